Context: an optimization exercise on an open-source flow, tuned for small area. The choices shown serve that exercise and are no tape-out recipe. Function was checked by simulation only, so behaviour that the tests miss may differ from the original. Order is by start time. A run may have started before the one above it ended, and the first run may already hold edits. The series may have gaps, and a smaller design here may also do less where the tests do not look. No driver is modelled on the clock port, so clocking that relies on it looks cheaper here than on a real chip. Power is estimated from default activity; no workload was simulated.

===== design/flow/run.sh =====
#!/bin/bash
# synth_recipe.tcl (not shown) runs the flow's synth.tcl, then flattens the netlist and writes it again
# the make line also repeats each setting of config.mk as NAME=value (left out here)
make -C /OpenROAD-flow-scripts/flow DESIGN_CONFIG=/design/flow/config.mk WORK_HOME=/design/flow/orfs CLKGATE_MAP_FILE= SYNTH_SCRIPT=/design/flow/synth_recipe.tcl finish

===== design/flow/config.mk =====
export PLATFORM = sky130hd
export DESIGN_NAME = i2c_master_axi
export DESIGN_NICKNAME = i2c_master_axi
export VERILOG_FILES = /design/flow/design.v
export SDC_FILE = /design/flow/constraint.sdc
export NUM_CORES = 4
export LEC_CHECK = 0
export CAP_MARGIN = 20
export CORE_MARGIN = 2
export CORE_UTILIZATION = 40
export SLEW_MARGIN = 20

===== design/flow/constraint.sdc =====
create_clock -name core_clock -period 10.0 [get_ports {s_axi_aclk}]
set_input_delay 2.0000 -clock core_clock [delete_from_list [all_inputs] [get_ports {s_axi_aclk}]]
set_output_delay 2.0000 -clock core_clock [all_outputs]
set_load 0.01 [all_outputs]

===== design/flow/design.v =====
`timescale 1ns / 1ps
module i2c_master_core (
    input  wire        clk_i,
    input  wire        rstn_i,
    input  wire        ena_i,             
    input  wire        cmd_valid_i,       
    input  wire [2:0]  cmd_i,             
    input  wire [7:0]  din_i,             
    output reg  [7:0]  dout_o,            
    output reg         rx_ack_o,          
    output reg         ready_o,           
    output reg         arb_lost_o,        
    input  wire        arb_lost_clear_i,  
    output reg         busy_o,            
    input  wire        scl_i,             
    output reg         scl_oen_o,         
    input  wire        sda_i,             
    output reg         sda_oen_o          
);
    localparam [2:0] CMD_NOP     = 3'd0,
                     CMD_START   = 3'd1,
                     CMD_WRITE   = 3'd2,
                     CMD_READ    = 3'd3,
                     CMD_STOP    = 3'd4,
                     CMD_RESTART = 3'd5;
    localparam [2:0] ST_IDLE    = 3'd0,
                     ST_START   = 3'd1,
                     ST_DATA    = 3'd2,
                     ST_STOP    = 3'd3,
                     ST_RESTART = 3'd4;
    reg [2:0] state_r;
    reg [1:0] phase_r;
    reg [2:0] cmd_r;          
    reg [3:0] bit_cnt_r;      
    reg [8:0] tx_shift_r;     
    reg [8:0] rx_shift_r;     
    reg sda_d_r;
    always @(posedge clk_i or negedge rstn_i) begin
        if (!rstn_i)
            sda_d_r <= 1'b1;
        else
            sda_d_r <= sda_i;
    end
    wire sda_rising  =  sda_i & ~sda_d_r;
    wire sda_falling = ~sda_i &  sda_d_r;
    wire start_on_bus = sda_falling & scl_i;
    wire stop_on_bus  = sda_rising  & scl_i;
    always @(posedge clk_i or negedge rstn_i) begin
        if (!rstn_i)
            busy_o <= 1'b0;
        else if (start_on_bus)
            busy_o <= 1'b1;
        else if (stop_on_bus)
            busy_o <= 1'b0;
    end
    wire sda_input_mode = (state_r == ST_DATA) && (
        (cmd_r == CMD_READ  && bit_cnt_r < 4'd8) ||
        (cmd_r == CMD_WRITE && bit_cnt_r == 4'd8)
    );
    wire al_data = (state_r == ST_DATA) && (phase_r == 2'd1) && scl_i &&
                   !sda_input_mode && sda_oen_o && !sda_i;
    wire al_start = (state_r == ST_START   && phase_r == 2'd0 && sda_oen_o && scl_i && !sda_i) ||
                    (state_r == ST_RESTART  && phase_r == 2'd1 && sda_oen_o && scl_i && !sda_i);
    wire al_event = al_data | al_start;
    always @(posedge clk_i or negedge rstn_i) begin
        if (!rstn_i)
            arb_lost_o <= 1'b0;
        else if (arb_lost_clear_i)
            arb_lost_o <= 1'b0;
        else if (ena_i && al_event)
            arb_lost_o <= 1'b1;
    end
    always @(posedge clk_i or negedge rstn_i) begin
        if (!rstn_i) begin
            state_r    <= ST_IDLE;
            phase_r    <= 2'd0;
            cmd_r      <= CMD_NOP;
            bit_cnt_r  <= 4'd0;
            tx_shift_r <= 9'd0;
            rx_shift_r <= 9'd0;
            scl_oen_o  <= 1'b1;
            sda_oen_o  <= 1'b1;
            ready_o    <= 1'b1;
            dout_o     <= 8'd0;
            rx_ack_o   <= 1'b0;
        end else if (ena_i) begin
            if (al_event && state_r != ST_IDLE) begin
                state_r   <= ST_IDLE;
                phase_r   <= 2'd0;
                scl_oen_o <= 1'b1;
                sda_oen_o <= 1'b1;
                ready_o   <= 1'b1;
            end else begin
            case (state_r)
            ST_IDLE: begin
                if (cmd_valid_i && !arb_lost_o) begin
                    ready_o <= 1'b0;
                    case (cmd_i)
                        CMD_START: begin
                            state_r <= ST_START;
                            phase_r <= 2'd0;
                        end
                        CMD_WRITE: begin
                            state_r    <= ST_DATA;
                            phase_r    <= 2'd0;
                            bit_cnt_r  <= 4'd0;
                            cmd_r      <= CMD_WRITE;
                            tx_shift_r <= {din_i, 1'b0};
                        end
                        CMD_READ: begin
                            state_r    <= ST_DATA;
                            phase_r    <= 2'd0;
                            bit_cnt_r  <= 4'd0;
                            cmd_r      <= CMD_READ;
                            tx_shift_r <= {8'hFF, din_i[0]};
                        end
                        CMD_STOP: begin
                            state_r <= ST_STOP;
                            phase_r <= 2'd0;
                        end
                        CMD_RESTART: begin
                            state_r <= ST_RESTART;
                            phase_r <= 2'd0;
                        end
                        default: ready_o <= 1'b1;
                    endcase
                end else if (!busy_o) begin
                    scl_oen_o <= 1'b1;
                    sda_oen_o <= 1'b1;
                end
            end
            ST_START: begin
                case (phase_r)
                    2'd0: begin
                        sda_oen_o <= 1'b1;
                        scl_oen_o <= 1'b1;
                        if (scl_i) phase_r <= 2'd1;
                    end
                    2'd1: begin
                        sda_oen_o <= 1'b1;
                        scl_oen_o <= 1'b1;
                        phase_r   <= 2'd2;
                    end
                    2'd2: begin
                        sda_oen_o <= 1'b0;    
                        scl_oen_o <= 1'b1;
                        phase_r   <= 2'd3;
                    end
                    2'd3: begin
                        sda_oen_o <= 1'b0;
                        scl_oen_o <= 1'b0;    
                        state_r   <= ST_IDLE;
                        ready_o   <= 1'b1;
                    end
                endcase
            end
            ST_DATA: begin
                case (phase_r)
                    2'd0: begin
                        scl_oen_o <= 1'b0;
                        if (sda_input_mode)
                            sda_oen_o <= 1'b1;
                        else
                            sda_oen_o <= tx_shift_r[8];
                        phase_r <= 2'd1;
                    end
                    2'd1: begin
                        scl_oen_o <= 1'b1;    
                        if (sda_input_mode)
                            sda_oen_o <= 1'b1;
                        else
                            sda_oen_o <= tx_shift_r[8];
                        if (scl_i) begin       
                            rx_shift_r <= {rx_shift_r[7:0], sda_i};
                            phase_r    <= 2'd2;
                        end
                    end
                    2'd2: begin
                        scl_oen_o <= 1'b1;
                        if (sda_input_mode)
                            sda_oen_o <= 1'b1;
                        else
                            sda_oen_o <= tx_shift_r[8];
                        phase_r <= 2'd3;
                    end
                    2'd3: begin
                        scl_oen_o <= 1'b0;    
                        if (bit_cnt_r == 4'd8) begin
                            dout_o   <= rx_shift_r[8:1];
                            rx_ack_o <= rx_shift_r[0];
                            state_r  <= ST_IDLE;
                            ready_o  <= 1'b1;
                        end else begin
                            bit_cnt_r  <= bit_cnt_r + 4'd1;
                            tx_shift_r <= {tx_shift_r[7:0], 1'b0};
                            phase_r    <= 2'd0;
                        end
                    end
                endcase
            end
            ST_STOP: begin
                case (phase_r)
                    2'd0: begin
                        sda_oen_o <= 1'b0;
                        scl_oen_o <= 1'b0;
                        phase_r   <= 2'd1;
                    end
                    2'd1: begin
                        sda_oen_o <= 1'b0;
                        scl_oen_o <= 1'b1;
                        if (scl_i) phase_r <= 2'd2;
                    end
                    2'd2: begin
                        sda_oen_o <= 1'b1;    
                        scl_oen_o <= 1'b1;
                        phase_r   <= 2'd3;
                    end
                    2'd3: begin
                        sda_oen_o <= 1'b1;
                        scl_oen_o <= 1'b1;
                        state_r   <= ST_IDLE;
                        ready_o   <= 1'b1;
                    end
                endcase
            end
            ST_RESTART: begin
                case (phase_r)
                    2'd0: begin
                        sda_oen_o <= 1'b1;
                        scl_oen_o <= 1'b0;
                        phase_r   <= 2'd1;
                    end
                    2'd1: begin
                        sda_oen_o <= 1'b1;
                        scl_oen_o <= 1'b1;
                        if (scl_i) phase_r <= 2'd2;
                    end
                    2'd2: begin
                        sda_oen_o <= 1'b0;    
                        scl_oen_o <= 1'b1;
                        phase_r   <= 2'd3;
                    end
                    2'd3: begin
                        sda_oen_o <= 1'b0;
                        scl_oen_o <= 1'b0;
                        state_r   <= ST_IDLE;
                        ready_o   <= 1'b1;
                    end
                endcase
            end
            default: begin
                state_r   <= ST_IDLE;
                scl_oen_o <= 1'b1;
                sda_oen_o <= 1'b1;
                ready_o   <= 1'b1;
            end
            endcase
            end  
        end  
    end
endmodule
`timescale 1ns / 1ps
module i2c_master_axi #(
    parameter C_S_AXI_DATA_WIDTH = 32,
    parameter C_S_AXI_ADDR_WIDTH = 5,
    parameter DEFAULT_PRESCALE   = 16'd249    
)(
    input  wire                              s_axi_aclk,
    input  wire                              s_axi_aresetn,
    input  wire [C_S_AXI_ADDR_WIDTH-1:0]     s_axi_awaddr,
    input  wire                              s_axi_awvalid,
    output reg                               s_axi_awready,
    input  wire [C_S_AXI_DATA_WIDTH-1:0]     s_axi_wdata,
    input  wire [C_S_AXI_DATA_WIDTH/8-1:0]   s_axi_wstrb,
    input  wire                              s_axi_wvalid,
    output reg                               s_axi_wready,
    output reg  [1:0]                        s_axi_bresp,
    output reg                               s_axi_bvalid,
    input  wire                              s_axi_bready,
    input  wire [C_S_AXI_ADDR_WIDTH-1:0]     s_axi_araddr,
    input  wire                              s_axi_arvalid,
    output reg                               s_axi_arready,
    output reg  [C_S_AXI_DATA_WIDTH-1:0]     s_axi_rdata,
    output reg  [1:0]                        s_axi_rresp,
    output reg                               s_axi_rvalid,
    input  wire                              s_axi_rready,
    output wire                              irq_o,
    input  wire                              scl_pad_i,
    output wire                              scl_pad_o,
    output wire                              scl_padoen_o,   
    input  wire                              sda_pad_i,
    output wire                              sda_pad_o,
    output wire                              sda_padoen_o    
);
    wire clk   = s_axi_aclk;
    wire rst_n = s_axi_aresetn;
    assign scl_pad_o = 1'b0;
    assign sda_pad_o = 1'b0;
    reg [1:0] scl_sync_r;
    reg [1:0] sda_sync_r;
    always @(posedge clk or negedge rst_n) begin
        if (!rst_n) begin
            scl_sync_r <= 2'b11;
            sda_sync_r <= 2'b11;
        end else begin
            scl_sync_r <= {scl_sync_r[0], scl_pad_i};
            sda_sync_r <= {sda_sync_r[0], sda_pad_i};
        end
    end
    wire scl_sync = scl_sync_r[1];
    wire sda_sync = sda_sync_r[1];
    localparam [C_S_AXI_ADDR_WIDTH-1:0]
        ADDR_CTRL     = 5'h00,
        ADDR_STATUS   = 5'h04,
        ADDR_CMD      = 5'h08,
        ADDR_TX_DATA  = 5'h0C,
        ADDR_RX_DATA  = 5'h10,
        ADDR_PRESCALE = 5'h14,
        ADDR_ISR      = 5'h18;
    reg        ctrl_en_r;         
    reg        ctrl_ien_r;        
    reg [15:0] prescale_r;        
    reg [7:0]  tx_data_r;         
    reg        cmd_sta_r, cmd_sto_r, cmd_rd_r, cmd_wr_r, cmd_nack_r;
    reg        cmd_write_strobe;
    reg        isr_done_r;        
    reg        isr_al_r;          
    wire [7:0] core_dout;
    wire       core_rx_ack;
    wire       core_ready;
    wire       core_arb_lost;
    wire       core_busy;
    wire       core_scl_oen;
    wire       core_sda_oen;
    assign scl_padoen_o = ctrl_en_r ? core_scl_oen : 1'b1;
    assign sda_padoen_o = ctrl_en_r ? core_sda_oen : 1'b1;
    reg [15:0] prescale_cnt_r;
    reg        core_ena_r;
    always @(posedge clk or negedge rst_n) begin
        if (!rst_n) begin
            prescale_cnt_r <= 16'd0;
            core_ena_r     <= 1'b0;
        end else if (!ctrl_en_r) begin
            prescale_cnt_r <= prescale_r;
            core_ena_r     <= 1'b0;
        end else if (prescale_cnt_r == 16'd0) begin
            prescale_cnt_r <= prescale_r;
            core_ena_r     <= 1'b1;
        end else begin
            prescale_cnt_r <= prescale_cnt_r - 16'd1;
            core_ena_r     <= 1'b0;
        end
    end
    localparam [2:0] CMD_C_NOP     = 3'd0,
                     CMD_C_START   = 3'd1,
                     CMD_C_WRITE   = 3'd2,
                     CMD_C_READ    = 3'd3,
                     CMD_C_STOP    = 3'd4,
                     CMD_C_RESTART = 3'd5;
    localparam [2:0] SEQ_IDLE  = 3'd0,
                     SEQ_START = 3'd1,
                     SEQ_WRITE = 3'd2,
                     SEQ_READ  = 3'd3,
                     SEQ_STOP  = 3'd4;
    reg [2:0]  seq_state_r;
    reg        seq_sto_r, seq_wr_r, seq_rd_r, seq_nack_r;
    reg        core_cmd_valid_r;
    reg [2:0]  core_cmd_r;
    reg [7:0]  core_din_r;
    reg        tip_r;
    reg        sub_cmd_sent_r;       
    wire       core_arb_lost_clear = cmd_write_strobe;
    reg        core_ready_d_r;
    always @(posedge clk or negedge rst_n) begin
        if (!rst_n) core_ready_d_r <= 1'b1;
        else        core_ready_d_r <= core_ready;
    end
    always @(posedge clk or negedge rst_n) begin
        if (!rst_n) begin
            seq_state_r      <= SEQ_IDLE;
            core_cmd_valid_r <= 1'b0;
            core_cmd_r       <= CMD_C_NOP;
            core_din_r       <= 8'd0;
            tip_r            <= 1'b0;
            sub_cmd_sent_r   <= 1'b0;
            seq_sto_r        <= 1'b0;
            seq_wr_r         <= 1'b0;
            seq_rd_r         <= 1'b0;
            seq_nack_r       <= 1'b0;
        end else if (!ctrl_en_r) begin
            seq_state_r      <= SEQ_IDLE;
            core_cmd_valid_r <= 1'b0;
            tip_r            <= 1'b0;
            sub_cmd_sent_r   <= 1'b0;
        end else if (core_arb_lost) begin
            seq_state_r      <= SEQ_IDLE;
            core_cmd_valid_r <= 1'b0;
            tip_r            <= 1'b0;
            sub_cmd_sent_r   <= 1'b0;
        end else begin
            case (seq_state_r)
            SEQ_IDLE: begin
                core_cmd_valid_r <= 1'b0;
                sub_cmd_sent_r   <= 1'b0;
                if (cmd_write_strobe) begin
                    tip_r      <= 1'b1;
                    seq_sto_r  <= cmd_sto_r;
                    seq_wr_r   <= cmd_wr_r;
                    seq_rd_r   <= cmd_rd_r;
                    seq_nack_r <= cmd_nack_r;
                    if (cmd_sta_r) begin
                        core_cmd_r       <= core_busy ? CMD_C_RESTART : CMD_C_START;
                        core_cmd_valid_r <= 1'b1;
                        seq_state_r      <= SEQ_START;
                    end else if (cmd_wr_r) begin
                        core_cmd_r       <= CMD_C_WRITE;
                        core_din_r       <= tx_data_r;
                        core_cmd_valid_r <= 1'b1;
                        seq_state_r      <= SEQ_WRITE;
                    end else if (cmd_rd_r) begin
                        core_cmd_r       <= CMD_C_READ;
                        core_din_r       <= {7'd0, cmd_nack_r};
                        core_cmd_valid_r <= 1'b1;
                        seq_state_r      <= SEQ_READ;
                    end else if (cmd_sto_r) begin
                        core_cmd_r       <= CMD_C_STOP;
                        core_cmd_valid_r <= 1'b1;
                        seq_state_r      <= SEQ_STOP;
                    end else begin
                        tip_r <= 1'b0;
                    end
                end
            end
            SEQ_START: begin
                if (!sub_cmd_sent_r) begin
                    if (!core_ready) begin
                        core_cmd_valid_r <= 1'b0;
                        sub_cmd_sent_r   <= 1'b1;
                    end
                end else begin
                    if (core_ready) begin
                        sub_cmd_sent_r <= 1'b0;
                        if (seq_wr_r) begin
                            core_cmd_r       <= CMD_C_WRITE;
                            core_din_r       <= tx_data_r;
                            core_cmd_valid_r <= 1'b1;
                            seq_state_r      <= SEQ_WRITE;
                        end else if (seq_rd_r) begin
                            core_cmd_r       <= CMD_C_READ;
                            core_din_r       <= {7'd0, seq_nack_r};
                            core_cmd_valid_r <= 1'b1;
                            seq_state_r      <= SEQ_READ;
                        end else begin
                            tip_r       <= 1'b0;
                            seq_state_r <= SEQ_IDLE;
                        end
                    end
                end
            end
            SEQ_WRITE: begin
                if (!sub_cmd_sent_r) begin
                    if (!core_ready) begin
                        core_cmd_valid_r <= 1'b0;
                        sub_cmd_sent_r   <= 1'b1;
                    end
                end else begin
                    if (core_ready) begin
                        sub_cmd_sent_r <= 1'b0;
                        if (seq_sto_r) begin
                            core_cmd_r       <= CMD_C_STOP;
                            core_cmd_valid_r <= 1'b1;
                            seq_state_r      <= SEQ_STOP;
                        end else begin
                            tip_r       <= 1'b0;
                            seq_state_r <= SEQ_IDLE;
                        end
                    end
                end
            end
            SEQ_READ: begin
                if (!sub_cmd_sent_r) begin
                    if (!core_ready) begin
                        core_cmd_valid_r <= 1'b0;
                        sub_cmd_sent_r   <= 1'b1;
                    end
                end else begin
                    if (core_ready) begin
                        sub_cmd_sent_r <= 1'b0;
                        if (seq_sto_r) begin
                            core_cmd_r       <= CMD_C_STOP;
                            core_cmd_valid_r <= 1'b1;
                            seq_state_r      <= SEQ_STOP;
                        end else begin
                            tip_r       <= 1'b0;
                            seq_state_r <= SEQ_IDLE;
                        end
                    end
                end
            end
            SEQ_STOP: begin
                if (!sub_cmd_sent_r) begin
                    if (!core_ready) begin
                        core_cmd_valid_r <= 1'b0;
                        sub_cmd_sent_r   <= 1'b1;
                    end
                end else begin
                    if (core_ready) begin
                        sub_cmd_sent_r <= 1'b0;
                        tip_r          <= 1'b0;
                        seq_state_r    <= SEQ_IDLE;
                    end
                end
            end
            default: seq_state_r <= SEQ_IDLE;
            endcase
        end
    end
    reg tip_d_r;
    reg core_al_d_r;
    always @(posedge clk or negedge rst_n) begin
        if (!rst_n) begin
            tip_d_r     <= 1'b0;
            core_al_d_r <= 1'b0;
        end else begin
            tip_d_r     <= tip_r;
            core_al_d_r <= core_arb_lost;
        end
    end
    wire tip_fall = tip_d_r & ~tip_r;
    wire al_rise  = core_arb_lost & ~core_al_d_r;
    assign irq_o = ctrl_ien_r & (isr_done_r | isr_al_r);
    reg aw_done_r, w_done_r;
    reg [C_S_AXI_ADDR_WIDTH-1:0] aw_addr_r;
    reg [C_S_AXI_DATA_WIDTH-1:0] w_data_r;
    reg [C_S_AXI_DATA_WIDTH/8-1:0] w_strb_r;
    always @(posedge clk or negedge rst_n) begin
        if (!rst_n) begin
            s_axi_awready <= 1'b0;
            s_axi_wready  <= 1'b0;
            s_axi_bvalid  <= 1'b0;
            s_axi_bresp   <= 2'b00;
            aw_done_r     <= 1'b0;
            w_done_r      <= 1'b0;
            aw_addr_r     <= {C_S_AXI_ADDR_WIDTH{1'b0}};
            w_data_r      <= {C_S_AXI_DATA_WIDTH{1'b0}};
            w_strb_r      <= {(C_S_AXI_DATA_WIDTH/8){1'b0}};
            ctrl_en_r     <= 1'b0;
            ctrl_ien_r    <= 1'b0;
            prescale_r    <= DEFAULT_PRESCALE;
            tx_data_r     <= 8'd0;
            cmd_sta_r     <= 1'b0;
            cmd_sto_r     <= 1'b0;
            cmd_rd_r      <= 1'b0;
            cmd_wr_r      <= 1'b0;
            cmd_nack_r    <= 1'b0;
            cmd_write_strobe <= 1'b0;
            isr_done_r    <= 1'b0;
            isr_al_r      <= 1'b0;
        end else begin
            s_axi_awready    <= 1'b0;
            s_axi_wready     <= 1'b0;
            cmd_write_strobe <= 1'b0;
            if (tip_fall) isr_done_r <= 1'b1;
            if (al_rise)  isr_al_r   <= 1'b1;
            if (s_axi_awvalid && !aw_done_r) begin
                s_axi_awready <= 1'b1;
                aw_addr_r     <= s_axi_awaddr;
                aw_done_r     <= 1'b1;
            end
            if (s_axi_wvalid && !w_done_r) begin
                s_axi_wready <= 1'b1;
                w_data_r     <= s_axi_wdata;
                w_strb_r     <= s_axi_wstrb;
                w_done_r     <= 1'b1;
            end
            if (aw_done_r && w_done_r && !s_axi_bvalid) begin
                s_axi_bvalid <= 1'b1;
                s_axi_bresp  <= 2'b00;     
                aw_done_r    <= 1'b0;
                w_done_r     <= 1'b0;
                case (aw_addr_r)
                    ADDR_CTRL: begin
                        if (w_strb_r[0]) begin
                            ctrl_en_r  <= w_data_r[0];
                            ctrl_ien_r <= w_data_r[1];
                        end
                    end
                    ADDR_CMD: begin
                        if (w_strb_r[0]) begin
                            cmd_sta_r  <= w_data_r[0];
                            cmd_sto_r  <= w_data_r[1];
                            cmd_rd_r   <= w_data_r[2];
                            cmd_wr_r   <= w_data_r[3];
                            cmd_nack_r <= w_data_r[4];
                            cmd_write_strobe <= 1'b1;
                        end
                    end
                    ADDR_TX_DATA: begin
                        if (w_strb_r[0]) tx_data_r <= w_data_r[7:0];
                    end
                    ADDR_PRESCALE: begin
                        if (w_strb_r[0]) prescale_r[7:0]  <= w_data_r[7:0];
                        if (w_strb_r[1]) prescale_r[15:8]  <= w_data_r[15:8];
                    end
                    ADDR_ISR: begin
                        if (w_strb_r[0]) begin
                            if (w_data_r[0]) isr_done_r <= 1'b0;
                            if (w_data_r[1]) isr_al_r   <= 1'b0;
                        end
                    end
                    default: ;
                endcase
            end
            if (s_axi_bvalid && s_axi_bready)
                s_axi_bvalid <= 1'b0;
        end
    end
    always @(posedge clk or negedge rst_n) begin
        if (!rst_n) begin
            s_axi_arready <= 1'b0;
            s_axi_rvalid  <= 1'b0;
            s_axi_rdata   <= {C_S_AXI_DATA_WIDTH{1'b0}};
            s_axi_rresp   <= 2'b00;
        end else begin
            s_axi_arready <= 1'b0;
            if (s_axi_arvalid && !s_axi_rvalid) begin
                s_axi_arready <= 1'b1;
                s_axi_rvalid  <= 1'b1;
                s_axi_rresp   <= 2'b00;
                s_axi_rdata   <= {C_S_AXI_DATA_WIDTH{1'b0}};
                case (s_axi_araddr)
                    ADDR_CTRL:     s_axi_rdata[1:0]  <= {ctrl_ien_r, ctrl_en_r};
                    ADDR_STATUS:   s_axi_rdata[3:0]  <= {core_arb_lost, core_busy, core_rx_ack, tip_r};
                    ADDR_CMD:      s_axi_rdata        <= {C_S_AXI_DATA_WIDTH{1'b0}};
                    ADDR_TX_DATA:  s_axi_rdata[7:0]  <= tx_data_r;
                    ADDR_RX_DATA:  s_axi_rdata[7:0]  <= core_dout;
                    ADDR_PRESCALE: s_axi_rdata[15:0] <= prescale_r;
                    ADDR_ISR:      s_axi_rdata[1:0]  <= {isr_al_r, isr_done_r};
                    default:       s_axi_rdata        <= {C_S_AXI_DATA_WIDTH{1'b0}};
                endcase
            end
            if (s_axi_rvalid && s_axi_rready)
                s_axi_rvalid <= 1'b0;
        end
    end
    i2c_master_core u_core (
        .clk_i            (clk),
        .rstn_i           (rst_n),
        .ena_i            (core_ena_r),
        .cmd_valid_i      (core_cmd_valid_r),
        .cmd_i            (core_cmd_r),
        .din_i            (core_din_r),
        .dout_o           (core_dout),
        .rx_ack_o         (core_rx_ack),
        .ready_o          (core_ready),
        .arb_lost_o       (core_arb_lost),
        .arb_lost_clear_i (core_arb_lost_clear),
        .busy_o           (core_busy),
        .scl_i            (scl_sync),
        .scl_oen_o        (core_scl_oen),
        .sda_i            (sda_sync),
        .sda_oen_o        (core_sda_oen)
    );
endmodule

==> reports/summary.log, run 1 <==
[run_status] status no timing/DRC/antenna violations
[synth] largest cells by area after synthesis dfrtp_1 (49%), mux2_2 (11%), nand2_1 (4.9%)
[synth] predominant post-synthesis flop cell dfrtp_1
[clocking] level count of the clock H-tree 4
[critical_path] slowest cell delay on critical path 0.62 ns
[cells_and_area] Syn-to-layout area delta 16.9%
[global_route] number of antenna violations at the first check in global routing 0
[critical_path] Slowest cell on crit path nor2_1
[clocking] clock transition at the registers of the reported paths 0.06 ns
[placement] # port buffers 60
[cells_and_area] final cell count without fillers 1,072
[sta] Min Clock Period, post-route 3.81 ns
[drt] Detailed Route WL 17,100 µm
[floorplanning] Chip Width 145 µm
[critical_path] number of buffers and inverters on the critical path 1
[cells_and_area] final design instance area without fill 9280 µm²
[sta] final setup fails 0
[power] worst vdd ir 0.000163 V
[global_route] maximum number of pins on one net before global-route repair 98
[critical_path] Setup Crit Path Kind in -> reg
[drt] via count of the routed design 5,588
[synth] async set or reset register ratio after synthesis 1.00
[clocking] clock sinks 168
[synth] per-instance average area after synthesis 10.7 µm²
[drt] post-route ant nets 0
[synth] share of Yosys cell area claimed by the top area cell type 0.486
[sta] worst max-slew margin expressed relative to the limit 0.399
[sta] Max Fclk 262 MHz
[critical_path] required time at the worst-slack endpoint 10.37 ns
[sta] period utilization 0.381
[drt] total iterations of the first detailed-routing run 5
[synth] number of flops mapped to enable cells by yosys 0
[synth] leading cell types by count after synthesis dfrtp_1 (154), nand2_1 (104), mux2_2 (78)
[worst_hold_path] class of the tightest hold or removal check reg -> reg
[drt] count of unresolved DRC violations after routing 0
[sta] pin slew with the least headroom to its limit 0.901 ns
[critical_path] crit-path cells clkdlybuf4s50_1 -> nor3_1 -> nand2_1 -> nor2_1 -> a222oi_1 -> o311ai_0 -> o21a_1
[floorplanning] chip height 145 µm
[synth] total number of yosys warnings 2
[sta] Worst Clk Skew 0.00986 ns
[clocking] # Post-CTS Setup Buffers 0
[synth] register bit total from synthesis 168
[cells_and_area] proportion of layout cells with a drive suffix above 1 0.169
[critical_path] nature of the critical path endpoint flop
[sta] Final WS setup 6.19 ns
[sta] Hold Worst Slack 0.356 ns
[clocking] root cell of the clock tree clkbuf_16
[flow_run] Maximum Capacitance Violations 0
[synth] count of unique library cells instantiated by Yosys 66
[sta] accumulated negative setup slack 0 ns
[cells_and_area] final layout net count 859
[placement] placed wire-length estimate after detailed placement 12,400 µm
[critical_path] arrival time of the worst setup path 4.19 ns
[global_route] overall routing resource usage 0.175
[cells_and_area] antenna cells 0
[critical_path] CP max FO 10
[floorplanning] number of cell rows 51
[sta] RSZ-0062 raised after global routing no
[power] LEAKAGE 4.07 nW
[placement] # placed instances 1,040
[clocking] hold_buf cts 0
[synth] largest area contributor in the netlist dfrtp_1
[clocking] number of gates resized after CTS 0
[placement] Setup WS pre-CTS 5.76 ns
[floorplanning] I/O Pins 101
[critical_path] kind of start point of the critical path input port
[drt] mean number of vias per cell 5.21
[synth] Syn Std Cell Area 7940 µm²
[clocking] maximum clock insertion buffer count 2
[drt] average detailed-routed wire length per instance 16.0 µm
[synth] cells after synthesis 745
[global_route] wire length of the first global-routing pass 28,500 µm
[clocking] cts bufs inserted 17
[global_route] total gr overflow 0
[drt] count of routing violations after the opening detailed-route iteration 404
[floorplanning] area of the die 21,000 µm²
[sta] Hold Fails Final Rpt 0
[power] PD cells 222 nW/µm²
[floorplanning] placeable core area 19,500 µm²
[power] total power consumption of the routed design 2.06 mW
[cells_and_area] final design utilization 0.477
[synth] Seq/Total Area, Yosys 0.532
[placement] placed cell areas 8670 µm²
[synth] most instantiated library cell after synthesis dfrtp_1
[sta] Max Transition Viols Final 0
[placement] Routability Congestion 0.895
[clocking] clock latency reported for the late side of the worst-skew pair 0.44 ns
[global_route] number of global-route vias before repair 5,596
[critical_path] cell type group with the largest total delay on the critical path simple AND/OR/NAND/NOR gates
[clocking] clock tree from TritonCTS done
[floorplanning] starting density of the core 0.408
## sequential cells by signal, summed over array words and instances (netlist names), 4 cells and up
name,cells
u_core.bit_cnt_r,4
prescale_r,16
u_core.dout_o,8
prescale_cnt_r,16
s_axi_rdata,16
w_data_r,16
aw_addr_r,5
u_core.tx_shift_r,9
core_din_r,8
tx_data_r,8
u_core.rx_shift_r,9
## where the power goes
part	internal [mW]	total, mW	switching [mW]
Combinational	0.231	0.449	0.218
Clock	0.382	0.669	0.287
Sequential	0.814	0.941	0.127
Total	1.43	2.06	0.632
## metal layers
metal	wire, µm	vias up	track usage
met5	0	-	0
met1	8120	2720	0.238
met4	342	0	0.0613
met2	7880	159	0.269
met3	792	28	0.0474
li1	-	2681	-
## kinds of logic (layout without fill, tap and decap cells)
logic type / Yosys count / in the layout / synth area share
and+or+nand+nor: 224 / 224 / 0.133
DFF: 168 / 168 / 0.532
AOI/OAI and AO/OA: 154 / 154 / 0.126
muxes: 89 / 89 / 0.125
buffers and inverters: 82 / 123 / 0.0500
xor gates and xnor gates: 17 / 17 / 0.0188
adders and majority gates: 10 / 10 / 0.0158
other: 1 / 22 / 0.000473
## worst paths after layout
check / from / to / slack, ns / depth (start not counted)
worst min-delay path: sda_sync_r[0] / sda_sync_r[1] / 0.36 / 0
worst max-delay path: s_axi_araddr[1] / s_axi_rdata[0] / 6.19 / 7
worst min register to register: sda_sync_r[0] / sda_sync_r[1] / 0.36 / 0
min in group asynchronous: s_axi_aresetn / u_core.phase_r[0] / 1.62 / 1
max in group asynchronous: s_axi_aresetn / tx_data_r[6] / 6.92 / 2
worst max register to register: u_core.state_r[1] / u_core.bit_cnt_r[3] / 7.12 / 6
## placed cells by master (no fill, tap or decap), drive strengths merged, types with 10 or more instances in the layout
cell type	netlist	layout
clkbuf	27	19
inv	29	35
nand3	10	10
conb	1	22
o22ai	10	10
nor2	43	43
a21oi	27	27
mux2	78	78
mux2i	11	11
nand2	104	104
ha	10	10
clkdlybuf4s50	0	59
o21ai	68	68
nor3	18	18
dfstp	14	14
dfrtp	154	154
## layout make-up
type / count / area [µm²]
Timing Repair Buffer: 62 / 617
Clock inverter: 13 / 159
Inverter: 29 / 109
Multi-Input combinational cell: 516 / 3400
Sequential cell: 168 / 4220
Fill cell: 1802 / 10200
Tap cell: 265 / 332
Clock buffer: 19 / 443
## worst register-to-register path: stages, from the launching register on
cell and delay (ns):
dfrtp_1 0.71, nor3b_4 0.46, o2111ai_2 0.23, a41oi_4 0.45, o211ai_4 0.30, or4_1 0.56
nand2_1 0.08
==> run 2, diff against run 1 <==
==> design/flow/design.v (replaced) <==
`timescale 1ns / 1ps
module i2c_master_core (
    input  wire        clk_i,
    input  wire        rstn_i,
    input  wire        ena_i,
    input  wire        cmd_valid_i,
    input  wire [2:0]  cmd_i,
    input  wire        load_i,            
    input  wire [8:0]  din_i,             
    output reg  [7:0]  dout_o,
    output reg         rx_ack_o,
    output wire        ready_o,
    output reg         arb_lost_o,
    input  wire        arb_lost_clear_i,
    output reg         busy_o,
    input  wire        scl_i,
    output reg         scl_oen_o,
    input  wire        sda_i,
    output reg         sda_oen_o
);
    localparam [2:0] CMD_START   = 3'd1,
                     CMD_WRITE   = 3'd2,
                     CMD_READ    = 3'd3,
                     CMD_STOP    = 3'd4,
                     CMD_RESTART = 3'd5;
    localparam [2:0] ST_IDLE    = 3'd0,
                     ST_START   = 3'd1,
                     ST_DATA    = 3'd2,
                     ST_STOP    = 3'd3,
                     ST_RESTART = 3'd4;
    reg [2:0] state_r;
    reg [1:0] phase_r;
    reg       rd_r;           
    reg [3:0] bit_cnt_r;
    reg [8:0] shift_r;
    assign ready_o = (state_r == ST_IDLE);
    reg sda_d_r;
    always @(posedge clk_i or negedge rstn_i) begin
        if (!rstn_i) sda_d_r <= 1'b1;
        else         sda_d_r <= sda_i;
    end
    wire sda_rising  =  sda_i & ~sda_d_r;
    wire sda_falling = ~sda_i &  sda_d_r;
    always @(posedge clk_i or negedge rstn_i) begin
        if (!rstn_i)
            busy_o <= 1'b0;
        else if (sda_falling & scl_i)
            busy_o <= 1'b1;
        else if (sda_rising & scl_i)
            busy_o <= 1'b0;
    end
    wire in_data = (state_r == ST_DATA);
    wire last_bit = (bit_cnt_r == 4'd8);
    wire sda_input_mode = in_data && (rd_r ? !last_bit : last_bit);
    wire al_data = in_data && (phase_r == 2'd1) && scl_i &&
                   !sda_input_mode && sda_oen_o && !sda_i;
    wire al_start = (((state_r == ST_START) && (phase_r == 2'd0)) ||
                     ((state_r == ST_RESTART) && (phase_r == 2'd1))) &&
                    sda_oen_o && scl_i && !sda_i;
    wire al_event = al_data | al_start;
    always @(posedge clk_i or negedge rstn_i) begin
        if (!rstn_i)
            arb_lost_o <= 1'b0;
        else if (arb_lost_clear_i)
            arb_lost_o <= 1'b0;
        else if (ena_i && al_event)
            arb_lost_o <= 1'b1;
    end
    wire data_end = in_data && (phase_r == 2'd3) && last_bit && ena_i;
    always @(posedge clk_i) begin
        if (load_i && (!in_data || data_end))
            shift_r <= din_i;
        else if (ena_i && in_data && (phase_r == 2'd1) && scl_i)
            shift_r <= {shift_r[7:0], sda_i};
    end
    always @(posedge clk_i or negedge rstn_i) begin
        if (!rstn_i) begin
            state_r    <= ST_IDLE;
            phase_r    <= 2'd0;
            rd_r       <= 1'b0;
            bit_cnt_r  <= 4'd0;
            scl_oen_o  <= 1'b1;
            sda_oen_o  <= 1'b1;
            dout_o     <= 8'd0;
            rx_ack_o   <= 1'b0;
        end else if (ena_i) begin
            if (al_event && state_r != ST_IDLE) begin
                state_r   <= ST_IDLE;
                phase_r   <= 2'd0;
                scl_oen_o <= 1'b1;
                sda_oen_o <= 1'b1;
            end else begin
            case (state_r)
            ST_IDLE: begin
                if (cmd_valid_i && !arb_lost_o) begin
                    phase_r <= 2'd0;
                    case (cmd_i)
                        CMD_START:   state_r <= ST_START;
                        CMD_WRITE: begin
                            state_r   <= ST_DATA;
                            bit_cnt_r <= 4'd0;
                            rd_r      <= 1'b0;
                        end
                        CMD_READ: begin
                            state_r   <= ST_DATA;
                            bit_cnt_r <= 4'd0;
                            rd_r      <= 1'b1;
                        end
                        CMD_STOP:    state_r <= ST_STOP;
                        CMD_RESTART: state_r <= ST_RESTART;
                        default: ;
                    endcase
                end else if (!busy_o) begin
                    scl_oen_o <= 1'b1;
                    sda_oen_o <= 1'b1;
                end
            end
            ST_START: begin
                case (phase_r)
                    2'd0: begin
                        sda_oen_o <= 1'b1;
                        scl_oen_o <= 1'b1;
                        if (scl_i) phase_r <= 2'd1;
                    end
                    2'd1: begin
                        sda_oen_o <= 1'b1;
                        scl_oen_o <= 1'b1;
                        phase_r   <= 2'd2;
                    end
                    2'd2: begin
                        sda_oen_o <= 1'b0;
                        scl_oen_o <= 1'b1;
                        phase_r   <= 2'd3;
                    end
                    2'd3: begin
                        sda_oen_o <= 1'b0;
                        scl_oen_o <= 1'b0;
                        state_r   <= ST_IDLE;
                    end
                endcase
            end
            ST_DATA: begin
                case (phase_r)
                    2'd0: begin
                        scl_oen_o <= 1'b0;
                        sda_oen_o <= sda_input_mode | shift_r[8];
                        phase_r   <= 2'd1;
                    end
                    2'd1: begin
                        scl_oen_o <= 1'b1;
                        if (scl_i) phase_r <= 2'd2;
                    end
                    2'd2: begin
                        phase_r <= 2'd3;
                    end
                    2'd3: begin
                        scl_oen_o <= 1'b0;
                        if (last_bit) begin
                            dout_o   <= shift_r[8:1];
                            rx_ack_o <= shift_r[0];
                            state_r  <= ST_IDLE;
                        end else begin
                            bit_cnt_r <= bit_cnt_r + 4'd1;
                            phase_r   <= 2'd0;
                        end
                    end
                endcase
            end
            ST_STOP: begin
                case (phase_r)
                    2'd0: begin
                        sda_oen_o <= 1'b0;
                        scl_oen_o <= 1'b0;
                        phase_r   <= 2'd1;
                    end
                    2'd1: begin
                        sda_oen_o <= 1'b0;
                        scl_oen_o <= 1'b1;
                        if (scl_i) phase_r <= 2'd2;
                    end
                    2'd2: begin
                        sda_oen_o <= 1'b1;
                        scl_oen_o <= 1'b1;
                        phase_r   <= 2'd3;
                    end
                    2'd3: begin
                        sda_oen_o <= 1'b1;
                        scl_oen_o <= 1'b1;
                        state_r   <= ST_IDLE;
                    end
                endcase
            end
            ST_RESTART: begin
                case (phase_r)
                    2'd0: begin
                        sda_oen_o <= 1'b1;
                        scl_oen_o <= 1'b0;
                        phase_r   <= 2'd1;
                    end
                    2'd1: begin
                        sda_oen_o <= 1'b1;
                        scl_oen_o <= 1'b1;
                        if (scl_i) phase_r <= 2'd2;
                    end
                    2'd2: begin
                        sda_oen_o <= 1'b0;
                        scl_oen_o <= 1'b1;
                        phase_r   <= 2'd3;
                    end
                    2'd3: begin
                        sda_oen_o <= 1'b0;
                        scl_oen_o <= 1'b0;
                        state_r   <= ST_IDLE;
                    end
                endcase
            end
            default: begin
                state_r   <= ST_IDLE;
                scl_oen_o <= 1'b1;
                sda_oen_o <= 1'b1;
            end
            endcase
            end
        end
    end
endmodule
`timescale 1ns / 1ps
module i2c_master_axi #(
    parameter C_S_AXI_DATA_WIDTH = 32,
    parameter C_S_AXI_ADDR_WIDTH = 5,
    parameter DEFAULT_PRESCALE   = 16'd249
)(
    input  wire                              s_axi_aclk,
    input  wire                              s_axi_aresetn,
    input  wire [C_S_AXI_ADDR_WIDTH-1:0]     s_axi_awaddr,
    input  wire                              s_axi_awvalid,
    output reg                               s_axi_awready,
    input  wire [C_S_AXI_DATA_WIDTH-1:0]     s_axi_wdata,
    input  wire [C_S_AXI_DATA_WIDTH/8-1:0]   s_axi_wstrb,
    input  wire                              s_axi_wvalid,
    output reg                               s_axi_wready,
    output wire [1:0]                        s_axi_bresp,
    output reg                               s_axi_bvalid,
    input  wire                              s_axi_bready,
    input  wire [C_S_AXI_ADDR_WIDTH-1:0]     s_axi_araddr,
    input  wire                              s_axi_arvalid,
    output reg                               s_axi_arready,
    output wire [C_S_AXI_DATA_WIDTH-1:0]     s_axi_rdata,
    output wire [1:0]                        s_axi_rresp,
    output reg                               s_axi_rvalid,
    input  wire                              s_axi_rready,
    output wire                              irq_o,
    input  wire                              scl_pad_i,
    output wire                              scl_pad_o,
    output wire                              scl_padoen_o,
    input  wire                              sda_pad_i,
    output wire                              sda_pad_o,
    output wire                              sda_padoen_o
);
    wire clk   = s_axi_aclk;
    wire rst_n = s_axi_aresetn;
    assign scl_pad_o   = 1'b0;
    assign sda_pad_o   = 1'b0;
    assign s_axi_bresp = 2'b00;
    assign s_axi_rresp = 2'b00;
    reg [1:0] scl_sync_r;
    reg [1:0] sda_sync_r;
    always @(posedge clk or negedge rst_n) begin
        if (!rst_n) begin
            scl_sync_r <= 2'b11;
            sda_sync_r <= 2'b11;
        end else begin
            scl_sync_r <= {scl_sync_r[0], scl_pad_i};
            sda_sync_r <= {sda_sync_r[0], sda_pad_i};
        end
    end
    wire scl_sync = scl_sync_r[1];
    wire sda_sync = sda_sync_r[1];
    localparam [4:0] ADDR_CTRL     = 5'h00,
                     ADDR_STATUS   = 5'h04,
                     ADDR_CMD      = 5'h08,
                     ADDR_TX_DATA  = 5'h0C,
                     ADDR_RX_DATA  = 5'h10,
                     ADDR_PRESCALE = 5'h14,
                     ADDR_ISR      = 5'h18;
    reg        ctrl_en_r;
    reg        ctrl_ien_r;
    reg [15:0] prescale_r;
    reg [7:0]  tx_data_r;
    reg        cmd_write_strobe;
    reg        isr_done_r;
    reg        isr_al_r;
    reg [15:0] data_r;
    assign s_axi_rdata = {16'd0, data_r};
    wire [7:0] core_dout;
    wire       core_rx_ack;
    wire       core_ready;
    wire       core_arb_lost;
    wire       core_busy;
    wire       core_scl_oen;
    wire       core_sda_oen;
    assign scl_padoen_o = ~ctrl_en_r | core_scl_oen;
    assign sda_padoen_o = ~ctrl_en_r | core_sda_oen;
    reg [15:0] prescale_cnt_r;
    reg        core_ena_r;
    wire       cnt_zero = (prescale_cnt_r == 16'd0);
    always @(posedge clk) begin
        if (!ctrl_en_r || cnt_zero)
            prescale_cnt_r <= prescale_r;
        else
            prescale_cnt_r <= prescale_cnt_r - 16'd1;
    end
    always @(posedge clk or negedge rst_n) begin
        if (!rst_n) core_ena_r <= 1'b0;
        else        core_ena_r <= ctrl_en_r & cnt_zero;
    end
    localparam [2:0] SEQ_IDLE    = 3'd0,
                     SEQ_START   = 3'd1,
                     SEQ_WRITE   = 3'd2,
                     SEQ_READ    = 3'd3,
                     SEQ_STOP    = 3'd4,
                     SEQ_RESTART = 3'd5;
    reg [2:0] seq_state_r;
    reg       seq_sto_r, seq_wr_r, seq_rd_r, seq_nack_r;
    reg       sub_cmd_sent_r;
    wire tip = (seq_state_r != SEQ_IDLE);
    wire core_cmd_valid = tip & ~sub_cmd_sent_r;
    reg       core_load;
    reg       load_rd;
    reg       load_nack;
    always @(*) begin
        core_load = 1'b0;
        load_rd   = 1'b0;
        load_nack = 1'b0;
        if (ctrl_en_r && !core_arb_lost) begin
            if (seq_state_r == SEQ_IDLE) begin
                if (cmd_write_strobe && !data_r[0]) begin
                    core_load = data_r[3] | data_r[2];
                    load_rd   = ~data_r[3];
                    load_nack = data_r[4];
                end
            end else if ((seq_state_r == SEQ_START || seq_state_r == SEQ_RESTART) &&
                         sub_cmd_sent_r && core_ready) begin
                core_load = seq_wr_r | seq_rd_r;
                load_rd   = ~seq_wr_r;
                load_nack = seq_nack_r;
            end
        end
    end
    wire [8:0] core_din = load_rd ? {8'hFF, load_nack} : {tx_data_r, 1'b0};
    always @(posedge clk or negedge rst_n) begin
        if (!rst_n) begin
            seq_state_r    <= SEQ_IDLE;
            sub_cmd_sent_r <= 1'b0;
        end else if (!ctrl_en_r || core_arb_lost) begin
            seq_state_r    <= SEQ_IDLE;
            sub_cmd_sent_r <= 1'b0;
        end else begin
            case (seq_state_r)
            SEQ_IDLE: begin
                if (cmd_write_strobe) begin
                    if (data_r[0])
                        seq_state_r <= core_busy ? SEQ_RESTART : SEQ_START;
                    else if (data_r[3])
                        seq_state_r <= SEQ_WRITE;
                    else if (data_r[2])
                        seq_state_r <= SEQ_READ;
                    else if (data_r[1])
                        seq_state_r <= SEQ_STOP;
                end
            end
            SEQ_START, SEQ_RESTART: begin
                if (!sub_cmd_sent_r) begin
                    if (!core_ready) sub_cmd_sent_r <= 1'b1;
                end else if (core_ready) begin
                    sub_cmd_sent_r <= 1'b0;
                    if (seq_wr_r)      seq_state_r <= SEQ_WRITE;
                    else if (seq_rd_r) seq_state_r <= SEQ_READ;
                    else               seq_state_r <= SEQ_IDLE;
                end
            end
            SEQ_WRITE, SEQ_READ: begin
                if (!sub_cmd_sent_r) begin
                    if (!core_ready) sub_cmd_sent_r <= 1'b1;
                end else if (core_ready) begin
                    sub_cmd_sent_r <= 1'b0;
                    seq_state_r <= seq_sto_r ? SEQ_STOP : SEQ_IDLE;
                end
            end
            SEQ_STOP: begin
                if (!sub_cmd_sent_r) begin
                    if (!core_ready) sub_cmd_sent_r <= 1'b1;
                end else if (core_ready) begin
                    sub_cmd_sent_r <= 1'b0;
                    seq_state_r    <= SEQ_IDLE;
                end
            end
            default: seq_state_r <= SEQ_IDLE;
            endcase
        end
    end
    always @(posedge clk) begin
        if (seq_state_r == SEQ_IDLE && cmd_write_strobe) begin
            seq_sto_r  <= data_r[1];
            seq_rd_r   <= data_r[2];
            seq_wr_r   <= data_r[3];
            seq_nack_r <= data_r[4];
        end
    end
    reg tip_d_r;
    reg core_al_d_r;
    always @(posedge clk or negedge rst_n) begin
        if (!rst_n) begin
            tip_d_r     <= 1'b0;
            core_al_d_r <= 1'b0;
        end else begin
            tip_d_r     <= tip;
            core_al_d_r <= core_arb_lost;
        end
    end
    wire tip_fall = tip_d_r & ~tip;
    wire al_rise  = core_arb_lost & ~core_al_d_r;
    assign irq_o = ctrl_ien_r & (isr_done_r | isr_al_r);
    reg       aw_done_r, w_done_r;
    reg [4:0] aw_addr_r;
    reg [1:0] w_strb_r;
    wire aw_take = s_axi_awvalid & ~aw_done_r;
    wire w_take  = s_axi_wvalid & ~w_done_r;
    wire do_wr   = aw_done_r & w_done_r & ~s_axi_bvalid;
    wire ar_take = s_axi_arvalid & ~s_axi_rvalid;
    always @(posedge clk) begin
        if (aw_take) aw_addr_r <= s_axi_awaddr;
        if (w_take)  w_strb_r  <= s_axi_wstrb[1:0];
    end
    always @(posedge clk or negedge rst_n) begin
        if (!rst_n) begin
            s_axi_awready    <= 1'b0;
            s_axi_wready     <= 1'b0;
            s_axi_bvalid     <= 1'b0;
            aw_done_r        <= 1'b0;
            w_done_r         <= 1'b0;
            ctrl_en_r        <= 1'b0;
            ctrl_ien_r       <= 1'b0;
            prescale_r       <= DEFAULT_PRESCALE;
            tx_data_r        <= 8'd0;
            cmd_write_strobe <= 1'b0;
            isr_done_r       <= 1'b0;
            isr_al_r         <= 1'b0;
        end else begin
            s_axi_awready    <= aw_take;
            s_axi_wready     <= w_take;
            cmd_write_strobe <= 1'b0;
            if (tip_fall) isr_done_r <= 1'b1;
            if (al_rise)  isr_al_r   <= 1'b1;
            if (aw_take) aw_done_r <= 1'b1;
            if (w_take)  w_done_r  <= 1'b1;
            if (do_wr) begin
                s_axi_bvalid <= 1'b1;
                aw_done_r    <= 1'b0;
                w_done_r     <= 1'b0;
                if (w_strb_r[0]) begin
                    case (aw_addr_r)
                        ADDR_CTRL: begin
                            ctrl_en_r  <= data_r[0];
                            ctrl_ien_r <= data_r[1];
                        end
                        ADDR_CMD:      cmd_write_strobe <= 1'b1;
                        ADDR_TX_DATA:  tx_data_r <= data_r[7:0];
                        ADDR_PRESCALE: prescale_r[7:0] <= data_r[7:0];
                        ADDR_ISR: begin
                            if (data_r[0]) isr_done_r <= 1'b0;
                            if (data_r[1]) isr_al_r   <= 1'b0;
                        end
                        default: ;
                    endcase
                end
                if (w_strb_r[1] && aw_addr_r == ADDR_PRESCALE)
                    prescale_r[15:8] <= data_r[15:8];
            end
            if (s_axi_bvalid && s_axi_bready)
                s_axi_bvalid <= 1'b0;
        end
    end
    always @(posedge clk or negedge rst_n) begin
        if (!rst_n) begin
            s_axi_arready <= 1'b0;
            s_axi_rvalid  <= 1'b0;
        end else begin
            s_axi_arready <= ar_take;
            if (ar_take)
                s_axi_rvalid <= 1'b1;
            else if (s_axi_rready)
                s_axi_rvalid <= 1'b0;
        end
    end
    reg [15:0] rd_mux;
    always @(*) begin
        case (s_axi_araddr)
            ADDR_CTRL:     rd_mux = {14'd0, ctrl_ien_r, ctrl_en_r};
            ADDR_STATUS:   rd_mux = {12'd0, core_arb_lost, core_busy, core_rx_ack, tip};
            ADDR_TX_DATA:  rd_mux = {8'd0, tx_data_r};
            ADDR_RX_DATA:  rd_mux = {8'd0, core_dout};
            ADDR_PRESCALE: rd_mux = prescale_r;
            ADDR_ISR:      rd_mux = {14'd0, isr_al_r, isr_done_r};
            default:       rd_mux = 16'd0;
        endcase
    end
    always @(posedge clk) begin
        if (ar_take)
            data_r <= rd_mux;
        else if (w_take)
            data_r <= s_axi_wdata[15:0];
    end
    i2c_master_core u_core (
        .clk_i            (clk),
        .rstn_i           (rst_n),
        .ena_i            (core_ena_r),
        .cmd_valid_i      (core_cmd_valid),
        .cmd_i            (seq_state_r),
        .load_i           (core_load),
        .din_i            (core_din),
        .dout_o           (core_dout),
        .rx_ack_o         (core_rx_ack),
        .ready_o          (core_ready),
        .arb_lost_o       (core_arb_lost),
        .arb_lost_clear_i (cmd_write_strobe),
        .busy_o           (core_busy),
        .scl_i            (scl_sync),
        .scl_oen_o        (core_scl_oen),
        .sda_i            (sda_sync),
        .sda_oen_o        (core_sda_oen)
    );
endmodule
==> run 2 against run 1 <==
Effect of this change:
- still clean on timing, DRC and antenna
- clock skew grew 0.0064 ns
- final area shrank 20%
- global-route usage grew 0.94 points
- critical endpoint is now data_r[1]
==> reports/summary.log, run 2 <==
[sta] final setup fails 0 [unchanged]
[floorplanning] Chip Width 128 µm [-12%]
[synth] leading cell types by count after synthesis dfrtp_1 (58), mux2_2 (45), nand2_1 (43)
[sta] Hold Fails Final Rpt 0 [unchanged]
[synth] cells after synthesis 549 [-26%]
[placement] Routability Congestion 0.837 [-6.6%]
[sta] worst max-slew margin expressed relative to the limit 0.364 [-0.0356]
[drt] total iterations of the first detailed-routing run 8 [+3]
[global_route] maximum number of pins on one net before global-route repair 72 [-27%]
[floorplanning] area of the die 16,400 µm² [-22%]
[synth] async set or reset register ratio after synthesis 0.577 [-0.423]
[sta] accumulated negative setup slack 0 ns [unchanged]
[power] worst vdd ir 0.000139 V [-15%]
[worst_hold_path] class of the tightest hold or removal check reg -> reg
[cells_and_area] leading cell type in the layout, fill and taps excluded clkdlybuf4s50_1
[synth] number of flops mapped to enable cells by yosys 36 [+36]
[floorplanning] placeable core area 15,100 µm² [-22%]
[cells_and_area] filler cell count in the final layout 1,388 [-23%]
[synth] simple-gate portion of the synthesized area 0.141 [+0.00780]
[synth] largest cells by area after synthesis dfrtp_1 (24%), edfxtp_1 (18%), mux2_2 (8.2%)
[clocking] clock transition at the registers of the reported paths 0.05 ns [about the same]
[drt] count of unresolved DRC violations after routing 0 [unchanged]
[clocking] maximum clock insertion buffer count 2 [unchanged]
[synth] parity-gate share of the synthesized area counting xor and xnor cells 0.0199 [+0.00117]
[sta] Min Clock Period, post-route 3.69 ns [-0.125 ns]
[critical_path] slowest cell delay on critical path 0.70 ns [+0.08 ns]
[flow_run] Maximum Capacitance Violations 0 [unchanged]
[cells_and_area] proportion of layout cells with a drive suffix above 1 0.171 [+0.00272]
[placement] placed wire-length estimate after detailed placement 10000 µm [-19%]
[synth] main combinational cell family by area after synthesis compound AO/OA/AOI/OAI gates
[floorplanning] starting density of the core 0.408 [about the same]
[clocking] root cell of the clock tree clkbuf_16
[clocking] cts bufs inserted 17 [unchanged]
[clocking] hold_buf cts 0 [unchanged]
[critical_path] required time at the worst-slack endpoint 10.13 ns [-0.24 ns]
[placement] # port buffers 60 [unchanged]
[clocking] clock tree from TritonCTS done
[cells_and_area] most frequent cells in the layout clkdlybuf4s50_1 (59), dfrtp_1 (58), mux2_2 (45)
[synth] predominant post-synthesis flop cell dfrtp_1
[clocking] # Post-CTS Setup Buffers 0 [unchanged]
[clocking] level count of the clock H-tree 4 [unchanged]
[critical_path] Worst Reg2Reg Path Length in Cells 4 [-2]
[placement] Setup WS pre-CTS 5.91 ns [+0.155 ns]
[critical_path] CP max FO 14 [+4]
[synth] count of unique library cells instantiated by Yosys 77 [+17%]
[clocking] clock latency reported for the late side of the worst-skew pair 0.42 ns [-0.02 ns]
[cells_and_area] antenna cells 0 [unchanged]
[drt] count of routing violations after the opening detailed-route iteration 446 [+10%]
[cells_and_area] final design utilization 0.490 [+0.0133]
[power] LEAKAGE 3.05 nW [-25%]
[synth] adder and majority cell fraction of the synthesized area 0.0224 [+0.00661]
[global_route] number of antenna violations at the first check in global routing 0 [unchanged]
[global_route] wire length of the first global-routing pass 23,400 µm [-18%]
[synth] Syn Std Cell Area 6150 µm² [-22%]
[synth] fraction of the mapped netlist area in compound gates 0.151 [+0.0249]
[drt] via count of the routed design 4,525 [-19%]
[sta] pin slew with the least headroom to its limit 0.954 ns [+0.0535 ns]
[global_route] overall routing resource usage 0.184 [+0.00942]
[drt] post-route ant nets 0 [unchanged]
[cells_and_area] Syn-to-layout area delta 20.2%
[sta] Max Transition Viols Final 0 [unchanged]
[floorplanning] number of cell rows 45 [-12%]
[worst_hold_path] startpoint of the lowest-slack hold path scl_sync_r[0]
[critical_path] Setup Crit Path Kind in -> reg
[global_route] total gr overflow 0 [unchanged]
[drt] average detailed-routed wire length per instance 17.8 µm [+11%]
[critical_path] arrival time of the worst setup path 3.82 ns [-0.37 ns]
[critical_path] cell type group with the largest total delay on the critical path buffers and inverters
[sta] Final WS setup 6.31 ns [+0.125 ns]
[critical_path] Slowest cell on crit path clkdlybuf4s50_1
[cells_and_area] top flop regs data_r: 16 flops, prescale_cnt_r: 16 flops, prescale_r: 16 flops
[synth] total number of yosys warnings 2 [unchanged]
[critical_path] kind of start point of the critical path input port
[synth] share of Yosys cell area claimed by the top area cell type 0.236 [-0.250]
[critical_path] destination of the worst register-to-register timing path u_core.shift_r[1]
[synth] per-instance average area after synthesis 11.2 µm² [+5.2%]
[synth] register bit total from synthesis 123 [-27%]
[floorplanning] I/O Pins 101 [unchanged]
[worst_hold_path] hold path endpoint scl_sync_r[1]
[critical_path] setup slack of the worst register-to-register path 7.05 ns [-0.07 ns]
[synth] Seq/Total Area, Yosys 0.519 [-0.0127]
[cells_and_area] final layout net count 672 [-22%]
[worst_hold_path] Hold Crit Depth 0 [unchanged]
[synth] mux cell area share after synthesis 0.0930 [-0.0316]
[critical_path] nature of the critical path endpoint flop
[synth] most instantiated library cell after synthesis dfrtp_1
[floorplanning] chip height 128 µm [-12%]
[drt] mean number of vias per cell 5.61 [+7.6%]
[critical_path] number of buffers and inverters on the critical path 1 [unchanged]
[power] PD cells 242 nW/µm² [+8.9%]
[synth] largest area contributor in the netlist dfrtp_1
[sta] Max Fclk 271 MHz [+3.4%]
[drt] Detailed Route WL 14,400 µm [-16%]
[critical_path] crit-path cells clkdlybuf4s50_1 -> nor2b_1 -> and3_1 -> a222oi_1 -> o21ai_0
[critical_path] Crit Reg-Reg Startpoint u_core.state_r[0]
[sta] Worst Clk Skew 0.0163 ns [+0.00640 ns]
[sta] RSZ-0062 raised after global routing no
[clocking] number of gates resized after CTS 0 [unchanged]
[sta] period utilization 0.369 [-0.0125]
[clocking] clock sinks 123 [-27%]
[run_status] status no timing/DRC/antenna violations
[global_route] number of global-route vias before repair 4,549 [-19%]
[run 2: changes by cell type after synthesis, moves of 16 or more]
cell	before	now
o21ai_0	63	40
dfxtp_1	0	16
nor2_1	42	25
nand2_1	104	43
a22o_1	1	19
mux2_2	78	45
edfxtp_1	0	36
dfrtp_1	154	58
[run 2: cells by family after synthesis]
kind of cell	count (synthesis)
AOI/OAI and AO/OA	129
xor gates and xnor gates	14
adders and majority gates	11
buffers and inverters	63
DFF	123
muxes	51
other	1
and+or+nand+nor	157
[run 2: final cells by class]
cell class | count | area (µm²) | share of cell area
clock buffer | 19 | 443 | 0.0599
clock inverter | 13 | 143 | 0.0193
inverter | 20 | 75.1 | 0.0102
multi-input combinational | 384 | 2710 | 0.366
sequential | 123 | 3190 | 0.432
tap | 188 | 235 | 0.0318
timing repair buffer | 60 | 598 | 0.0809
[run 2: worst max path at each step]
stage | slack (ns) | start | to | cells past startpoint
2_1_floorplan | 6.74 | s_axi_araddr[3] | data_r[10] | 6
3_3_place_gp | 5.93 | s_axi_araddr[2] | data_r[1] | 5
3_5_place_dp | 5.91 | s_axi_araddr[2] | data_r[1] | 5
4_1_cts | 6.33 | data_r[0] | s_axi_rdata[0] | 1
5_1_grt | 6.14 | s_axi_araddr[2] | data_r[2] | 4
6_report | 6.31 | s_axi_araddr[2] | data_r[1] | 5
[run 2: stage by stage]
stage	cell area (µm²)	total power, mW	hold WS, ns	instances
detailed placement	6810	1.19	0.347	775
global route	7390	1.89	0.356	807
CTS	7390	1.80	0.355	807
finish	7390	1.79	0.354	807
global placement	6810	1.18	0.346	775
floorplan	6230	1.04	0.345	570
[run 2: per-layer routing]
metal | up-vias | global-route usage | wire, µm | share of wire
met4 | 0 | 0.0595 | 120 | 0.0084
li1 | 2102 | - | - | -
met1 | 2283 | 0.241 | 6460 | 0.45
met3 | 11 | 0.0434 | 645 | 0.045
met5 | - | 0 | 0 | 0
met2 | 129 | 0.303 | 7130 | 0.50
[run 2: where the power goes]
| part | internal [mW] | total [mW] | switching, mW |
|---|---|---|---|
| combinational | 0.216 | 0.447 | 0.231 |
| clock | 0.375 | 0.606 | 0.231 |
| sequential | 0.631 | 0.733 | 0.102 |
==> run 3, diff against run 2 <==
--- a/design/flow/design.v
+++ b/design/flow/design.v
@@ -11,6 +11,7 @@
     output reg         rx_ack_o,
     output wire        ready_o,
     output reg         arb_lost_o,
+    output wire        al_abort_o,        
     input  wire        arb_lost_clear_i,
     output reg         busy_o,
     input  wire        scl_i,
@@ -25,12 +26,12 @@
                      CMD_RESTART = 3'd5;
     localparam [2:0] ST_IDLE    = 3'd0,
                      ST_START   = 3'd1,
-                     ST_DATA    = 3'd2,
-                     ST_STOP    = 3'd3,
-                     ST_RESTART = 3'd4;
+                     ST_DATA_W  = 3'd2,
+                     ST_DATA_R  = 3'd3,
+                     ST_STOP    = 3'd4,
+                     ST_RESTART = 3'd5;
     reg [2:0] state_r;
     reg [1:0] phase_r;
-    reg       rd_r;           
     reg [3:0] bit_cnt_r;
     reg [8:0] shift_r;
     assign ready_o = (state_r == ST_IDLE);
@@ -49,7 +50,8 @@
         else if (sda_rising & scl_i)
             busy_o <= 1'b0;
     end
-    wire in_data = (state_r == ST_DATA);
+    wire in_data = (state_r[2:1] == 2'b01);
+    wire rd_r    = state_r[0];
     wire last_bit = (bit_cnt_r == 4'd8);
     wire sda_input_mode = in_data && (rd_r ? !last_bit : last_bit);
     wire al_data = in_data && (phase_r == 2'd1) && scl_i &&
@@ -73,12 +75,32 @@
         else if (ena_i && in_data && (phase_r == 2'd1) && scl_i)
             shift_r <= {shift_r[7:0], sda_i};
     end
+    assign al_abort_o = (state_r == ST_IDLE) && (phase_r == 2'd1);
+    always @(posedge clk_i) begin
+        if (ena_i && al_event) begin
+            phase_r <= 2'd1;
+        end else if (al_abort_o) begin
+            phase_r <= 2'd0;
+        end else if (ena_i) begin
+            if (state_r == ST_IDLE) begin
+                phase_r   <= 2'd0;
+                bit_cnt_r <= 4'd0;
+            end else begin
+                case (phase_r)
+                    2'd0: if (scl_i || state_r != ST_START) phase_r <= 2'd1;
+                    2'd1: if (scl_i || state_r == ST_START) phase_r <= 2'd2;
+                    2'd2: phase_r <= 2'd3;
+                    2'd3: begin
+                        phase_r <= 2'd0;
+                        if (in_data) bit_cnt_r <= bit_cnt_r + 4'd1;
+                    end
+                endcase
+            end
+        end
+    end
     always @(posedge clk_i or negedge rstn_i) begin
         if (!rstn_i) begin
             state_r    <= ST_IDLE;
-            phase_r    <= 2'd0;
-            rd_r       <= 1'b0;
-            bit_cnt_r  <= 4'd0;
             scl_oen_o  <= 1'b1;
             sda_oen_o  <= 1'b1;
             dout_o     <= 8'd0;
@@ -86,30 +108,13 @@
         end else if (ena_i) begin
             if (al_event && state_r != ST_IDLE) begin
                 state_r   <= ST_IDLE;
-                phase_r   <= 2'd0;
                 scl_oen_o <= 1'b1;
                 sda_oen_o <= 1'b1;
             end else begin
             case (state_r)
             ST_IDLE: begin
                 if (cmd_valid_i && !arb_lost_o) begin
-                    phase_r <= 2'd0;
-                    case (cmd_i)
-                        CMD_START:   state_r <= ST_START;
-                        CMD_WRITE: begin
-                            state_r   <= ST_DATA;
-                            bit_cnt_r <= 4'd0;
-                            rd_r      <= 1'b0;
-                        end
-                        CMD_READ: begin
-                            state_r   <= ST_DATA;
-                            bit_cnt_r <= 4'd0;
-                            rd_r      <= 1'b1;
-                        end
-                        CMD_STOP:    state_r <= ST_STOP;
-                        CMD_RESTART: state_r <= ST_RESTART;
-                        default: ;
-                    endcase
+                    state_r <= cmd_i;
                 end else if (!busy_o) begin
                     scl_oen_o <= 1'b1;
                     sda_oen_o <= 1'b1;
@@ -120,17 +125,14 @@
                     2'd0: begin
                         sda_oen_o <= 1'b1;
                         scl_oen_o <= 1'b1;
-                        if (scl_i) phase_r <= 2'd1;
                     end
                     2'd1: begin
                         sda_oen_o <= 1'b1;
                         scl_oen_o <= 1'b1;
-                        phase_r   <= 2'd2;
                     end
                     2'd2: begin
                         sda_oen_o <= 1'b0;
                         scl_oen_o <= 1'b1;
-                        phase_r   <= 2'd3;
                     end
                     2'd3: begin
                         sda_oen_o <= 1'b0;
@@ -139,19 +141,14 @@
                     end
                 endcase
             end
-            ST_DATA: begin
+            ST_DATA_W, ST_DATA_R: begin
                 case (phase_r)
                     2'd0: begin
                         scl_oen_o <= 1'b0;
                         sda_oen_o <= sda_input_mode | shift_r[8];
-                        phase_r   <= 2'd1;
                     end
                     2'd1: begin
                         scl_oen_o <= 1'b1;
-                        if (scl_i) phase_r <= 2'd2;
-                    end
-                    2'd2: begin
-                        phase_r <= 2'd3;
                     end
                     2'd3: begin
                         scl_oen_o <= 1'b0;
@@ -159,9 +156,6 @@
                             dout_o   <= shift_r[8:1];
                             rx_ack_o <= shift_r[0];
                             state_r  <= ST_IDLE;
-                        end else begin
-                            bit_cnt_r <= bit_cnt_r + 4'd1;
-                            phase_r   <= 2'd0;
                         end
                     end
                 endcase
@@ -171,17 +165,14 @@
                     2'd0: begin
                         sda_oen_o <= 1'b0;
                         scl_oen_o <= 1'b0;
-                        phase_r   <= 2'd1;
                     end
                     2'd1: begin
                         sda_oen_o <= 1'b0;
                         scl_oen_o <= 1'b1;
-                        if (scl_i) phase_r <= 2'd2;
                     end
                     2'd2: begin
                         sda_oen_o <= 1'b1;
                         scl_oen_o <= 1'b1;
-                        phase_r   <= 2'd3;
                     end
                     2'd3: begin
                         sda_oen_o <= 1'b1;
@@ -195,17 +186,14 @@
                     2'd0: begin
                         sda_oen_o <= 1'b1;
                         scl_oen_o <= 1'b0;
-                        phase_r   <= 2'd1;
                     end
                     2'd1: begin
                         sda_oen_o <= 1'b1;
                         scl_oen_o <= 1'b1;
-                        if (scl_i) phase_r <= 2'd2;
                     end
                     2'd2: begin
                         sda_oen_o <= 1'b0;
                         scl_oen_o <= 1'b1;
-                        phase_r   <= 2'd3;
                     end
                     2'd3: begin
                         sda_oen_o <= 1'b0;
@@ -296,6 +284,7 @@
     wire       core_rx_ack;
     wire       core_ready;
     wire       core_arb_lost;
+    wire       core_al_abort;
     wire       core_busy;
     wire       core_scl_oen;
     wire       core_sda_oen;
@@ -310,10 +299,8 @@
         else
             prescale_cnt_r <= prescale_cnt_r - 16'd1;
     end
-    always @(posedge clk or negedge rst_n) begin
-        if (!rst_n) core_ena_r <= 1'b0;
-        else        core_ena_r <= ctrl_en_r & cnt_zero;
-    end
+    always @(posedge clk)
+        core_ena_r <= ctrl_en_r & cnt_zero;
     localparam [2:0] SEQ_IDLE    = 3'd0,
                      SEQ_START   = 3'd1,
                      SEQ_WRITE   = 3'd2,
@@ -322,7 +309,7 @@
                      SEQ_RESTART = 3'd5;
     reg [2:0] seq_state_r;
     reg       seq_sto_r, seq_wr_r, seq_rd_r, seq_nack_r;
-    reg       sub_cmd_sent_r;
+    reg       sub_cmd_sent_r;    
     wire tip = (seq_state_r != SEQ_IDLE);
     wire core_cmd_valid = tip & ~sub_cmd_sent_r;
     reg       core_load;
@@ -354,10 +341,11 @@
             sub_cmd_sent_r <= 1'b0;
         end else if (!ctrl_en_r || core_arb_lost) begin
             seq_state_r    <= SEQ_IDLE;
-            sub_cmd_sent_r <= 1'b0;
+            sub_cmd_sent_r <= tip;
         end else begin
             case (seq_state_r)
             SEQ_IDLE: begin
+                sub_cmd_sent_r <= 1'b0;
                 if (cmd_write_strobe) begin
                     if (data_r[0])
                         seq_state_r <= core_busy ? SEQ_RESTART : SEQ_START;
@@ -372,30 +360,34 @@
             SEQ_START, SEQ_RESTART: begin
                 if (!sub_cmd_sent_r) begin
                     if (!core_ready) sub_cmd_sent_r <= 1'b1;
+                end else if (seq_wr_r | seq_rd_r) begin
+                    if (core_ready) begin
+                        sub_cmd_sent_r <= 1'b0;
+                        seq_state_r    <= seq_wr_r ? SEQ_WRITE : SEQ_READ;
+                    end
                 end else if (core_ready) begin
-                    sub_cmd_sent_r <= 1'b0;
-                    if (seq_wr_r)      seq_state_r <= SEQ_WRITE;
-                    else if (seq_rd_r) seq_state_r <= SEQ_READ;
-                    else               seq_state_r <= SEQ_IDLE;
+                    seq_state_r <= SEQ_IDLE;
                 end
             end
             SEQ_WRITE, SEQ_READ: begin
                 if (!sub_cmd_sent_r) begin
                     if (!core_ready) sub_cmd_sent_r <= 1'b1;
                 end else if (core_ready) begin
-                    sub_cmd_sent_r <= 1'b0;
-                    seq_state_r <= seq_sto_r ? SEQ_STOP : SEQ_IDLE;
+                    sub_cmd_sent_r <= ~seq_sto_r;
+                    seq_state_r    <= seq_sto_r ? SEQ_STOP : SEQ_IDLE;
                 end
             end
             SEQ_STOP: begin
                 if (!sub_cmd_sent_r) begin
                     if (!core_ready) sub_cmd_sent_r <= 1'b1;
                 end else if (core_ready) begin
-                    sub_cmd_sent_r <= 1'b0;
                     seq_state_r    <= SEQ_IDLE;
                 end
             end
-            default: seq_state_r <= SEQ_IDLE;
+            default: begin
+                seq_state_r    <= SEQ_IDLE;
+                sub_cmd_sent_r <= 1'b1;
+            end
             endcase
         end
     end
@@ -407,29 +399,33 @@
             seq_nack_r <= data_r[4];
         end
     end
-    reg tip_d_r;
-    reg core_al_d_r;
-    always @(posedge clk or negedge rst_n) begin
-        if (!rst_n) begin
-            tip_d_r     <= 1'b0;
-            core_al_d_r <= 1'b0;
-        end else begin
-            tip_d_r     <= tip;
-            core_al_d_r <= core_arb_lost;
-        end
-    end
-    wire tip_fall = tip_d_r & ~tip;
-    wire al_rise  = core_arb_lost & ~core_al_d_r;
+    wire tip_fall = ~tip & sub_cmd_sent_r;
+    wire al_rise  = core_arb_lost & core_al_abort;
     assign irq_o = ctrl_ien_r & (isr_done_r | isr_al_r);
     reg       aw_done_r, w_done_r;
-    reg [4:0] aw_addr_r;
+    reg [2:0] aw_sel_r;         
     reg [1:0] w_strb_r;
+    localparam [2:0] SEL_NONE = 3'd0, SEL_CTRL = 3'd1, SEL_CMD = 3'd2,
+                     SEL_TX = 3'd3, SEL_PRE = 3'd4, SEL_ISR = 3'd5;
+    reg [2:0] aw_sel;
+    always @(*) begin
+        case (s_axi_awaddr)
+            ADDR_CTRL:     aw_sel = SEL_CTRL;
+            ADDR_CMD:      aw_sel = SEL_CMD;
+            ADDR_TX_DATA:  aw_sel = SEL_TX;
+            ADDR_PRESCALE: aw_sel = SEL_PRE;
+            ADDR_ISR:      aw_sel = SEL_ISR;
+            default:       aw_sel = SEL_NONE;
+        endcase
+    end
     wire aw_take = s_axi_awvalid & ~aw_done_r;
     wire w_take  = s_axi_wvalid & ~w_done_r;
     wire do_wr   = aw_done_r & w_done_r & ~s_axi_bvalid;
     wire ar_take = s_axi_arvalid & ~s_axi_rvalid;
+    always @(posedge clk)
+        cmd_write_strobe <= do_wr & w_strb_r[0] & (aw_sel_r == SEL_CMD);
     always @(posedge clk) begin
-        if (aw_take) aw_addr_r <= s_axi_awaddr;
+        if (aw_take) aw_sel_r <= aw_sel;
         if (w_take)  w_strb_r  <= s_axi_wstrb[1:0];
     end
     always @(posedge clk or negedge rst_n) begin
@@ -443,13 +439,11 @@
             ctrl_ien_r       <= 1'b0;
             prescale_r       <= DEFAULT_PRESCALE;
             tx_data_r        <= 8'd0;
-            cmd_write_strobe <= 1'b0;
             isr_done_r       <= 1'b0;
             isr_al_r         <= 1'b0;
         end else begin
             s_axi_awready    <= aw_take;
             s_axi_wready     <= w_take;
-            cmd_write_strobe <= 1'b0;
             if (tip_fall) isr_done_r <= 1'b1;
             if (al_rise)  isr_al_r   <= 1'b1;
             if (aw_take) aw_done_r <= 1'b1;
@@ -459,22 +453,21 @@
                 aw_done_r    <= 1'b0;
                 w_done_r     <= 1'b0;
                 if (w_strb_r[0]) begin
-                    case (aw_addr_r)
-                        ADDR_CTRL: begin
+                    case (aw_sel_r)
+                        SEL_CTRL: begin
                             ctrl_en_r  <= data_r[0];
                             ctrl_ien_r <= data_r[1];
                         end
-                        ADDR_CMD:      cmd_write_strobe <= 1'b1;
-                        ADDR_TX_DATA:  tx_data_r <= data_r[7:0];
-                        ADDR_PRESCALE: prescale_r[7:0] <= data_r[7:0];
-                        ADDR_ISR: begin
+                        SEL_TX:  tx_data_r <= data_r[7:0];
+                        SEL_PRE: prescale_r[7:0] <= data_r[7:0];
+                        SEL_ISR: begin
                             if (data_r[0]) isr_done_r <= 1'b0;
                             if (data_r[1]) isr_al_r   <= 1'b0;
                         end
                         default: ;
                     endcase
                 end
-                if (w_strb_r[1] && aw_addr_r == ADDR_PRESCALE)
+                if (w_strb_r[1] && aw_sel_r == SEL_PRE)
                     prescale_r[15:8] <= data_r[15:8];
             end
             if (s_axi_bvalid && s_axi_bready)
@@ -523,6 +516,7 @@
         .rx_ack_o         (core_rx_ack),
         .ready_o          (core_ready),
         .arb_lost_o       (core_arb_lost),
+        .al_abort_o       (core_al_abort),
         .arb_lost_clear_i (cmd_write_strobe),
         .busy_o           (core_busy),
         .scl_i            (scl_sync),
==> design/flow/flow/run.sh (new file) <==
#!/bin/bash
# The standard ORFS layout (standard.sh), changed only in how cells are chosen:
#  - synthesis maps the combinational logic with an area-oriented abc script
#    (flow/synth.tcl wraps synth_recipe.tcl; registers are mapped as standard);
#  - every input and output port still gets a buffer, of the smallest size;
#  - the clock tree uses clkbuf_8 buffers and no dummy loads.
set -euo pipefail
here=$(pwd)
bash standard.sh \
  "SYNTH_SCRIPT=$here/flow/synth.tcl" \
  "BUFFER_PORTS_ARGS=-buffer_cell sky130_fd_sc_hd__buf_1" \
  "CTS_ARGS=-sink_clustering_enable -repair_clock_nets -dont_use_dummy_load -buf_list sky130_fd_sc_hd__clkbuf_8" \
  finish > standard.log 2>&1
==> design/flow/flow/abc_area.script (new file) <==
strash
dch
map -a
topo
dnsize
==> design/flow/flow/synth.tcl (new file) <==
# The standard synthesis (synth_recipe.tcl, one folder up), with the
# combinational logic mapped by the area-oriented abc script beside this file
# instead of ORFS's speed script. Flip-flops are mapped before abc runs, so
# the registers are the standard synthesis's.
set my_dir [file dirname [file normalize [info script]]]
proc abc {args} {
  set i [lsearch -exact $args -script]
  if {$i >= 0} { set args [lreplace $args $i [expr {$i + 1}]] }
  set args [linsert $args 0 -script [file join $::my_dir abc_area.script]]
  puts "abc (flow/synth.tcl): $args"
  yosys abc {*}$args
}
source [file join [file dirname $my_dir] synth_recipe.tcl]
==> design/flow/standard.sh (new file) <==
#!/bin/bash
# synth_recipe.tcl (not shown) runs the flow's synth.tcl, then flattens the netlist and writes it again
# the make line also repeats each setting of config.mk as NAME=value (left out here)
make -C /OpenROAD-flow-scripts/flow DESIGN_CONFIG=/design/flow/config.mk WORK_HOME=/design/flow/orfs CLKGATE_MAP_FILE= SYNTH_SCRIPT=/design/flow/synth_recipe.tcl "${@:-finish}"
removed: design/flow/run.sh
==> run 3 against run 2 <==
Effect of this change:
- routed wire length shrank 11%
- synthesized cell count grew 13%
- fmax grew 4.3%
- setup slack gained 0.15 ns
- sequential share of layout area grew 5.7 points
- final area shrank 15%
- register-to-register slack gained 0.11 ns
- critical path depth grew 1
- critical path type unchanged
- critical endpoint is now data_r[11]
- highest routed layer unchanged
==> reports/summary.log, run 3 <==
[critical_path] slowest cell delay on critical path 0.56 ns [-0.14 ns]
[synth] register bit total from synthesis 118 [-4.1%]
[critical_path] CP max FO 9 [-5]
[critical_path] nature of the critical path endpoint flop
[cells_and_area] proportion of layout cells with a drive suffix above 1 0.0630 [-0.108]
[sta] accumulated negative setup slack 0 ns [unchanged]
[power] worst vdd ir 0.000115 V [-17%]
[cells_and_area] sequential standard cell area 3060 µm² [-4.2%]
[floorplanning] starting density of the core 0.407 [about the same]
[synth] total number of yosys warnings 2 [unchanged]
[critical_path] Top cell by count, worst path nor2_1
[synth] count of unique library cells instantiated by Yosys 36 [-53%]
[synth] per-instance average area after synthesis 9.08 µm² [-19%]
[drt] count of routing violations after the opening detailed-route iteration 255 [-43%]
[floorplanning] area of the die 15,000 µm² [-8.5%]
[global_route] total gr overflow 0 [unchanged]
[placement] # port buffers 60 [unchanged]
[placement] placed wire-length estimate after detailed placement 9260 µm [-7.4%]
[drt] post-route ant nets 0 [unchanged]
[floorplanning] placeable core area 13,800 µm² [-8.7%]
[critical_path] kind of start point of the critical path input port
[global_route] number of global-route vias before repair 4,222 [-7.2%]
[placement] Routability Congestion 0.993 [+19%]
[global_route] wire length of the first global-routing pass 20,800 µm [-11%]
[synth] most instantiated library cell after synthesis nand2_1
[drt] count of unresolved DRC violations after routing 0 [unchanged]
[synth] async set or reset register ratio after synthesis 0.508 [-0.0688]
[floorplanning] number of cell rows 43 [-4.4%]
[synth] share of Yosys cell area claimed by the top area cell type 0.210 [-0.0264]
[cells_and_area] final layout net count 765 [+14%]
[drt] via count of the routed design 4,522 [-0.066%]
[flow_run] Maximum Capacitance Violations 0 [unchanged]
[floorplanning] chip height 122 µm [-4.3%]
[critical_path] crit-path cells buf_1 -> nor2_1 -> nand3_1 -> nor2_1 -> clkinv_1 -> o31ai_1
[run_status] status no timing/DRC/antenna violations
[critical_path] required time at the worst-slack endpoint 10.27 ns [+0.14 ns]
[critical_path] Slowest cell on crit path nor2_1
[critical_path] number of buffers and inverters on the critical path 2 [+1]
[synth] cells after synthesis 618 [+13%]
[critical_path] arrival time of the worst setup path 3.80 ns [-0.02 ns]
[clocking] cts bufs inserted 17 [unchanged]
[critical_path] Setup Crit Path Kind in -> reg
[critical_path] setup slack of the worst register-to-register path 7.16 ns [+0.11 ns]
[cells_and_area] area occupied by multi-input gates 2160 µm² [-20%]
[global_route] maximum number of pins on one net before global-route repair 61 [-15%]
[sta] worst max-slew margin expressed relative to the limit 0.361 [-0.00260]
[critical_path] Worst Reg2Reg Path Length in Cells 9 [+5]
[sta] Max Transition Viols Final 0 [unchanged]
[synth] number of flops mapped to enable cells by yosys 38 [+5.6%]
[sta] final setup fails 0 [unchanged]
[clocking] clock tree from TritonCTS done
[sta] Hold Fails Final Rpt 0 [unchanged]
[synth] predominant post-synthesis flop cell dfrtp_1
[global_route] number of antenna violations at the first check in global routing 1 [+1]
[floorplanning] I/O Pins 101 [unchanged]
[synth] Seq/Total Area, Yosys 0.545 [+0.0258]
[cells_and_area] top flop regs data_r: 16 flops, prescale_cnt_r: 16 flops, prescale_r: 16 flops
[global_route] overall routing resource usage 0.182 [-0.00216]
[synth] leading cell types by count after synthesis nand2_1 (86), clkinv_1 (85), o21ai_0 (80)
[worst_hold_path] Hold Crit Depth 0 [unchanged]
[cells_and_area] final design utilization 0.454 [-0.0360]
[sta] period utilization 0.354 [-0.0153]
[clocking] clock latency reported for the late side of the worst-skew pair 0.45 ns [+0.03 ns]
[sta] Min Clock Period, post-route 3.54 ns [-0.153 ns]
[drt] average detailed-routed wire length per instance 14.6 µm [-18%]
[power] PD cells 239 nW/µm² [-1.1%]
[drt] total iterations of the first detailed-routing run 5 [-3]
[clocking] # Post-CTS Setup Buffers 0 [unchanged]
[clocking] clock sinks 118 [-4.1%]
[clocking] root cell of the clock tree clkbuf_8
[critical_path] Crit Reg-Reg Startpoint u_core.state_r[0]
[cells_and_area] Syn-to-layout area delta 11.4%
[synth] largest area contributor in the netlist dfrtp_1
[clocking] hold_buf cts 0 [unchanged]
[clocking] clock transition at the registers of the reported paths 0.07 ns [+0.02 ns]
[clocking] maximum clock insertion buffer count 2 [unchanged]
[critical_path] destination of the worst register-to-register timing path u_core.shift_r[2]
[sta] Max Fclk 283 MHz [+4.3%]
[drt] Detailed Route WL 12,800 µm [-11%]
[critical_path] cell type group with the largest total delay on the critical path simple AND/OR/NAND/NOR gates
[sta] Final WS setup 6.46 ns [+0.153 ns]
[worst_hold_path] class of the tightest hold or removal check reg -> reg
[clocking] level count of the clock H-tree 4 [unchanged]
[sta] RSZ-0062 raised after global routing no
[floorplanning] Chip Width 122 µm [-4.3%]
[drt] mean number of vias per cell 5.14 [-8.3%]
[clocking] number of gates resized after CTS 0 [unchanged]
[worst_hold_path] startpoint of the lowest-slack hold path scl_sync_r[0]
[sta] Worst Clk Skew 0.0234 ns [+0.00714 ns]
[sta] pin slew with the least headroom to its limit 0.958 ns [+0.00389 ns]
[power] LEAKAGE 2.36 nW [-22%]
[worst_hold_path] hold path endpoint scl_sync_r[1]
[synth] largest cells by area after synthesis dfrtp_1 (21%), edfxtp_1 (20%), dfxtp_1 (7.1%)
[placement] Setup WS pre-CTS 6.03 ns [+0.114 ns]
[cells_and_area] filler cell count in the final layout 1,364 [-1.7%]
[synth] Syn Std Cell Area 5610 µm² [-8.8%]
[cells_and_area] most frequent cells in the layout nand2_1 (85), clkinv_1 (85), o21ai_0 (79)
-- run 3: cell types whose count changed after synthesis, sizes merged, moves of 19 or more --
cell / change
clkinv: +85
o21ai: +38
nand2: +43
nor2: +31
mux2: -45
a22o: -19
inv: -20
a21oi: +28
-- run 3: how the worst max path moves through the flow --
| stage | slack (ns) | startpoint | to | cells past startpoint |
|---|---|---|---|---|
| after global routing | 6.20 | s_axi_araddr[1] | data_r[11] | 6 |
| after global placement | 6.14 | s_axi_araddr[1] | data_r[11] | 6 |
| after CTS | 6.47 | ctrl_en_r | scl_padoen_o | 3 |
| final | 6.46 | s_axi_araddr[1] | data_r[11] | 6 |
| after floorplan | 6.24 | s_axi_arvalid | data_r[0] | 2 |
| after detailed placement | 6.03 | s_axi_araddr[1] | data_r[11] | 6 |
-- run 3: power breakdown --
group / switching [mW] / total, mW / internal, mW / leakage, nW
Sequential: 0.0996 / 0.747 / 0.648 / 1.27
Clock: 0.157 / 0.306 / 0.148 / 0.122
Combinational: 0.288 / 0.441 / 0.153 / 0.976
-- run 3: layout make-up --
cell class,instances,share of cell area
Sequential cell,118,0.489
Timing Repair Buffer,64,0.0410
Multi-Input combinational cell,414,0.345
Tap cell,180,0.0360
Inverter,85,0.0510
Antenna cell,1,0.000400
Clock buffer,17,0.0374
-- run 3: per-stage QoR --
step / cell area (µm²) / power, mW / cells / hold slack [ns]
after floorplan: 5690 / 1.05 / 639 / 0.345
after global placement: 6010 / 1.18 / 861 / 0.346
after detailed placement: 6010 / 1.19 / 861 / 0.348
after CTS: 6250 / 1.50 / 878 / 0.355
after global routing: 6250 / 1.61 / 878 / 0.352
final: 6250 / 1.49 / 879 / 0.355
-- run 3: logic make-up (layout without fill, tap and decap cells) --
kind of cell | after synthesis | after routing | share of synthesized area
fa+ha+maj | 10 | 10 | 0.0223
compound gates | 174 | 174 | 0.179
flops | 118 | 118 | 0.545
buf+inv | 107 | 166 | 0.0863
xor+xnor | 11 | 11 | 0.0172
simple gates | 196 | 196 | 0.147
mux | 1 | 1 | 0.00201
other cells | 1 | 23 | 0.000668
-- run 3: routing by layer --
metal | up-vias | wire length (µm) | track usage
li1 | 2247 | - | -
met1 | 2096 | 5870 | 0.236
met2 | 157 | 5960 | 0.279
met3 | 22 | 699 | 0.0516
met4 | 0 | 299 | 0.0905
met5 | - | 0 | 0
==> run 4, diff against run 3 <==
==> design/flow/flow/run.sh (replaced) <==
#!/bin/bash
# The standard ORFS layout (standard.sh), changed only in how cells are chosen:
#  - synthesis maps the combinational logic with an area-oriented abc script
#    (flow/synth.tcl wraps synth_recipe.tcl; registers are mapped as standard);
#  - every input and output port still gets a buffer, of the smallest size;
#  - the clock tree is built with clkbuf_8 and no dummy loads, then each
#    clock buffer is sized down as far as a 110 ps clock-pin slew allows
#    (flow/post_cts.tcl);
#  - the constant outputs share the one tie cell synthesis gives them
#    (SKIP_REPAIR_TIE_FANOUT) instead of one tie cell per port.
# standard.sh's make output goes to standard.log; ORFS keeps each step's
# log under orfs/logs.
set -euo pipefail
here=$(pwd)
bash standard.sh \
  "SYNTH_SCRIPT=$here/flow/synth.tcl" \
  "BUFFER_PORTS_ARGS=-buffer_cell sky130_fd_sc_hd__buf_1" \
  "CTS_ARGS=-sink_clustering_enable -repair_clock_nets -dont_use_dummy_load -buf_list sky130_fd_sc_hd__clkbuf_8" \
  "POST_CTS_TCL=$here/flow/post_cts.tcl" \
  SKIP_REPAIR_TIE_FANOUT=1 \
  finish > standard.log 2>&1
==> design/flow/flow/abc_area.script (replaced) <==
strash
dc2
dc2
dch -f
amap
topo
==> design/flow/flow/post_cts.tcl (new file) <==
set cts_slew_target 0.110
estimate_parasitics -placement
proc cts_load_slew {inst} {
  set net [get_nets -of_objects [get_pins -of_objects $inst -filter "direction==output"]]
  set mx 0
  foreach p [get_pins -of_objects $net -filter "direction==input"] {
    foreach e {rise fall} {
      set s [get_property $p slew_max_$e]
      if {$s > $mx} { set mx $s }
    }
  }
  return $mx
}
set cts_resized 0
foreach inst [get_cells clkbuf_*] {
  set orig [get_property $inst ref_name]
  foreach cand {sky130_fd_sc_hd__clkbuf_2 sky130_fd_sc_hd__clkbuf_4} {
    if {$cand eq $orig} break
    replace_cell $inst $cand
    estimate_parasitics -placement
    if {[cts_load_slew $inst] < $cts_slew_target} { incr cts_resized; break }
    replace_cell $inst $orig
    estimate_parasitics -placement
  }
}
puts "post_cts.tcl: resized $cts_resized clock buffers"
==> run 4 against run 3 <==
Effect of this change:
- total power decreased by 5.6%
- setup slack got worse by 0.23 ns
- hold slack improved by 0.0070 ns
- global-route usage increased by 0.27 points
==> reports/summary.log, run 4 <==
[synth] async set or reset register ratio after synthesis 0.508 [unchanged]
[sta] RSZ-0062 raised after global routing no
[global_route] number of global-route vias before repair 4,300 [+1.8%]
[synth] largest cells by area after synthesis dfrtp_1 (21%), edfxtp_1 (21%), dfxtp_1 (7.2%)
[run_status] status no timing/DRC/antenna violations
[worst_hold_path] startpoint of the lowest-slack hold path scl_sync_r[0]
[global_route] maximum number of pins on one net before global-route repair 61 [unchanged]
[floorplanning] starting density of the core 0.405 [-0.00223]
[sta] period utilization 0.377 [+0.0234]
[cells_and_area] top flop regs data_r: 16 flops, prescale_cnt_r: 16 flops, prescale_r: 16 flops
[placement] # port buffers 60 [unchanged]
[synth] Syn Std Cell Area 5560 µm² [-0.94%]
[sta] Hold Fails Final Rpt 0 [unchanged]
[critical_path] Slowest cell on crit path clkinv_1
[cells_and_area] final design utilization 0.439 [-0.0148]
[sta] accumulated negative setup slack 0 ns [unchanged]
[drt] mean number of vias per cell 5.33 [+3.6%]
[cells_and_area] filler cell count in the final layout 1,387 [+1.7%]
[synth] leading cell types by count after synthesis nor2_1 (86), clkinv_1 (82), dfrtp_1 (47)
[critical_path] Crit Reg-Reg Startpoint u_core.state_r[0]
[synth] count of unique library cells instantiated by Yosys 41 [+14%]
[drt] total iterations of the first detailed-routing run 4 [-1]
[cells_and_area] Syn-to-layout area delta 8.37%
[global_route] total gr overflow 0 [unchanged]
[sta] Hold Worst Slack 0.362 ns [+0.00703 ns]
[global_route] overall routing resource usage 0.185 [+0.00272]
[sta] pin slew with the least headroom to its limit 0.988 ns [+0.0294 ns]
[synth] number of flops mapped to enable cells by yosys 38 [unchanged]
[drt] post-route ant nets 0 [unchanged]
[power] Combinational Power Share 0.310 [+0.015]
[cells_and_area] leading cell type in the layout, fill and taps excluded nor2_1
[critical_path] destination of the worst register-to-register timing path u_core.state_r[0]
[sta] worst max-slew margin expressed relative to the limit 0.325 [-0.0366]
[critical_path] Top cell by count, worst path o21ai_0
[sta] Worst Clk Skew 0.0376 ns [+0.0142 ns]
[cells_and_area] final layout net count 706 [-7.7%]
[synth] register bit total from synthesis 118 [unchanged]
[synth] per-instance average area after synthesis 9.60 µm² [+5.7%]
[clocking] clock latency reported for the late side of the worst-skew pair 0.42 ns [-0.03 ns]
[power] worst vdd ir 0.000124 V [+8.4%]
[floorplanning] Chip Width 122 µm [-0.45%]
[power] PD cells 234 nW/µm² [-2.1%]
[placement] Setup WS pre-CTS 5.74 ns [-0.287 ns]
[worst_hold_path] hold path endpoint scl_sync_r[1]
[critical_path] cell type group with the largest total delay on the critical path compound AO/OA/AOI/OAI gates
[power] internal power of the cells 895 µW [-5.7%]
[floorplanning] number of cell rows 43 [unchanged]
[synth] largest area contributor in the netlist dfrtp_1
[drt] Detailed Route WL 12,800 µm [-0.10%]
[critical_path] slowest cell delay on critical path 0.60 ns [+0.04 ns]
[synth] share of Yosys cell area claimed by the top area cell type 0.212 [+0.00198]
[critical_path] Worst Reg2Reg Path Length in Cells 11 [+2]
[clocking] clock tree from TritonCTS done
[cells_and_area] most frequent cells in the layout nor2_1 (86), clkinv_1 (82), buf_1 (59)
[floorplanning] area of the die 14,900 µm² [-0.90%]
[flow_run] Maximum Capacitance Violations 0 [unchanged]
[critical_path] crit-path cells buf_1 -> nand2_1 -> clkinv_1 -> o21ai_0 -> a31o_1 -> o21ai_0
[critical_path] number of gates on the worst path with buffers counted 6 [unchanged]
[sta] Final WS setup 6.23 ns [-0.234 ns]
[synth] most instantiated library cell after synthesis nor2_1
[power] total power consumption of the routed design 1.41 mW [-5.6%]
[sta] Min Clock Period, post-route 3.77 ns [+0.234 ns]
[drt] via count of the routed design 4,364 [-3.5%]
[drt] count of unresolved DRC violations after routing 0 [unchanged]
[clocking] clock transition at the registers of the reported paths 0.09 ns [+0.02 ns]
[sta] final setup fails 0 [unchanged]
[placement] placed wire-length estimate after detailed placement 9460 µm [+2.2%]
[cells_and_area] antenna cells 0 [-1]
[critical_path] Crit. Startpoint s_axi_arvalid
[power] LEAKAGE 2.19 nW [-7.5%]
[critical_path] number of buffers and inverters on the critical path 2 [unchanged]
[power] switching power as a share of total power 0.365 [+0.000691]
[floorplanning] placeable core area 13,700 µm² [-0.39%]
[clocking] clock sinks 118 [unchanged]
[critical_path] setup slack of the worst register-to-register path 6.50 ns [-0.66 ns]
[critical_path] Setup Crit Path Kind in -> reg
[critical_path] CP max FO 17 [+8]
[cells_and_area] sequential standard cell area 3060 µm² [unchanged]
[drt] count of routing violations after the opening detailed-route iteration 311 [+22%]
[synth] predominant post-synthesis flop cell dfrtp_1
[synth] Seq/Total Area, Yosys 0.550 [+0.00515]
[critical_path] nature of the critical path endpoint flop
[sta] Max Fclk 265 MHz [-6.2%]
[global_route] wire length of the first global-routing pass 21,000 µm [+0.99%]
[sta] Max Transition Viols Final 0 [unchanged]
[floorplanning] I/O Pins 101 [unchanged]
[placement] Routability Congestion 0.903 [-9.0%]
[worst_hold_path] class of the tightest hold or removal check reg -> reg
[critical_path] kind of start point of the critical path input port
[synth] total number of yosys warnings 2 [unchanged]
[floorplanning] chip height 122 µm [-0.45%]
[global_route] number of antenna violations at the first check in global routing 0 [-1]
[power] share of total power in the clock network 0.160 [-0.045]
[cells_and_area] proportion of layout cells with a drive suffix above 1 0.0579 [-0.00513]
[critical_path] required time at the worst-slack endpoint 10.14 ns [-0.13 ns]
[synth] cells after synthesis 579 [-6.3%]
[worst_hold_path] Hold Crit Depth 0 [unchanged]
[cells_and_area] area occupied by multi-input gates 2040 µm² [-5.5%]
[power] net switching power 515 µW [-5.5%]
[drt] average detailed-routed wire length per instance 15.6 µm [+7.2%]
[critical_path] arrival time of the worst setup path 3.91 ns [+0.11 ns]
[power] sequential power share 0.530 [+0.030]
run 4: changes by cell type in the layout (fill, tap and decap cells not counted), moves of 11 or more:
cell      previous run  this run
conb_1              22         1
o22a_1               0        17
o21ai_0             79        30
o22ai_1              4        21
nor2_1              57        86
clkbuf_4             0        11
nand2_1             85        38
clkbuf_8            17         2
nand3_1             24         7
run 4: kinds of logic after synthesis:
family / after synthesis / share of synthesized area
AO/OA/AOI/OAI: 169 / 0.204
other: 1 / 0.000675
AND/OR/NAND/NOR: 177 / 0.138
buffers and inverters: 104 / 0.0851
flip-flops: 118 / 0.550
adder cells (fa/ha/maj): 10 / 0.0225
run 4: worst max-delay path by stage:
| stage | to | slack (ns) |
|---|---|---|
| after global placement | data_r[3] | 5.84 |
| after global routing | data_r[3] | 6.01 |
| final | data_r[3] | 6.23 |
| after floorplan | data_r[0] | 6.34 |
| after detailed placement | data_r[3] | 5.74 |
run 4: metrics by stage:
step	instances	area, µm²
2_1_floorplan	579	5560
3_3_place_gp	802	5890
3_5_place_dp	802	5890
5_1_grt	819	6020
6_report	819	6020
run 4: power groups by stage:
stage                     combinational [mW]  clock (mW)  sequential (mW)
after floorplan                        0.321           0            0.737
after global placement                 0.424           0            0.751
after detailed placement               0.436           0            0.757
after global routing                   0.500       0.254            0.764
final                                  0.437       0.226            0.747
run 4: worst reg2reg max path, cell delays in order, from the launching register on:
cell and delay (ns):
dfrtp_1 0.36, clkinv_1 0.14, nor2_1 0.26, clkinv_1 0.14, nor2_1 0.16, a21boi_0 0.12, o22a_1 0.17, nor3_1 0.44
nor2_1 0.15, a2111oi_0 0.90, clkinv_1 0.27, o32ai_1 0.29
run 4: cell type report:
cell class / count / share of cell area
tap: 180 / 0.0374
multi-input combinational: 357 / 0.338
inverter: 82 / 0.0511
timing repair buffer: 65 / 0.0438
sequential: 118 / 0.508
clock buffer: 17 / 0.0216
run 4: routing by layer:
| metal | global-route usage | routed length, µm | part of all wire |
|---|---|---|---|
| met5 | 0 | 0 | 0 |
| met2 | 0.301 | 6110 | 0.48 |
| met1 | 0.232 | 5740 | 0.45 |
| met4 | 0.0726 | 305 | 0.024 |
| met3 | 0.0534 | 658 | 0.051 |
==> run 5, diff against run 4 <==
--- a/design/flow/design.v
+++ b/design/flow/design.v
@@ -52,7 +52,7 @@
     end
     wire in_data = (state_r[2:1] == 2'b01);
     wire rd_r    = state_r[0];
-    wire last_bit = (bit_cnt_r == 4'd8);
+    wire last_bit = bit_cnt_r[2] & ~bit_cnt_r[1] & ~bit_cnt_r[0];
     wire sda_input_mode = in_data && (rd_r ? !last_bit : last_bit);
     wire al_data = in_data && (phase_r == 2'd1) && scl_i &&
                    !sda_input_mode && sda_oen_o && !sda_i;
@@ -92,7 +92,7 @@
                     2'd2: phase_r <= 2'd3;
                     2'd3: begin
                         phase_r <= 2'd0;
-                        if (in_data) bit_cnt_r <= bit_cnt_r + 4'd1;
+                        if (in_data) bit_cnt_r <= {bit_cnt_r[2:0], ~(bit_cnt_r[3] ^ bit_cnt_r[2])};
                     end
                 endcase
             end
@@ -313,28 +313,20 @@
     wire tip = (seq_state_r != SEQ_IDLE);
     wire core_cmd_valid = tip & ~sub_cmd_sent_r;
     reg       core_load;
-    reg       load_rd;
-    reg       load_nack;
+    wire      load_nack = (seq_state_r == SEQ_IDLE) ? data_r[4] : seq_nack_r;
     always @(*) begin
         core_load = 1'b0;
-        load_rd   = 1'b0;
-        load_nack = 1'b0;
         if (ctrl_en_r && !core_arb_lost) begin
             if (seq_state_r == SEQ_IDLE) begin
-                if (cmd_write_strobe && !data_r[0]) begin
+                if (cmd_write_strobe && !data_r[0])
                     core_load = data_r[3] | data_r[2];
-                    load_rd   = ~data_r[3];
-                    load_nack = data_r[4];
-                end
             end else if ((seq_state_r == SEQ_START || seq_state_r == SEQ_RESTART) &&
                          sub_cmd_sent_r && core_ready) begin
                 core_load = seq_wr_r | seq_rd_r;
-                load_rd   = ~seq_wr_r;
-                load_nack = seq_nack_r;
             end
         end
     end
-    wire [8:0] core_din = load_rd ? {8'hFF, load_nack} : {tx_data_r, 1'b0};
+    wire [8:0] core_din = {tx_data_r, load_nack};
     always @(posedge clk or negedge rst_n) begin
         if (!rst_n) begin
             seq_state_r    <= SEQ_IDLE;
==> design/flow/flow/abc_area.script (replaced) <==
strash
&get -n
&deepsyn -J 100 -T 120
&put
amap
topo
==> run 5 against run 4 <==
Effect of this change:
- count of clock-buffer cells in the layout is the same
- final cell count decreased by 4.8%
- critical path depth rose by 2
- synthesized cell count shrank 6.2%
- fmax fell by 11%
- register-to-register slack worse by 0.08 ns
- clock power about the same
- hold slack about the same
==> reports/summary.log, run 5 <==
[synth] share of Yosys cell area claimed by the top area cell type 0.219 [+0.00780]
[critical_path] required time at the worst-slack endpoint 10.22 ns [+0.08 ns]
[flow_run] Maximum Capacitance Violations 0 [unchanged]
[power] total power consumption of the routed design 1.38 mW [-2.4%]
[sta] pin slew with the least headroom to its limit 1.03 ns [+0.0389 ns]
[critical_path] Crit. Startpoint s_axi_arvalid
[drt] post-route ant nets 0 [unchanged]
[sta] RSZ-0062 raised after global routing no
[synth] largest area contributor in the netlist dfrtp_1
[cells_and_area] most frequent cells in the layout clkinv_1 (113), buf_1 (59), o22ai_1 (56)
[clocking] clock latency reported for the late side of the worst-skew pair 0.40 ns [-0.02 ns]
[placement] # port buffers 60 [unchanged]
[synth] predominant post-synthesis flop cell dfrtp_1
[power] LEAKAGE 2.11 nW [-3.7%]
[cells_and_area] final layout net count 669 [-5.2%]
[critical_path] slowest cell delay on critical path 0.62 ns [+0.02 ns]
[run_status] status no timing/DRC/antenna violations
[synth] count of unique library cells instantiated by Yosys 37 [-9.8%]
[cells_and_area] antenna cells 0 [unchanged]
[clocking] clock sinks 118 [unchanged]
[sta] Worst Clk Skew 0.0477 ns [+0.0101 ns]
[critical_path] capture point of the critical path data_r[0]
[cells_and_area] Syn-to-layout area delta 8.77%
[clocking] clock transition at the registers of the reported paths 0.10 ns [about the same]
[critical_path] setup slack of the worst register-to-register path 6.42 ns [-0.08 ns]
[critical_path] nature of the critical path endpoint flop
[sta] Min Clock Period, post-route 4.21 ns [+0.443 ns]
[critical_path] arrival time of the worst setup path 4.44 ns [+0.53 ns]
[synth] mux cell area share after synthesis 0 [unchanged]
[critical_path] Setup Crit Path Kind in -> reg
[floorplanning] chip height 120 µm [-1.7%]
[global_route] number of global-route vias before repair 4,214 [-2.0%]
[cells_and_area] top flop regs data_r: 16 flops, prescale_cnt_r: 16 flops, prescale_r: 16 flops
[cells_and_area] final design utilization 0.442 [+0.00301]
[floorplanning] area of the die 14,300 µm² [-3.4%]
[sta] worst max-slew margin expressed relative to the limit 0.310 [-0.0141]
[critical_path] CP max FO 20 [+3]
[placement] placed wire-length estimate after detailed placement 9430 µm [-0.33%]
[floorplanning] number of cell rows 42 [-2.3%]
[drt] mean number of vias per cell 5.36 [+0.50%]
[critical_path] crit-path cells buf_1 -> nand2_1 -> or3_1 -> nand2b_1 -> nor3_1 -> buf_4 -> clkinv_1 -> o211ai_1
[placement] Routability Congestion 0.902 [-0.14%]
[sta] Max Transition Viols Final 0 [unchanged]
[floorplanning] Chip Width 120 µm [-1.7%]
[sta] Max Fclk 237 MHz [-11%]
[cells_and_area] leading cell type in the layout, fill and taps excluded clkinv_1
[critical_path] number of buffers and inverters on the critical path 3 [+1]
[sta] period utilization 0.421 [+0.0443]
[drt] count of routing violations after the opening detailed-route iteration 241 [-23%]
[drt] Detailed Route WL 12,600 µm [-1.5%]
[sta] accumulated negative setup slack 0 ns [unchanged]
[drt] average detailed-routed wire length per instance 16.2 µm [+3.4%]
[global_route] routing usage on met1 0.257 [+0.0249]
[global_route] routing usage on met3 0.0433 [-0.0101]
[floorplanning] I/O Pins 101 [unchanged]
[critical_path] kind of start point of the critical path input port
[critical_path] Worst Reg2Reg Path Length in Cells 12 [+1]
[drt] count of unresolved DRC violations after routing 0 [unchanged]
[global_route] number of antenna violations at the first check in global routing 0 [unchanged]
[synth] register bit total from synthesis 118 [unchanged]
[synth] Seq/Total Area, Yosys 0.571 [+0.0203]
[critical_path] destination of the worst register-to-register timing path u_core.shift_r[0]
[cells_and_area] proportion of layout cells with a drive suffix above 1 0.0646 [+0.00667]
[critical_path] Slowest cell on crit path nor3_1
[power] worst vdd ir 0.000108 V [-13%]
[synth] per-instance average area after synthesis 9.87 µm² [+2.8%]
[synth] total number of yosys warnings 2 [unchanged]
[sta] final setup fails 0 [unchanged]
[synth] Syn Std Cell Area 5360 µm² [-3.6%]
[sta] Hold Fails Final Rpt 0 [unchanged]
[floorplanning] starting density of the core 0.406 [+0.00127]
[synth] number of flops mapped to enable cells by yosys 38 [unchanged]
[critical_path] Crit Reg-Reg Startpoint u_core.state_r[1]
[cells_and_area] final cell count without fillers 780 [-4.8%]
[synth] simple-gate portion of the synthesized area 0.107 [-0.0304]
[clocking] clock tree from TritonCTS done
[power] PD cells 236 nW/µm² [+0.78%]
[drt] via count of the routed design 4,177 [-4.3%]
[synth] async set or reset register ratio after synthesis 0.508 [unchanged]
[global_route] wire length of the first global-routing pass 21,100 µm [+0.49%]
[synth] cells after synthesis 543 [-6.2%]
[synth] leading cell types by count after synthesis clkinv_1 (113), o22ai_1 (56), dfrtp_1 (47)
[worst_hold_path] class of the tightest hold or removal check reg -> reg
[placement] # placed instances 763 [-4.9%]
[synth] fraction of the mapped netlist area in compound gates 0.193 [-0.0109]
[synth] largest cells by area after synthesis dfrtp_1 (22%), edfxtp_1 (21%), clkinv_1 (7.9%)
[synth] parity-gate share of the synthesized area counting xor and xnor cells 0 [unchanged]
[global_route] maximum number of pins on one net before global-route repair 61 [unchanged]
[global_route] total gr overflow 0 [unchanged]
[synth] most instantiated library cell after synthesis clkinv_1
[global_route] busiest layer in global routing met2
[synth] main combinational cell family by area after synthesis compound AO/OA/AOI/OAI gates
[global_route] overall routing resource usage 0.190 [+0.00571]
[floorplanning] placeable core area 13,200 µm² [-3.9%]
[global_route] met2 demand-to-capacity share in global routing 0.292 [-0.00883]
[synth] adder and majority cell fraction of the synthesized area 0.0187 [-0.00384]
[drt] total iterations of the first detailed-routing run 5 [+1]
[critical_path] number of gates on the worst path with buffers counted 8 [+2]
[critical_path] cell type group with the largest total delay on the critical path simple AND/OR/NAND/NOR gates
## run 5: area by class of cell
| type | instances | area (µm²) |
|---|---|---|
| timing repair buffer | 66 | 272 |
| fill | 1300 | 7360 |
| tap | 176 | 220 |
| clock buffer | 17 | 133 |
| inverter | 113 | 424 |
| multi-input combinational | 290 | 1720 |
| sequential | 118 | 3060 |
## run 5: how the worst min path moves through the flow
stage / startpoint / slack [ns] / endpoint / cells past startpoint
2_1_floorplan: scl_sync_r[0] / 0.35 / scl_sync_r[1] / 0
3_3_place_gp: scl_sync_r[0] / 0.35 / scl_sync_r[1] / 0
3_5_place_dp: scl_sync_r[0] / 0.35 / scl_sync_r[1] / 0
5_1_grt: sda_sync_r[0] / 0.37 / sda_sync_r[1] / 0
6_report: scl_sync_r[0] / 0.36 / scl_sync_r[1] / 0
## run 5: kinds of logic after synthesis
| kind of cell | count (synthesis) |
|---|---|
| AO/OA/AOI/OAI | 157 |
| AND/OR/NAND/NOR | 124 |
| flip-flops | 118 |
| buffers and inverters | 135 |
| adder cells (fa/ha/maj) | 8 |
| other | 1 |
## run 5: per-layer routing
metal / share of wire / vias up
li1: - / 2027
met1: 0.46 / 2004
met2: 0.46 / 125
met3: 0.062 / 21
met4: 0.024 / 0
met5: 0 / -
## run 5: report_power, final
| group | leakage [nW] | switching [mW] | internal (mW) | total (mW) |
|---|---|---|---|---|
| clock network | 0.0820 | 0.148 | 0.0816 | 0.229 |
| logic | 0.749 | 0.270 | 0.153 | 0.423 |
| registers | 1.28 | 0.0824 | 0.641 | 0.723 |
## run 5: stage by stage
| step | hold slack (ns) | cell area [µm²] | setup slack (ns) |
|---|---|---|---|
| after floorplan | 0.345 | 5360 | 5.92 |
| final | 0.362 | 5830 | 5.79 |
| after detailed placement | 0.349 | 5690 | 5.46 |
| after global placement | 0.346 | 5690 | 5.48 |
| after global routing | 0.370 | 5830 | 5.58 |
## run 5: worst register-to-register path, cell delays in order, from the launching register on
cell	delay (ns)
dfrtp_1	0.46
clkinv_1	0.14
nand2_1	0.10
nor2_1	0.51
clkinv_1	0.33
nor3_1	0.21
nor4_1	0.09
nor2_1	0.12
o21ai_0	0.15
a31oi_1	0.23
buf_4	0.22
clkinv_1	0.28
nand2_1	0.41
==> run 6, diff against run 5 <==
==> design/flow/flow/post_cts.tcl (replaced) <==
set cts_slew_target 0.110
set cts_sizes {sky130_fd_sc_hd__clkbuf_1 sky130_fd_sc_hd__clkbuf_2 sky130_fd_sc_hd__clkbuf_4 sky130_fd_sc_hd__clkbuf_8 sky130_fd_sc_hd__clkbuf_16}
set ::cts_ck_pins [all_registers -clock_pins]
proc cts_worst_slew {} {
  estimate_parasitics -placement
  set mx 0
  foreach p $::cts_ck_pins {
    foreach e {rise fall} {
      set s [get_property $p slew_max_$e]
      if {$s > $mx} { set mx $s }
    }
  }
  return $mx
}
set cts_bufs [get_cells clkbuf_*]
# leaves (names with a level index above 0) before the root
set cts_order [concat [lsearch -all -inline -not -glob [lmap c $cts_bufs {get_full_name $c}] clkbuf_0_*] \
                      [lsearch -all -inline -glob [lmap c $cts_bufs {get_full_name $c}] clkbuf_0_*]]
set cts_resized 0
puts "post_cts.tcl: worst clock pin slew before [cts_worst_slew]"
foreach name $cts_order {
  set inst [get_cells $name]
  set orig [get_property $inst ref_name]
  set oi [lsearch -exact $cts_sizes $orig]
  if {$oi <= 0} continue
  foreach cand [lrange $cts_sizes 0 [expr {$oi - 1}]] {
    replace_cell $inst $cand
    if {[cts_worst_slew] < $cts_slew_target} { incr cts_resized; break }
    replace_cell $inst $orig
  }
}
puts "post_cts.tcl: resized $cts_resized clock buffers, worst clock pin slew [cts_worst_slew]"
==> run 6 against run 5 <==
Effect of this change:
- area after synthesis unchanged
- count of clock-buffer cells in the layout unchanged
- fmax did not move
- critical path depth unchanged
- flip-flop and latch count unchanged
- register-to-register slack about the same
- non-clock buffer count unchanged
- routed wire length stayed put
- die area did not move
- setup slack unchanged
- first-iteration DRC count unchanged
- via count unchanged
- largest power group unchanged
==> reports/summary.log, run 6 <==
[sta] accumulated negative setup slack 0 ns [unchanged]
[critical_path] Crit Reg-Reg Startpoint u_core.state_r[1]
[drt] Detailed Route WL 12,600 µm [unchanged]
[critical_path] kind of start point of the critical path input port
[floorplanning] I/O Pins 101 [unchanged]
[synth] most instantiated library cell after synthesis clkinv_1
[drt] count of unresolved DRC violations after routing 0 [unchanged]
[sta] Worst Clk Skew 0.0477 ns [unchanged]
[sta] period utilization 0.421 [unchanged]
[power] LEAKAGE 2.11 nW [unchanged]
[synth] total number of yosys warnings 2 [unchanged]
[placement] Routability Congestion 0.902 [unchanged]
[clocking] clock latency reported for the late side of the worst-skew pair 0.40 ns [about the same]
[floorplanning] chip height 120 µm [unchanged]
[global_route] maximum number of pins on one net before global-route repair 61 [unchanged]
[drt] count of routing violations after the opening detailed-route iteration 241 [unchanged]
[floorplanning] number of cell rows 42 [unchanged]
[sta] Min Clock Period, post-route 4.21 ns [unchanged]
[clocking] clock tree from TritonCTS done
[global_route] routing usage on met3 0.0433 [unchanged]
[cells_and_area] antenna cells 0 [unchanged]
[critical_path] CP max FO 20 [unchanged]
[sta] Max Fclk 237 MHz [unchanged]
[worst_hold_path] startpoint of the lowest-slack hold path scl_sync_r[0]
[synth] Seq/Total Area, Yosys 0.571 [unchanged]
[placement] # placed instances 763 [unchanged]
[global_route] busiest layer in global routing met2
[flow_run] Maximum Capacitance Violations 0 [unchanged]
[sta] Hold Fails Final Rpt 0 [unchanged]
[drt] total iterations of the first detailed-routing run 5 [unchanged]
[sta] Max Transition Viols Final 0 [unchanged]
[placement] placed wire-length estimate after detailed placement 9430 µm [unchanged]
[synth] per-instance average area after synthesis 9.87 µm² [unchanged]
[drt] post-route ant nets 0 [unchanged]
[cells_and_area] final layout net count 669 [unchanged]
[drt] mean number of vias per cell 5.36 [unchanged]
[critical_path] Crit. Startpoint s_axi_arvalid
[floorplanning] Chip Width 120 µm [unchanged]
[cells_and_area] final design utilization 0.442 [unchanged]
[synth] largest area contributor in the netlist dfrtp_1
[drt] via count of the routed design 4,177 [unchanged]
[sta] final setup fails 0 [unchanged]
[sta] pin slew with the least headroom to its limit 1.03 ns [unchanged]
[synth] predominant post-synthesis flop cell dfrtp_1
[global_route] routing usage on met1 0.257 [unchanged]
[sta] RSZ-0062 raised after global routing no
[global_route] wire length of the first global-routing pass 21,100 µm [unchanged]
[synth] async set or reset register ratio after synthesis 0.508 [unchanged]
[floorplanning] area of the die 14,300 µm² [unchanged]
[cells_and_area] leading cell type in the layout, fill and taps excluded clkinv_1
[critical_path] nature of the critical path endpoint flop
[drt] average detailed-routed wire length per instance 16.2 µm [unchanged]
[clocking] clock transition at the registers of the reported paths 0.10 ns [about the same]
[cells_and_area] top flop regs data_r: 16 flops, prescale_cnt_r: 16 flops, prescale_r: 16 flops
[global_route] met2 demand-to-capacity share in global routing 0.292 [unchanged]
[floorplanning] starting density of the core 0.406 [unchanged]
[run_status] status no timing/DRC/antenna violations
[cells_and_area] proportion of layout cells with a drive suffix above 1 0.0646 [unchanged]
[placement] # port buffers 60 [unchanged]
[critical_path] arrival time of the worst setup path 4.44 ns [about the same]
[synth] share of Yosys cell area claimed by the top area cell type 0.219 [unchanged]
[global_route] number of global-route vias before repair 4,214 [unchanged]
[sta] worst max-slew margin expressed relative to the limit 0.310 [unchanged]
[synth] register bit total from synthesis 118 [unchanged]
[worst_hold_path] class of the tightest hold or removal check reg -> reg
[critical_path] Setup Crit Path Kind in -> reg
[synth] largest cells by area after synthesis dfrtp_1 (22%), edfxtp_1 (21%), clkinv_1 (7.9%)
[synth] cells after synthesis 543 [unchanged]
[critical_path] required time at the worst-slack endpoint 10.22 ns [about the same]
[synth] leading cell types by count after synthesis clkinv_1 (113), o22ai_1 (56), dfrtp_1 (47)
[cells_and_area] final cell count without fillers 780 [unchanged]
[global_route] overall routing resource usage 0.190 [unchanged]
[synth] number of flops mapped to enable cells by yosys 38 [unchanged]
[power] PD cells 236 nW/µm² [unchanged]
[global_route] total gr overflow 0 [unchanged]
[cells_and_area] most frequent cells in the layout clkinv_1 (113), buf_1 (59), o22ai_1 (56)
[global_route] number of antenna violations at the first check in global routing 0 [unchanged]
[synth] count of unique library cells instantiated by Yosys 37 [unchanged]
[cells_and_area] Syn-to-layout area delta 8.77% [unchanged]
[synth] Syn Std Cell Area 5360 µm² [unchanged]
[floorplanning] placeable core area 13,200 µm² [unchanged]
[clocking] clock sinks 118 [unchanged]
[power] worst vdd ir 0.000108 V [unchanged]
-- run 6: power by group --
part           internal (mW)  switching, mW  total (mW)
Clock                 0.0816          0.148       0.229
Sequential             0.641         0.0824       0.723
Combinational          0.153          0.270       0.423
Total                  0.876          0.500        1.38
-- run 6: routing by layer --
layer | routed length, µm | vias to the layer above | part of all wire
met5 | 0 | - | 0
met4 | 297 | 0 | 0.024
met3 | 788 | 21 | 0.062
met2 | 5780 | 125 | 0.46
met1 | 5750 | 2004 | 0.46
li1 | - | 2027 | -
-- run 6: final timing paths --
| kind | to | slack [ns] | depth (start not counted) |
|---|---|---|---|
| worst max register to register | u_core.shift_r[0] | 6.42 | 12 |
| worst min-delay path | scl_sync_r[1] | 0.36 | 0 |
| worst max-delay path | data_r[0] | 5.79 | 8 |
| max in group asynchronous | u_core.state_r[2] | 7.69 | 2 |
| min in group asynchronous | prescale_r[13] | 1.76 | 2 |
| worst min register to register | scl_sync_r[1] | 0.36 | 0 |
-- run 6: stage by stage --
stage | cell area [µm²] | power, mW | hold WS, ns | setup WS (ns)
5_1_grt | 5830 | 1.48 | 0.370 | 5.58
2_1_floorplan | 5360 | 1.01 | 0.345 | 5.92
3_3_place_gp | 5690 | 1.14 | 0.346 | 5.48
6_report | 5830 | 1.38 | 0.362 | 5.79
3_5_place_dp | 5690 | 1.16 | 0.349 | 5.46
-- run 6: cell families after synthesis --
logic type	share of synthesized area
buf+inv	0.110
compound gates	0.193
other cells	0.000699
fa+ha+maj	0.0187
flops	0.571
simple gates	0.107
-- run 6: worst max-delay path, stage by stage --
cell	delay (ns)
buf_1	0.06
nand2_1	0.44
or3_1	0.51
nand2b_1	0.17
nor3_1	0.62
buf_4	0.29
clkinv_1	0.15
o211ai_1	0.19
-- run 6: cell type report --
type,instances,area (µm²)
Fill cell,1300,7360
Tap cell,176,220
Multi-Input combinational cell,290,1720
Timing Repair Buffer,66,272
Inverter,113,424
Clock buffer,17,133
Sequential cell,118,3060

## re-timing with driven ports
The results above use ideal ports. As a check the final layouts listed here were re-extracted and re-timed, cells and wires unchanged.
Step 1 (the two cells are an assumption about what drives the block):
set clk [get_ports {s_axi_aclk}]
set_driving_cell -lib_cell sky130_fd_sc_hd__clkbuf_16 $clk
set_driving_cell -lib_cell sky130_fd_sc_hd__buf_2 [delete_from_list [all_inputs] $clk]
Step 2, shift: input delay + t, output delay - t, t = (earliest + latest rising clock arrival at the registers) / 2. This alone moves slack from input paths to output paths.
Slacks: no drivers / after step 1 / after step 2; pairs: no drivers / after step 1.
run | shift t [ns] | setup WS [ns] | clock arrival spread, ns | worst slew at a driven data input, ns | pins driven straight from the clock port
run 1 | 0.480 | 6.185 / 6.210 / 5.730 | 0.012 / 0.013 | 0.04 | 1
run 2 | 0.453 | 6.310 / 6.297 / 5.874 | 0.016 / 0.016 | 0.03 | 1
run 3 | 0.472 | 6.464 / 6.451 / 6.009 | 0.025 / 0.025 | 0.07 | 1
run 4 | 0.439 | 6.230 / 6.246 / 5.807 | 0.038 / 0.037 | 0.05 | 1
run 5 | 0.415 | 5.788 / 5.796 / 5.381 | 0.050 / 0.050 | 0.05 | 1
run 6 | 0.415 | 5.788 / 5.796 / 5.381 | 0.050 / 0.050 | 0.05 | 1
After both steps every run listed still meets setup and hold.
